From an optimization exercise on the open Yosys and OpenROAD flow, aimed at small area, a short achievable clock period and few clock cycles; shortcuts taken in it are not production practice.
Function was checked by simulation only, so behaviour that the tests miss may differ from the original.
Runs are listed by start time; runs that overlapped did not see each other's results, and the first one shown may already differ from the original design.
Some runs may be left out. An edit can pass the tests and still lose a function that they never use.
No activity file was given, so power comes from the tool's default toggle rates.

===== design/flow/design.v =====
`timescale 1ns/100ps
module addsub_no_u(
    input       [31:0]                  A,
    input       [31:0]                  B,
    input                               CLK,
    input                               ADD,
    input                               CE,
    output  reg [31:0]                  S
);
always @ (posedge CLK) begin
    if(CE)
        S <= ADD ? (A + B) : (A - B);
end
endmodule
module cmp_signed(
    input       [31:0]                  A,
    input       [31:0]                  B,
    input                               CLK,
    input                               CE,
    output  reg [31:0]                  S
);
always @ (posedge CLK) begin
    if(CE)
        S <= A - B;
end
endmodule
module cmp_u(
    input       [32:0]                  A,
    input       [32:0]                  B,
    input                               CLK,
    input                               CE,
    output  reg [32:0]                  S
);
always @ (posedge CLK) begin
    if(CE)
        S <= A - B;
end
endmodule
`timescale 1ns/100ps
module ADD_SUB(
    input                               clk,
    input                               rst,
    input       [31:0]                  op1,
    input       [31:0]                  op2,
    input                               start,
    input       [1:0]                   use_part,
    input       [1:0]                   op_mode1,
    input       [2:0]                   op_mode2,
    output      reg                             done,
    output      reg     [31:0]                  res
);
reg                                     u0_en;
reg                                     u1_en;
reg                                     u0_add;
reg                                     u1_add;
reg      [1:0]                          u0_run_cnter;
reg      [1:0]                          u1_run_cnter;
wire     [31:0]                         u0_res;
wire     [31:0]                         u1_res;
addsub_no_u addsub_no_u_0(
    .A                      (op1),
    .B                      (op2),
    .CLK                    (clk),
    .ADD                    (u0_add),
    .CE                     (u0_en),
    .S                      (u0_res)
);
addsub_no_u addsub_no_u_1(
    .A                      (op1),
    .B                      (op2),
    .CLK                    (clk),
    .ADD                    (u1_add),
    .CE                     (u1_en),
    .S                      (u1_res)
);
always @ (posedge clk) begin
    if(!rst) begin
        case (use_part)
        'b10: begin
            if(start) begin
                u1_en <= 'd1;
                u0_en <= u0_add;
                u0_add <= u0_add;
                if(op_mode2[2] == 'b1) begin
                    u1_add <= 'd0;
                end
                else begin
                    u1_add <= 'd1;
                end
            end
            else if(u1_run_cnter == 'd0) begin
                u1_en <= 'd0;
                u1_add <= u1_add;
                u1_add <= u1_add;
                u0_add <= u0_add;
            end
            else begin
                u1_en <= u1_en;
                u0_en <= u0_en;
                u0_add <= u0_add;
                u1_add <= u1_add;
            end
        end
        'b01: begin
            if(start) begin
                u0_en <= 'b1;
                u1_en <= u1_en;
                u1_add <= u1_add;
                if(op_mode2[2] == 'b1) begin
                    u0_add <= 'd0;
                end
                else begin
                    u0_add <= 'd1;
                end
            end
            else if(u0_run_cnter == 'd0) begin
                u0_en <= 'd0;
                u0_add <= u0_add;
                u1_add <= u1_add;
                u1_en <= u1_en;
            end
            else begin
                u0_en <= u0_en;
                u0_add <= u0_add;
                u1_add <= u1_add;
                u1_en <= u1_en;
            end
        end
        default: begin
            u1_en <= 'b0;
            u1_add <= 'b1;
            u0_en <= 'd0;
            u0_add <= 'b1;
        end
        endcase
    end   
    else begin
        u1_en <= 'd0;
        u1_add <= 'd1;
        u0_en <= 'd0;
        u0_add <= 'd1;
    end
end
always @ (posedge clk) begin
    if(!rst) begin
        if(u1_en) begin
            if(u1_run_cnter == 'd0)
                u1_run_cnter <= 'd1;
            else
                u1_run_cnter <= u1_run_cnter - 'd1;
        end
        else begin
            u1_run_cnter <= 'd1;
        end
    end
    else begin
        u1_run_cnter <= 'd1;
    end
end
always @ (posedge clk) begin
    if(!rst) begin
        if(u0_en) begin
            if(u0_run_cnter == 'd0)
                u0_run_cnter <= 'd1;
            else
                u0_run_cnter <= u0_run_cnter - 'd1;
        end
        else begin
            u0_run_cnter <= 'd1;
        end
    end
    else begin
        u0_run_cnter <= 'd1;
    end
end
always @ (posedge clk) begin
    if(!rst) begin
        if(u0_run_cnter == 'd0 || u1_run_cnter == 'd0) begin
            done <= 'd1;
        end
        else begin
            done <= 'd0;
        end
    end
    else begin
        done <= 'd0;
    end
end
always @ (posedge clk) begin
    if(!rst) begin
        if(u0_run_cnter == 'd0 || u1_run_cnter == 'd0) begin
            if(u0_run_cnter == 'd0)
                res <= u0_res;
            else 
                res <= u1_res;
        end
        else begin
            res <= res;
        end
    end
    else begin
        res <= 'd0;
    end
end
endmodule
`timescale 1ns/100ps
module SHIFT(
    input                               clk,
    input                               rst,
    input       [31:0]                  op1,
    input       [31:0]                  op2,
	input		[31:0]					imm_data,
    input                               start,
    input       [1:0]                   use_part,
    input       [1:0]                   op_mode1,
    input       [2:0]                   op_mode2,
    output      reg                             done,
    output      reg     [31:0]                  res
);
always @ (posedge clk) begin
	if(!rst) begin
		if(start) begin
			done <= 'd1;
			if(op_mode1 == 'd0 && op_mode2 == 'd0) begin
				res <= op1 << op2[4:0];
			end
			else if (op_mode1 == 'd0 && op_mode2 == 'b010) begin
				res <= op1 >> op2[4:0];
			end
			else if (op_mode1 == 'b10 && op_mode2 == 'b000) begin
				res <= op1 << imm_data[4:0];
			end
			else if (op_mode1 == 'b10 && op_mode2 == 'b010) begin
				res <= op1 >> imm_data[4:0];
			end
			else if ( op_mode1 == 'b00 && op_mode2 == 'b100 ) begin
				case (op2[4:0])
				'd0: begin
					res <= op1;
				end
				'd1: begin
					res <= {op1[31], op1[31:1]};
				end
				'd2: begin
					res <= {{2{op1[31]}}, op1[31:2]};
				end
				'd3: begin
					res <= {{3{op1[31]}}, op1[31:3]};
				end
				'd4: begin
					res <= {{4{op1[31]}}, op1[31:4]};
				end
				'd5: begin
					res <= {{5{op1[31]}}, op1[31:5]};
				end
				'd6: begin
					res <= {{6{op1[31]}}, op1[31:6]};
				end
				'd7: begin
					res <= {{7{op1[31]}}, op1[31:7]};
				end
				'd8: begin
					res <= {{8{op1[31]}}, op1[31:8]};
				end
				'd9: begin
					res <= {{9{op1[31]}}, op1[31:9]};
				end
				'd10: begin
					res <= {{10{op1[31]}}, op1[31:10]};
				end
				'd11: begin
					res <= {{11{op1[31]}}, op1[31:11]};
				end
				'd12: begin
					res <= {{12{op1[31]}}, op1[31:12]};
				end
				'd13: begin
					res <= {{13{op1[31]}}, op1[31:13]};
				end
				'd14: begin
					res <= {{14{op1[31]}}, op1[31:14]};
				end
				'd15: begin
					res <= {{15{op1[31]}}, op1[31:15]};
				end
				'd16: begin
					res <= {{16{op1[31]}}, op1[31:16]};
				end
				'd17: begin
					res <= {{17{op1[31]}}, op1[31:17]};
				end
				'd18: begin
					res <= {{18{op1[31]}}, op1[31:18]};
				end
				'd19: begin
					res <= {{19{op1[31]}}, op1[31:19]};
				end
				'd20: begin
					res <= {{20{op1[31]}}, op1[31:20]};
				end
				'd21: begin
					res <= {{21{op1[31]}}, op1[31:21]};
				end
				'd22: begin
					res <= {{22{op1[31]}}, op1[31:22]};
				end
				'd23: begin
					res <= {{23{op1[31]}}, op1[31:23]};
				end
				'd24: begin
					res <= {{24{op1[31]}}, op1[31:24]};
				end
				'd25: begin
					res <= {{25{op1[31]}}, op1[31:25]};
				end
				'd26: begin
					res <= {{26{op1[31]}}, op1[31:26]};
				end
				'd27: begin
					res <= {{27{op1[31]}}, op1[31:27]};
				end
				'd28: begin
					res <= {{28{op1[31]}}, op1[31:28]};
				end
				'd29: begin
					res <= {{29{op1[31]}}, op1[31:29]};
				end
				'd30: begin
					res <= {{30{op1[31]}}, op1[31:30]};
				end
				'd31: begin
					res <= {{31{op1[31]}}, op1[31:31]};
				end
				default: begin
					res <= res;
				end
				endcase
			end
			else if ( op_mode1 == 'b10 && op_mode2 == 'b100 ) begin
				case (imm_data[4:0])
				'd0: begin
					res <= op1;
				end
				'd1: begin
					res <= {op1[31], op1[31:1]};
				end
				'd2: begin
					res <= {{2{op1[31]}}, op1[31:2]};
				end
				'd3: begin
					res <= {{3{op1[31]}}, op1[31:3]};
				end
				'd4: begin
					res <= {{4{op1[31]}}, op1[31:4]};
				end
				'd5: begin
					res <= {{5{op1[31]}}, op1[31:5]};
				end
				'd6: begin
					res <= {{6{op1[31]}}, op1[31:6]};
				end
				'd7: begin
					res <= {{7{op1[31]}}, op1[31:7]};
				end
				'd8: begin
					res <= {{8{op1[31]}}, op1[31:8]};
				end
				'd9: begin
					res <= {{9{op1[31]}}, op1[31:9]};
				end
				'd10: begin
					res <= {{10{op1[31]}}, op1[31:10]};
				end
				'd11: begin
					res <= {{11{op1[31]}}, op1[31:11]};
				end
				'd12: begin
					res <= {{12{op1[31]}}, op1[31:12]};
				end
				'd13: begin
					res <= {{13{op1[31]}}, op1[31:13]};
				end
				'd14: begin
					res <= {{14{op1[31]}}, op1[31:14]};
				end
				'd15: begin
					res <= {{15{op1[31]}}, op1[31:15]};
				end
				'd16: begin
					res <= {{16{op1[31]}}, op1[31:16]};
				end
				'd17: begin
					res <= {{17{op1[31]}}, op1[31:17]};
				end
				'd18: begin
					res <= {{18{op1[31]}}, op1[31:18]};
				end
				'd19: begin
					res <= {{19{op1[31]}}, op1[31:19]};
				end
				'd20: begin
					res <= {{20{op1[31]}}, op1[31:20]};
				end
				'd21: begin
					res <= {{21{op1[31]}}, op1[31:21]};
				end
				'd22: begin
					res <= {{22{op1[31]}}, op1[31:22]};
				end
				'd23: begin
					res <= {{23{op1[31]}}, op1[31:23]};
				end
				'd24: begin
					res <= {{24{op1[31]}}, op1[31:24]};
				end
				'd25: begin
					res <= {{25{op1[31]}}, op1[31:25]};
				end
				'd26: begin
					res <= {{26{op1[31]}}, op1[31:26]};
				end
				'd27: begin
					res <= {{27{op1[31]}}, op1[31:27]};
				end
				'd28: begin
					res <= {{28{op1[31]}}, op1[31:28]};
				end
				'd29: begin
					res <= {{29{op1[31]}}, op1[31:29]};
				end
				'd30: begin
					res <= {{30{op1[31]}}, op1[31:30]};
				end
				'd31: begin
					res <= {{31{op1[31]}}, op1[31:31]};
				end
				default: begin
					res <= res;
				end
				endcase
			end
			else begin
				res <= res;
			end
		end
		else begin
			done <= 'd0;
			res <= res;
		end
	end
	else begin
		done <= 'd0;
		res <= 'd0;
	end
end
endmodule
`timescale 1ns/100ps
module LOGIC(
    input                               clk,
    input                               rst,
    input       [31:0]                  op1,
    input       [31:0]                  op2,
    input                               start,
    input       [1:0]                   use_part,
    input       [1:0]                   op_mode1,
    input       [2:0]                   op_mode2,
    output      reg                             done,
    output      reg     [31:0]                  res
);
always @ (posedge clk) begin
    if(!rst) begin
        if(start) begin
            case (op_mode2)
            'b000: begin
                res <= (~op1 & op2) | (op1 & ~op2);
                done <= 'd1;
            end
            'b100: begin
                res <= op1 | op2;
                done <= 'd1;
            end
            'b010: begin
                res <= op1 & op2;
                done <= 'd1;
            end
            default: begin
                done <= done;
                res <= res;
            end
            endcase
        end
        else begin
            res <= res;
            done <= 'd0;
        end
    end
    else begin
        done <= 'd0;
        res <= 'd0;
    end
end
endmodule
`timescale 1ns/100ps
module CMP_U_PART(
    input                       clk,
    input                       rst,
    input       [31:0]                  op1,
    input       [31:0]                  op2,
    input                               start,
    output      reg                             done,
    output      reg     [31:0]                  res
);
reg         [2:0]                         delay;
reg                                       u0_en;
wire         [32:0]                        cmp_res;
cmp_u cmp_u_0(
    .A                      ({1'b0, op1}),
    .B                      ({1'b0, op2}),
    .CLK                    (clk),
    .CE                     (u0_en),
    .S                      (cmp_res)
);
always @ (posedge clk) begin
    if(!rst) begin
        if(start) begin
            u0_en <= 'd1;
        end
        else if (delay == 'd0) begin
            u0_en <= 'd0;
        end
        else begin
            u0_en <= u0_en;
        end
    end
    else begin
        u0_en <= 'd0;
    end
end
always @ (posedge clk) begin
    if(!rst) begin
        if(u0_en) begin
            if(delay == 'd0)
                delay <= 'd1;
            else
                delay <= delay - 'd1;
        end
        else begin
            delay <= 'd1;
        end
    end
    else begin
        delay <= 'd1;
    end
end
always @ (posedge clk) begin
    if(!rst) begin
        if(delay == 'd0) begin
            done <= 'd1;
        end
        else begin
            done <= 'd0;
        end
    end
    else begin
        done <= 'd0;
    end
end
always @ (posedge clk) begin
    if(!rst) begin
        if(delay == 'd0) begin
            if(cmp_res[32])
                res <= 'd1;
            else 
                res <= 'd0;
        end
        else begin
            res <= res;
        end
    end
    else begin
        res <= 'd0;
    end
end
endmodule
`timescale 1ns/100ps
module CMP_CMPU(
    input                               clk,
    input                               rst,
    input       [31:0]                  op1,
    input       [31:0]                  op2,
    input                               start,
    input       [1:0]                   use_part,
    input       [1:0]                   op_mode1,
    input       [2:0]                   op_mode2,
    output      reg                             done,
    output      reg     [31:0]                  res
);
reg                                     u0_en;
reg                                     u1_en;
reg                                     u_u0_en;
reg      [1:0]                          u0_run_cnter;
reg      [1:0]                          u1_run_cnter;
wire     [31:0]                         u0_res;
wire     [31:0]                         u1_res;
wire     [31:0]                         u_u0_res;
wire                                    u0_lt;
wire                                    u1_lt;
assign u0_lt = (op1[31] ^ op2[31]) ? op1[31] : u0_res[31];
assign u1_lt = (op1[31] ^ op2[31]) ? op1[31] : u1_res[31];
wire                                    cmp_u_done;
wire     [31:0]                         cmp_u_res;
cmp_signed cmp_s_0(
    .A                      (op1),
    .B                      (op2),
    .CLK                    (clk),
    .CE                     (u0_en),
    .S                      (u0_res)
);
cmp_signed cmp_s_1(
    .A                      (op1),
    .B                      (op2),
    .CLK                    (clk),
    .CE                     (u1_en),
    .S                      (u1_res)
);
CMP_U_PART cmp_u_part(
    .clk                    (clk),
    .rst                    (rst),
    .op1                    (op1),
    .op2                    (op2),
    .start                  (start & op_mode1[0]),
    .done                   (cmp_u_done),
    .res                    (cmp_u_res)
);
always @ (posedge clk) begin
    if(!rst) begin
        case (use_part)
        'b10: begin
            if(start) begin
                if(op_mode1[0] == 'd0) begin
                    u1_en <= 'd1;
                    u0_en <= u0_en;
                    u_u0_en <= u_u0_en;
                end
                else begin
                    u1_en <= 'd0;
                    u0_en <= u0_en;
                    u_u0_en <= u_u0_en;
                end
            end
            else if (u1_run_cnter == 'd0) begin
                u1_en <= 'd0;
                u0_en <= u0_en;
                u_u0_en <= u_u0_en;
            end
            else begin
                u1_en <= u1_en;
                u0_en <= u0_en;
                u_u0_en <= u_u0_en;
            end
        end
        'b01: begin
            if(start) begin
                if(op_mode1[0] == 'd0) begin
                    u0_en <= 'd1;
                    u1_en <= u1_en;
                    u_u0_en <= u_u0_en;
                end
                else begin
                    u1_en <= u1_en;
                    u0_en <= u0_en;
                    u_u0_en <= 'd1;
                end
            end
            else if (u0_run_cnter == 'd0) begin
                u1_en <= u1_en;
                u0_en <= 'd0;
                u_u0_en <= u_u0_en;
            end
            else if (cmp_u_done == 'd0) begin
                u1_en <= u1_en;
                u0_en <= u0_en;
                u_u0_en <= 'd0;
            end
            else begin
                u1_en <= u1_en;
                u0_en <= u0_en;
                u_u0_en <= u_u0_en;
            end
        end
        default: begin
            u1_en <= u1_en;
            u0_en <= u0_en;
            u_u0_en <= u_u0_en;
        end
        endcase
    end
    else begin
        u1_en <= 'd0;
        u0_en <= 'd0;
        u_u0_en <= 'd0;
    end
end
always @ (posedge clk) begin
    if(!rst) begin
        if(u1_en) begin
            if(u1_run_cnter == 'd0)
                u1_run_cnter <= 'd1;
            else
                u1_run_cnter <= u1_run_cnter - 'd1;
        end
        else begin
            u1_run_cnter <= 'd1;
        end
    end
    else begin
        u1_run_cnter <= 'd1;
    end
end
always @ (posedge clk) begin
    if(!rst) begin
        if(u0_en) begin
            if(u0_run_cnter == 'd0)
                u0_run_cnter <= 'd1;
            else
                u0_run_cnter <= u0_run_cnter - 'd1;
        end
        else begin
            u0_run_cnter <= 'd1;
        end
    end
    else begin
        u0_run_cnter <= 'd1;
    end
end
always @ (posedge clk) begin
    if(!rst) begin
        if(u0_run_cnter == 'd0 || u1_run_cnter == 'd0 || cmp_u_done == 'd1) begin
            done <= 'd1;
        end
        else begin
            done <= 'd0;
        end
    end
    else begin
        done <= 'd0;
    end
end
always @ (posedge clk) begin
    if(!rst) begin
        if(u0_run_cnter == 'd0 || u1_run_cnter == 'd0 || cmp_u_done == 'd1) begin
            if(u0_run_cnter == 'd0) begin
                if(u0_lt)
                    res <= 'd1;
                else 
                    res <= 'd0;
            end
            else if(u1_run_cnter == 'd0) begin
                if(u1_lt)
                    res <= 'd1;
                else 
                    res <= 'd0;
            end
            else if (cmp_u_done == 'd1)
                res <= cmp_u_res;
            else 
                res <= res;
        end
        else begin
            res <= res;
        end
    end
    else begin
        res <= 'd0;
    end
end
endmodule
`timescale 1ns/100ps
module BRANCH (
    input                               clk,
    input                               rst,
    input       [31:0]                  op1,   
    input       [31:0]                  op2,   
    input       [31:0]                  imm_data,   
    input       [31:0]                  cur_pc,
    input                               start,
    input       [1:0]                   use_part,
    input       [1:0]                   op_mode1,
    input       [2:0]                   op_mode2,
    output      reg                             done,
    output      reg     [31:0]                  res,
    output      reg     [31:0]                  tar_addr,
    output      reg                             need_jmp
);
reg         [32:0]                      op1_u;
reg         [32:0]                      op2_u;
always @ (*) begin
    op1_u = {1'b0, op1};
    op2_u = {1'b0, op2};
end
always @ (posedge clk) begin
    if(!rst) begin
        if(start) begin
            done <= 'd1;
        end
        else begin
            done <= 'd0;
        end
    end
    else begin
        done <= 'd0;
    end
end
always @ (posedge clk) begin
    if(!rst) begin
        if(start) begin
            case (op_mode1)
            'b00: begin
                res <= cur_pc;
            end
            'b11: begin
                if(op_mode2 == 'd0) begin
                    res <= cur_pc;
                end
                else begin
                    res <= res;
                end
            end
            default: begin
                res <= res;
            end
            endcase
        end
        else begin
            res <= res;
        end
    end
    else begin
        res <= 'd0;
    end
end
always @ (posedge clk) begin
    if(!rst) begin
        if(start) begin
            case (op_mode1)
            'b00: begin
                need_jmp <= 'd1;
                if(op_mode2[2] == 'd0) begin
                    tar_addr <= imm_data + cur_pc;
                end
                else begin
                    tar_addr <= op1 + imm_data;
                end
            end
            'b01: begin
                case (op_mode2) 
                'b000: begin
                    if(op1 == op2) begin
                        need_jmp <= 'd1;
                        tar_addr <= imm_data + cur_pc;
                    end
                    else begin
                        need_jmp <= 'd0;
                        tar_addr <= 'd0;
                    end
                end
                'b001: begin
                    if(op1 != op2) begin
                        need_jmp <= 'd1;
                        tar_addr <= imm_data + cur_pc;
                    end
                    else begin
                        need_jmp <= 'd0;
                        tar_addr <= 'd0;
                    end
                end
                'b010: begin
                    if($signed(op1) < $signed(op2)) begin
                        need_jmp <= 'd1;
                        tar_addr <= imm_data + cur_pc;
                    end
                    else begin
                        need_jmp <= 'd0;
                        tar_addr <= 'd0;
                    end
                end
                'b011: begin
                    if($signed(op1) >= $signed(op2)) begin
                        need_jmp <= 'd1;
                        tar_addr <= imm_data + cur_pc;
                    end
                    else begin
                        need_jmp <= 'd0;
                        tar_addr <= 'd0;
                    end
                end
                'b100: begin
                    if(op1_u < op2_u) begin
                        need_jmp <= 'd1;
                        tar_addr <= imm_data + cur_pc;
                    end
                    else begin
                        need_jmp <= 'd0;
                        tar_addr <= 'd0;
                    end
                end
                'b110: begin
                    if(op1_u >= op2_u) begin
                        need_jmp <= 'd1;
                        tar_addr <= imm_data + cur_pc;
                    end
                    else begin
                        need_jmp <= 'd0;
                        tar_addr <= 'd0;
                    end
                end
                default: begin
                    need_jmp <= 'd0;
                    tar_addr <= 'd0;
                end
                endcase
            end
            'b11: begin
                if(op_mode2 == 3'b000) begin
                    tar_addr <= imm_data + cur_pc;
                    need_jmp <= 'd1;
                end
                else begin
                    tar_addr <= 'd0;
                    need_jmp <= 'd0;
                end
            end
            default: begin
                tar_addr <= 'd0;
                need_jmp <= 'd0;
            end
            endcase
        end
        else begin
            tar_addr <= 'd0;
            need_jmp <= 'd0;
        end
    end
    else begin
        tar_addr <= 'd0;
        need_jmp <= 'd0;
    end
end
endmodule
`timescale 1ns/100ps
module rv052b_alu(
    input                               clk,
    input                               rst,
    input                               start,
    input       [2:0]                   fu,
    input       [1:0]                   op_mode1,
    input       [2:0]                   op_mode2,
    input       [31:0]                  op1,
    input       [31:0]                  op2,
    input       [31:0]                  imm_data,
    input       [31:0]                  cur_pc,
    output                              done,
    output      [31:0]                  res,
    output      [31:0]                  tar_addr,
    output                              need_jmp
);
wire                add_done,   shift_done,   logic_done,   cmp_done,   br_done;
wire    [31:0]      add_res,    shift_res,    logic_res,    cmp_res,    br_res;
ADD_SUB add_sub(
    .clk        (clk),
    .rst        (rst),
    .op1        (op1),
    .op2        (op2),
    .start      (start && fu == 3'd0),
    .use_part   (2'b01),
    .op_mode1   (op_mode1),
    .op_mode2   (op_mode2),
    .done       (add_done),
    .res        (add_res)
);
SHIFT shift(
    .clk        (clk),
    .rst        (rst),
    .op1        (op1),
    .op2        (op2),
    .imm_data   (imm_data),
    .start      (start && fu == 3'd1),
    .use_part   (2'b01),
    .op_mode1   (op_mode1),
    .op_mode2   (op_mode2),
    .done       (shift_done),
    .res        (shift_res)
);
LOGIC logic_u(
    .clk        (clk),
    .rst        (rst),
    .op1        (op1),
    .op2        (op2),
    .start      (start && fu == 3'd2),
    .use_part   (2'b01),
    .op_mode1   (op_mode1),
    .op_mode2   (op_mode2),
    .done       (logic_done),
    .res        (logic_res)
);
CMP_CMPU cmp_cmpu(
    .clk        (clk),
    .rst        (rst),
    .op1        (op1),
    .op2        (op2),
    .start      (start && fu == 3'd3),
    .use_part   (2'b01),
    .op_mode1   (op_mode1),
    .op_mode2   (op_mode2),
    .done       (cmp_done),
    .res        (cmp_res)
);
BRANCH branch(
    .clk        (clk),
    .rst        (rst),
    .op1        (op1),
    .op2        (op2),
    .imm_data   (imm_data),
    .cur_pc     (cur_pc),
    .start      (start && fu == 3'd4),
    .use_part   (2'b01),
    .op_mode1   (op_mode1),
    .op_mode2   (op_mode2),
    .done       (br_done),
    .res        (br_res),
    .tar_addr   (tar_addr),
    .need_jmp   (need_jmp)
);
assign done = add_done | shift_done | logic_done | cmp_done | br_done;
assign res  = add_done   ? add_res   :
              shift_done ? shift_res :
              logic_done ? logic_res :
              cmp_done   ? cmp_res   :
                           br_res;
endmodule

===== design/flow/constraint.sdc =====
create_clock -name core_clock -period 5.0 [get_ports {clk}]
set_input_delay 1.0000 -clock core_clock [delete_from_list [all_inputs] [get_ports {clk}]]
set_output_delay 1.0000 -clock core_clock [all_outputs]
set_load 0.01 [all_outputs]

===== design/flow/config.mk =====
export PLATFORM = sky130hd
export DESIGN_NAME = rv052b_alu
export DESIGN_NICKNAME = rv052b_alu
export VERILOG_FILES = /design/flow/design.v
export SDC_FILE = /design/flow/constraint.sdc
export NUM_CORES = 4
export LEC_CHECK = 0
export CAP_MARGIN = 20
export CORE_MARGIN = 2
export CORE_UTILIZATION = 25
export PLACE_DENSITY = 0.5
export SLEW_MARGIN = 20

===== design/flow/run.sh =====
#!/bin/bash
# synth_recipe.tcl (not shown) runs the flow's synth.tcl, then flattens the netlist and writes it again
# the make line also repeats each setting of config.mk as NAME=value (left out here)
make -C /OpenROAD-flow-scripts/flow DESIGN_CONFIG=/design/flow/config.mk WORK_HOME=/design/flow/orfs CLKGATE_MAP_FILE= SYNTH_SCRIPT=/design/flow/synth_recipe.tcl finish

==> results of run 1 <==
==> layout make-up <==
class | instances | share of cell area (%)
antenna | 7 | 0.0490
sequential | 214 | 12.9
multi-input combinational | 3366 | 65.2
tap | 1612 | 5.64
clock inverter | 10 | 0.203
timing repair buffer | 516 | 12.9
inverter | 115 | 1.21
clock buffer | 31 | 1.90
==> routing by layer <==
layer	vias up	part of all wire [%]	track usage (%)
met5	-	0.023	0
met4	6	6.8	16.2
met3	626	11	5.96
met2	2689	44	43.3
met1	17829	38	34.8
li1	15926	-	-
==> cells in the mapped netlist, drive strengths merged (66+ instances only) <==
cell type / count / share of area (%)
a221oi: 124 / 3.6
a22oi: 161 / 4.0
buf: 87 / 1.2
nor3: 118 / 2.0
mux2i: 137 / 4.6
nor2: 538 / 6.7
nand4: 68 / 1.4
dfxtp: 180 / 12
nand3: 85 / 1.4
mux4: 99 / 7.4
a211oi: 87 / 2.2
clkbuf: 391 / 4.9
a22o: 66 / 1.9
a21oi: 382 / 6.4
nand2: 319 / 4.0
inv: 111 / 1.4
o21ai: 237 / 4.0
ha: 164 / 6.8
==> metrics by stage <==
| step | hold slack [ns] | setup TNS (ns) | instance area, µm² |
|---|---|---|---|
| after floorplan | 0.381 | 0 | 30100 |
| after global placement | 0.392 | -0.0509 | 35000 |
| after detailed placement | 0.400 | -0.128 | 35000 |
| after CTS | 0.414 | 0 | 35700 |
| after global routing | 0.431 | 0 | 35800 |
| final | 0.414 | 0 | 35800 |
==> critical path: cells and delay by family <==
family | cells | cell delay [ns]
multiplexers | 1 | 0.52
buffers and inverters | 5 | 1.35
AO/OA/AOI/OAI | 7 | 1.45
adder cells (fa/ha/maj) | 1 | 0.26
AND/OR/NAND/NOR | 2 | 0.42
==> worst paths after layout <==
check                                end  slack, ns  cells past startpoint
min reg2reg     cmp_cmpu.u0_run_cnter[0]       0.41                      1
max                  branch.tar_addr[12]       0.46                     16
min             cmp_cmpu.u0_run_cnter[0]       0.41                      1
max reg2reg  add_sub.addsub_no_u_0.S[28]       2.55                      5
==> sequential cells by signal (all words and copies together), names as in the netlist, 2 cells and up <==
name                       count
add_sub.addsub_no_u_0.S       32
add_sub.res                   32
branch.res                    32
branch.tar_addr               32
logic_u.res                   32
shift.res                     32
cmp_cmpu.cmp_u_part.delay      3
add_sub.u0_run_cnter           2
cmp_cmpu.u0_run_cnter          2
==> cell families after synthesis <==
group | count (synthesis) | share of synthesized area [%]
xor+xnor | 88 | 2.56
fa+ha+maj | 168 | 7.08
mux | 254 | 12.6
simple gates | 1340 | 20.3
compound gates | 1516 | 34.5
flops | 214 | 15.4
buf+inv | 593 | 7.54
==> power groups by stage <==
stage | clock network (mW) | registers, mW | logic, mW
final | 1.79 | 1.81 | 3.17
after global placement | 0 | 1.85 | 3.06
after detailed placement | 0 | 1.85 | 3.04
after floorplan | 0 | 1.84 | 1.81
after CTS | 1.82 | 1.81 | 3.05
after global routing | 1.86 | 1.81 | 3.32
==> flow_summary.json, run 1 <==
{
  "p_total_mw": 6.77,
  "hold_class": "flip-flop to flip-flop",
  "powerDensity_nw_per_um2": 189,
  "yosysSeqAreaShare_pct": 15.4,
  "finalMaxSlewViolations": 0,
  "irDropWorstVdd_v": 0.000216,
  "slowest_stage": "clkdlybuf4s50_1",
  "wl_per_cell_um": 30.3,
  "avgViaCountPerCell": 6.32,
  "rsz0062_at_grt": "false",
  "place_hpwl_um": 125000,
  "pwr-share-comb_pct": 46.8,
  "rows": 127,
  "setup_ws_ns": 0.458,
  "seqPwrFrac_pct": 26.7,
  "syn_area_um2": 30100,
  "io_buffers": 204,
  "clockBufferDepth": 3,
  "crit_type": "input port to flip-flop",
  "h-tree-depth": 1,
  "power.switching_mw": 2.88,
  "grt_pass1_wl_um": 254000,
  "ant_nets": 0,
  "final_common_cell": "nor2_1",
  "ff_latch_area_um2": 4630,
  "gp_congestion": 1.01,
  "first_iter_violations": 5561,
  "cp-start-kind": "input port",
  "drc": 0,
  "hold_violations": 0,
  "area_growth_pct": 18.8,
  "synth_cells": 4173,
  "multi_input_area_um2": 23300,
  "p_clk_share_pct": 26.5,
  "finClkSkew_ns": 0.0197,
  "ys_async_sr_fraction_pct": 0,
  "tightestPinTransition_ns": 1.23,
  "grt_util_all_layers_pct": 27.6,
  "synth.avg_cell_area_um2": 7.22,
  "crit_fanout": 16,
  "maxCapViolations": 0,
  "boundaryPins": 205,
  "core-area_um2": 120000,
  "final_cell_mix": "535 x nor2_1, 380 x a21oi_1, 318 x nand2_1",
  "placed_cells": 5822,
  "status": "no timing/DRC/antenna violations",
  "cts_tree": "done",
  "cts_sinks": 214,
  "root_buffer": "clkbuf_16",
  "grt_antenna_before_repair": 12,
  "relSlewSlack_pct": 17.0,
  "drive_gt1_share_pct": 13.5,
  "p_int_mw": 3.89,
  "cp-end-kind": "flip-flop",
  "cts_hold_buffers": 0,
  "ys.flop_type": "dfxtp_1",
  "worstPathArrival_ns": 5.02,
  "synth_cell_type_count": 92,
  "post_cts_buffers": 0,
  "die_area_um2": 123000,
  "max_freq_mhz": 220,
  "slowest_delay_ns": 0.56,
  "cts_made_buffers": 23,
  "crit_start": "op1[1]",
  "grt_max_degree": 82,
  "worstPathRequired_ns": 5.48,
  "grt_pass1_vias": 35170,
  "path_cells": "clkdlybuf4s50_1 -> inv_1 -> fa_1 -> o21bai_1 -> a21oi_1 -> nor3_1 -> o21ai_0 -> a21oi_1 -> buf_4 -> buf_4 -> or2_2 -> mux4_2 -> o22ai_4 -> o211ai_4 -> buf_12 -> o21ai_0",
  "clock_latency_ns": 0.55,
  "fin_crit_sh_pct": 90.8,
  "chipWidth_um": 351,
  "nFillCells": 13019,
  "clkTransAtPathRegs_ns": 0.07,
  "place_ws_ns": -0.0338,
  "syn_nets": 4480,
  "yosys_warnings": 9,
  "start_util_pct": 25.2,
  "power.leakage_nw": 13.0,
  "num_vias": 37076,
  "synth-edff-count": 34,
  "synth_seq_cells": 214,
  "post-route-min-period_ns": 4.54,
  "fin_util_pct": 29.9,
  "wirelength_um": 178000,
  "setup_viol": 0,
  "grt_overflow": 0,
  "r2r-start": "add_sub.u0_add",
  "instances_no_fill": 5871,
  "hold_start": "cmp_cmpu.u0_run_cnter[0]",
  "nNetsFinal": 4543,
  "cts_resized": 0,
  "drtPass1Iterations": 12,
  "die_y_um": 351,
  "swShare_pct": 42.6
}
Testbench counts, summed over its fixed seeds: cycles 31,577.
==> run 2, diff against run 1 <==
==> design/flow/design.v (replaced) <==
`timescale 1ns/100ps
module rv052b_alu(
    input                               clk,
    input                               rst,
    input                               start,
    input       [2:0]                   fu,
    input       [1:0]                   op_mode1,
    input       [2:0]                   op_mode2,
    input       [31:0]                  op1,
    input       [31:0]                  op2,
    input       [31:0]                  imm_data,
    input       [31:0]                  cur_pc,
    output  reg                         done,
    output  reg [31:0]                  res,
    output  reg [31:0]                  tar_addr,
    output  reg                         need_jmp
);
wire    [31:0]  sum = op_mode2[2] ? (op1 - op2) : (op1 + op2);
wire            lt_u = op1 < op2;
wire            lt_s = (op1[31] ^ op2[31]) ? op1[31] : lt_u;
wire            eq   = op1 == op2;
wire    [4:0]   shamt = op_mode1[1] ? imm_data[4:0] : op2[4:0];
wire            left  = ~op_mode2[1] & ~op_mode2[2];
wire            arith = op_mode2[2];
reg     [31:0]  op1_rev;
reg     [31:0]  sh_rev;
integer k;
always @(*) for (k = 0; k < 32; k = k + 1) op1_rev[k] = op1[31-k];
wire    [31:0]  sh_in  = left ? op1_rev : op1;
wire signed [32:0] sh_ext = {arith & op1[31], sh_in};
wire    [32:0]  sh_all = sh_ext >>> shamt;
wire    [31:0]  sh_out = sh_all[31:0];
always @(*) for (k = 0; k < 32; k = k + 1) sh_rev[k] = sh_out[31-k];
wire    [31:0]  shift_res = left ? sh_rev : sh_out;
wire    [31:0]  logic_res = op_mode2[2] ? (op1 | op2) :
                            op_mode2[1] ? (op1 & op2) : (op1 ^ op2);
reg             taken;
always @(*) begin
    case (op_mode2)
    3'b000:  taken = eq;
    3'b001:  taken = ~eq;
    3'b010:  taken = lt_s;
    3'b011:  taken = ~lt_s;
    3'b100:  taken = lt_u;
    default: taken = ~lt_u;
    endcase
end
wire            cond   = op_mode1 == 2'b01;
wire            jmp    = ~cond | taken;
wire    [31:0]  base   = (op_mode1 == 2'b00 && op_mode2[2]) ? op1 : cur_pc;
wire    [31:0]  target = base + imm_data;
reg     [31:0]  res_d;
always @(*) begin
    case (fu)
    3'd0:    res_d = sum;
    3'd1:    res_d = shift_res;
    3'd2:    res_d = logic_res;
    3'd3:    res_d = {31'd0, op_mode1[0] ? lt_u : lt_s};
    default: res_d = cur_pc;
    endcase
end
always @(posedge clk) begin
    done     <= start & ~rst;
    res      <= res_d;
    tar_addr <= jmp ? target : 32'd0;
    need_jmp <= jmp;
end
endmodule
==> flow_summary.json, run 2 <==
{
  "timing.hold.ws_ns": 1.22,
  "synth_mux_area_share_pct": 13.4,
  "area_growth_pct": 36.8,
  "ys.flop_type": "dfxtp_1",
  "avgViaCountPerCell": 5.47,
  "post-route-min-period_ns": 4.59,
  "crit_buf_inv": 5,
  "grt_util_all_layers_pct": 26.2,
  "root_buffer": "clkbuf_16",
  "cp-end-kind": "flip-flop",
  "core-area_um2": 45300,
  "nNetsFinal": 2146,
  "synth.avg_cell_area_um2": 7.35,
  "relSlewSlack_pct": 39.2,
  "drc": 0,
  "worstPathArrival_ns": 4.79,
  "num_vias": 13584,
  "io_buffers": 204,
  "boundaryPins": 205,
  "hold_class": "input port to flip-flop",
  "fin_tns_setup_ns": 0,
  "synth-simple-area-share_pct": 17.7,
  "cts_resized": 0,
  "cts_tree": "done",
  "grt_pass1_vias": 13261,
  "worstPathRequired_ns": 5.21,
  "gp_congestion": 0.980,
  "grt_pass1_wl_um": 90700,
  "clockBufferDepth": 2,
  "synth_top_area_share_pct": 13.9,
  "slowest_stage": "clkdlybuf4s50_1",
  "cp-start-kind": "input port",
  "ys_async_sr_fraction_pct": 0,
  "yosysMostFrequentCell": "nand2_1",
  "max_freq_mhz": 218,
  "chipWidth_um": 218,
  "clkTransAtPathRegs_ns": 0.07,
  "syn_nets": 1826,
  "cts_hold_buffers": 0,
  "final_cell_mix": "201 x clkdlybuf4s50_1, 198 x buf_4, 145 x nand2_1",
  "wirelength_um": 63500,
  "irDropWorstVdd_v": 0.000157,
  "tightestPinTransition_ns": 0.912,
  "syn_area_um2": 11400,
  "cpLargestDelayFamily": "compound AO/OA/AOI/OAI gates",
  "synth_top_family_by_area": "compound AO/OA/AOI/OAI gates",
  "yosys_warnings": 1,
  "synth_area_leaders": "ha_1 14%, dfxtp_1 12%, a21oi_1 6.1%, mux4_2 5.3%, nand2_1 4.8%",
  "status": "no timing/DRC/antenna violations",
  "drtPass1Iterations": 7,
  "drive_gt1_share_pct": 16.8,
  "cp_num_cells": 15,
  "first_iter_violations": 1480,
  "crit_type": "input port to flip-flop",
  "setup_viol": 0,
  "synth-edff-count": 0,
  "grt_max_degree": 56,
  "h-tree-depth": 3,
  "cts_made_buffers": 9,
  "die_area_um2": 47500,
  "rsz0062_at_grt": "false",
  "start_util_pct": 25.3,
  "netlist_top_cells_count": "145 x nand2_1, 139 x a21oi_1, 137 x nor2_1, 127 x ha_1, 110 x inv_1",
  "top_regs": "res (32), tar_addr (32)",
  "fin_crit_sh_pct": 91.7,
  "place_hpwl_um": 52400,
  "synth_seq_cells": 66,
  "hold_violations": 0,
  "maxCapViolations": 0,
  "slowest_delay_ns": 0.55,
  "min_path_cells": 2,
  "synthAdderAreaFrac_pct": 14.4,
  "synth_cells": 1557,
  "powerDensity_nw_per_um2": 212,
  "grt_antenna_before_repair": 2,
  "final_common_cell": "clkdlybuf4s50_1",
  "synth_xor_area_share_pct": 4.36,
  "yosys.area.top_type": "ha_1",
  "crit_fanout": 8,
  "path_cells": "clkdlybuf4s50_1 -> inv_1 -> ha_1 -> buf_4 -> inv_1 -> a211oi_1 -> o2111ai_1 -> or3_1 -> a21boi_0 -> buf_4 -> nor3_1 -> o21ai_0 -> xnor2_1 -> a21oi_1 -> a21oi_1",
  "grt_overflow": 0,
  "yosysSeqAreaShare_pct": 11.5,
  "cts_sinks": 66,
  "finalMaxSlewViolations": 0,
  "nFillCells": 4882,
  "die_y_um": 218,
  "wl_per_cell_um": 25.6,
  "synth_compound_area_share_pct": 31.1,
  "power.leakage_nw": 6.78,
  "rows": 78,
  "post_cts_buffers": 0,
  "synth_cell_type_count": 85,
  "ant_nets": 0
}
## run 2: cell count changes in the layout (fill, tap and decap cells not counted), sizes merged, moves of 56 or more
cell / change
a211oi: -56
a21oi: -241
a221oi: -115
a22o: -65
a22oi: -152
buf: -141
dfxtp: -114
mux2i: -86
mux4: -72
nand2: -174
nand4: -62
nor2: -400
nor3: -89
o21ai: -125
## run 2: final cells by class
cell class	instances	area [µm²]	area share [%]
Tap cell	600	751	4.79
Clock inverter	5	32.5	0.208
Inverter	112	420	2.68
Timing Repair Buffer	407	3610	23.1
Sequential cell	66	1320	8.44
Antenna cell	1	2.50	0.0160
Clock buffer	10	229	1.46
Multi-Input combinational cell	1281	9290	59.3
## run 2: cells by family (layout without fill, tap and decap cells)
logic type	count (synthesis)	after routing
muxes	112	112
and+or+nand+nor	443	443
adders and majority gates	130	130
xor gates and xnor gates	57	57
AOI/OAI and AO/OA	539	539
buffers and inverters	210	534
DFF	66	66
other	0	1
## run 2: where the power goes
group	switching (mW)	leakage, nW	total (mW)	internal [mW]
Sequential	0.0355	0.556	0.663	0.628
Clock	0.260	0.120	0.592	0.332
Combinational	1.15	6.11	2.07	0.924
Total	1.44	6.78	3.32	1.88
## run 2: final timing paths
kind,startpoint,end,slack [ns]
worst min-delay path,rst,done,1.22
worst max-delay path,op1[14],res[25],0.41
## run 2: per-stage QoR
stage,instances,area [µm²],setup slack (ns),utilization [%],power (mW)
after floorplan,1557,11400,0.387,-,1.71
after global placement,2466,15400,0.100,34.0,2.72
after detailed placement,2466,15400,0.120,34.0,2.71
after CTS,2481,15700,0.444,34.6,3.32
after global routing,2481,15700,0.217,34.6,3.51
final,2482,15700,0.414,34.6,3.32
## run 2: per-layer routing
| metal | GRT usage, % | part of all wire [%] | vias up |
|---|---|---|---|
| met5 | 0 | 0 | - |
| met4 | 15.3 | 6.7 | 0 |
| met3 | 3.28 | 7.0 | 126 |
| met2 | 41.8 | 44 | 654 |
| met1 | 33.7 | 42 | 6467 |
| li1 | - | - | 6337 |
Testbench counts for the RTL of run 2, summed over its fixed seeds: cycles 16,000.
==> run 3, diff against run 2 <==
==> design/flow/design.v (replaced) <==
`timescale 1ns/100ps
module rv052b_alu(
    input                               clk,
    input                               rst,
    input                               start,
    input       [2:0]                   fu,
    input       [1:0]                   op_mode1,
    input       [2:0]                   op_mode2,
    input       [31:0]                  op1,
    input       [31:0]                  op2,
    input       [31:0]                  imm_data,
    input       [31:0]                  cur_pc,
    output  reg                         done,
    output  reg [31:0]                  res,
    output  reg [31:0]                  tar_addr,
    output  reg                         need_jmp
);
wire            f_add   = fu == 3'd0;
wire            f_shift = fu == 3'd1;
wire            f_logic = fu == 3'd2;
wire            f_cmp   = fu == 3'd3;
wire            f_br    = fu == 3'd4;
wire            sub     = op_mode2[2] & ~fu[1];
wire    [31:0]  sum;
wire    [31:0]  prop;
wire    [31:0]  gen;
pfx_add main_add(
    .a      (op1),
    .b      (op2 ^ {32{sub}}),
    .cin    (sub),
    .s      (sum),
    .p      (prop),
    .g      (gen),
    .cout   (),
    .pall   ()
);
wire            lt_lo;
wire            eq_lo;
cmp_tree cmp(
    .a      (op1[30:0]),
    .b      (op2[30:0]),
    .lt     (lt_lo),
    .eq     (eq_lo)
);
wire            eq_hi   = ~(op1[31] ^ op2[31]);
wire            lt_u    = (~op1[31] & op2[31]) | (eq_hi & lt_lo);
wire            lt_s    = (op1[31] & ~op2[31]) | (eq_hi & lt_lo);
wire            eq      = eq_hi & eq_lo;
wire    [4:0]   shamt   = op_mode1[1] ? imm_data[4:0] : op2[4:0];
wire            left    = ~op_mode2[1] & ~op_mode2[2];
wire            fill    = op_mode2[2] & op1[31];
reg     [31:0]  op1_rev;
integer k;
always @(*) for (k = 0; k < 32; k = k + 1) op1_rev[k] = op1[31-k];
wire    [31:0]  sh0     = left ? op1_rev : op1;
wire    [31:0]  sh1     = shamt[4] ? {{16{fill}}, sh0[31:16]} : sh0;
wire    [31:0]  sh2     = shamt[3] ? {{ 8{fill}}, sh1[31: 8]} : sh1;
wire    [31:0]  sh3     = shamt[2] ? {{ 4{fill}}, sh2[31: 4]} : sh2;
wire    [31:0]  sh4     = shamt[1] ? {{ 2{fill}}, sh3[31: 2]} : sh3;
wire    [31:0]  shr     = shamt[0] ? {      fill, sh4[31: 1]} : sh4;
reg     [31:0]  shr_rev;
always @(*) for (k = 0; k < 32; k = k + 1) shr_rev[k] = shr[31-k];
reg             taken;
always @(*) begin
    case (op_mode2)
    3'b000:  taken = eq;
    3'b001:  taken = ~eq;
    3'b010:  taken = lt_s;
    3'b011:  taken = ~lt_s;
    3'b100:  taken = lt_u;
    default: taken = ~lt_u;
    endcase
end
wire            cond    = ~op_mode1[1] & op_mode1[0];
wire            jmp     = ~cond | taken;
wire            jalr    = ~op_mode1[0] & op_mode2[2];
wire    [31:0]  base    = jalr ? op1 : cur_pc;
wire    [31:0]  target;
pfx_add tar_add(
    .a      (base),
    .b      (imm_data),
    .cin    (1'b0),
    .s      (target),
    .p      (),
    .g      (),
    .cout   (),
    .pall   ()
);
wire            s_sum   = f_add;
wire            s_xor   = f_logic & ~op_mode2[1];                    
wire            s_and   = f_logic & (op_mode2[1] | op_mode2[2]);     
wire            s_shr   = f_shift & ~left;
wire            s_shl   = f_shift & left;
wire            s_pc    = f_br;
wire            s_lt    = f_cmp;
wire            lt      = op_mode1[0] ? lt_u : lt_s;
wire    [31:0]  res_d   = ({32{s_sum}} & sum)
                        | ({32{s_xor}} & prop)
                        | ({32{s_and}} & gen)
                        | ({32{s_shr}} & shr)
                        | ({32{s_shl}} & shr_rev)
                        | ({32{s_pc }} & cur_pc)
                        | {31'd0, s_lt & lt};
always @(posedge clk) begin
    done     <= start & ~rst;
    res      <= res_d;
    tar_addr <= {32{jmp}} & target;
    need_jmp <= jmp;
end
endmodule
module pfx_add(
    input       [31:0]                  a,
    input       [31:0]                  b,
    input                               cin,
    output      [31:0]                  s,
    output      [31:0]                  p,
    output      [31:0]                  g,
    output                              cout,
    output                              pall
);
assign p = a ^ b;
assign g = a & b;
wire    [31:0]  gl [0:5];
wire    [31:0]  pl [0:5];
assign gl[0] = {g[31:1], g[0] | (p[0] & cin)};
assign pl[0] = p;
genvar l, i;
generate
    for (l = 0; l < 5; l = l + 1) begin : lvl
        for (i = 0; i < 32; i = i + 1) begin : bit_
            if ((i >> l) & 1) begin : comb
                localparam integer J = ((i >> l) << l) - 1;
                assign gl[l+1][i] = gl[l][i] | (pl[l][i] & gl[l][J]);
                assign pl[l+1][i] = pl[l][i] & pl[l][J];
            end else begin : pass
                assign gl[l+1][i] = gl[l][i];
                assign pl[l+1][i] = pl[l][i];
            end
        end
    end
endgenerate
assign s    = p ^ {gl[5][30:0], cin};
assign cout = gl[5][31];
assign pall = pl[5][31];
endmodule
module cmp_tree(
    input       [30:0]                  a,
    input       [30:0]                  b,
    output                              lt,
    output                              eq
);
wire    [31:0]  l0 = {~a & b, 1'b0};
wire    [31:0]  e0 = {~(a ^ b), 1'b1};
wire    [15:0]  l1, e1;
wire    [7:0]   l2, e2;
wire    [3:0]   l3, e3;
wire    [1:0]   l4, e4;
genvar i;
generate
    for (i = 0; i < 16; i = i + 1) begin : c1
        assign l1[i] = l0[2*i+1] | (e0[2*i+1] & l0[2*i]);
        assign e1[i] = e0[2*i+1] & e0[2*i];
    end
    for (i = 0; i < 8; i = i + 1) begin : c2
        assign l2[i] = l1[2*i+1] | (e1[2*i+1] & l1[2*i]);
        assign e2[i] = e1[2*i+1] & e1[2*i];
    end
    for (i = 0; i < 4; i = i + 1) begin : c3
        assign l3[i] = l2[2*i+1] | (e2[2*i+1] & l2[2*i]);
        assign e3[i] = e2[2*i+1] & e2[2*i];
    end
    for (i = 0; i < 2; i = i + 1) begin : c4
        assign l4[i] = l3[2*i+1] | (e3[2*i+1] & l3[2*i]);
        assign e4[i] = e3[2*i+1] & e3[2*i];
    end
endgenerate
assign lt = l4[1] | (e4[1] & l4[0]);
assign eq = e4[1] & e4[0];
endmodule
==> design/flow/flow/run.sh (new file) <==
#!/bin/bash
# The standard layout (standard.sh, unchanged steps and settings),
# with the port buffers made from sky130_fd_sc_hd__buf_2 instead of the
# cell buffer_ports picks by default.
set -euo pipefail
export BUFFER_PORTS_ARGS="-buffer_cell sky130_fd_sc_hd__buf_2"
bash standard.sh finish > standard_flow.log 2>&1
==> design/flow/standard.sh (new file) <==
#!/bin/bash
# synth_recipe.tcl (not shown) runs the flow's synth.tcl, then flattens the netlist and writes it again
# the make line also repeats each setting of config.mk as NAME=value (left out here)
make -C /OpenROAD-flow-scripts/flow DESIGN_CONFIG=/design/flow/config.mk WORK_HOME=/design/flow/orfs CLKGATE_MAP_FILE= SYNTH_SCRIPT=/design/flow/synth_recipe.tcl "${@:-finish}"
--- a/design/flow/config.mk
+++ b/design/flow/config.mk
@@ -9,4 +9,5 @@
 export CORE_MARGIN = 2
 export CORE_UTILIZATION = 25
 export PLACE_DENSITY = 0.5
+export SETUP_SLACK_MARGIN = 1
 export SLEW_MARGIN = 20
removed: design/flow/run.sh
==> flow_summary.json, run 3 <==
{
  "post-route-min-period_ns": 3.90,
  "h-tree-depth": 3,
  "p_clk_share_pct": 26.4,
  "p_int_mw": 1.63,
  "placed_cells": 1759,
  "area_growth_pct": 22.6,
  "cp-end-kind": "flip-flop",
  "pwr-share-comb_pct": 50.2,
  "powerDensity_nw_per_um2": 260,
  "fin_crit_sh_pct": 78.0,
  "grt_max_degree": 59,
  "max_freq_mhz": 256,
  "instances_no_fill": 1783,
  "gp_congestion": 0.949,
  "core-area_um2": 35400,
  "grt_antenna_before_repair": 1,
  "rows": 69,
  "netlist_top_cells_count": "137 x nand2_1, 95 x ha_1, 94 x o21ai_0, 66 x dfxtp_1, 64 x a21oi_1",
  "tightestPinTransition_ns": 0.966,
  "ys_async_sr_fraction_pct": 0,
  "design_area_um2": 10900,
  "crit_fanout": 7,
  "synth_compound_area_share_pct": 28.6,
  "wl_per_cell_um": 23.9,
  "start_util_pct": 25.2,
  "cts_tree": "done",
  "status": "no timing/DRC/antenna violations",
  "synth_top_area_share_pct": 14.8,
  "chipWidth_um": 193,
  "wirelength_um": 42600,
  "die_area_um2": 37200,
  "seqPwrFrac_pct": 23.3,
  "drtPass1Iterations": 6,
  "maxCapViolations": 0,
  "num_vias": 10029,
  "worstPathArrival_ns": 4.21,
  "nNetsFinal": 1561,
  "timing.hold.ws_ns": 0.780,
  "yosys.area.top_type": "dfxtp_1",
  "relSlewSlack_pct": 35.4,
  "placed_area_um2": 10400,
  "first_iter_violations": 1042,
  "cts_sinks": 66,
  "yosys_warnings": 2,
  "rsz0062_at_grt": "false",
  "drive_gt1_share_pct": 23.8,
  "syn_area_um2": 8920,
  "clockBufferDepth": 2,
  "io_buffers": 204,
  "power.switching_mw": 1.21,
  "synth_seq_cells": 66,
  "avgViaCountPerCell": 5.62,
  "final_common_cell": "buf_2",
  "drc": 0,
  "irDropWorstVdd_v": 0.000185,
  "synthAdderAreaFrac_pct": 15.6,
  "die_y_um": 193,
  "synth-edff-count": 0,
  "yosysMostFrequentCell": "nand2_1",
  "yosysSeqAreaShare_pct": 14.8,
  "synth_cells": 1144,
  "grt_pass1_wl_um": 60500,
  "syn_nets": 1388,
  "finalMaxSlewViolations": 0,
  "synth-simple-area-share_pct": 17.2,
  "worstPathRequired_ns": 5.31,
  "ant_nets": 0,
  "cp-start-kind": "input port",
  "synth_xor_area_share_pct": 5.99,
  "hold_class": "input port to flip-flop",
  "place_hpwl_um": 34600,
  "final_cell_mix": "204 x buf_2, 137 x nand2_1, 93 x ha_1",
  "grt_pass1_vias": 9266,
  "ys.flop_type": "dfxtp_1",
  "clkTransAtPathRegs_ns": 0.06,
  "root_buffer": "clkbuf_16",
  "grt_util_all_layers_pct": 22.4,
  "boundaryPins": 205,
  "cts_hold_buffers": 0,
  "synth_mux_area_share_pct": 12.0,
  "fin_tns_setup_ns": 0,
  "top_regs": "res (32), tar_addr (32)",
  "synth_area_leaders": "dfxtp_1 15%, ha_1 13%, nand2_1 5.8%, mux2i_1 5.5%, o21ai_0 5.3%",
  "n_antenna_cell": 0,
  "grt_overflow": 0,
  "swShare_pct": 42.5,
  "hold_violations": 0,
  "synth.avg_cell_area_um2": 7.80,
  "crit_type": "input port to flip-flop",
  "p_total_mw": 2.84,
  "power.leakage_nw": 4.98,
  "synth_top_family_by_area": "compound AO/OA/AOI/OAI gates",
  "synth_cell_type_count": 69,
  "cts_made_buffers": 9,
  "setup_viol": 0
}
run 3: changes by cell type after synthesis, moves of 15 or more:
| cell | delta |
|---|---|
| inv_1 | -51 |
| a21oi_1 | -75 |
| a211oi_1 | -18 |
| a222oi_1 | +19 |
| o21bai_1 | -17 |
| nor2_1 | -77 |
| mux2_2 | -23 |
| clkbuf_1 | -15 |
| ha_1 | -32 |
| nor2b_1 | -21 |
run 3: worst paths after layout:
check	start	endpoint	slack (ns)	cells after the start
max	fu[1]	res[31]	1.10	14
min	rst	done	0.78	2
run 3: what timing repair did:
| action | in CTS | in global routing |
|---|---|---|
| endpoints found under the setup margin | 5 | 22 |
| gates resized for setup | 1 | 17 |
| buffers inserted | 0 | 6 |
| pin swaps | 0 | 3 |
| gates cloned | 0 | 2 |
run 3: critical path, stage by stage:
cell      delay [ns]
buf_2           0.22
nand2b_4        0.27
buf_4           0.18
xnor2_1         0.07
ha_1            0.35
o21ai_0         0.16
o21ai_2         0.24
nand4_1         0.18
a21oi_2         0.23
o21ai_1         0.14
o22ai_2         0.40
a221oi_2        0.14
or4b_1          0.52
nand3_1         0.09
run 3: cell type report:
cell class / instances / area [µm²]
sequential: 66 / 1320
timing repair buffer: 230 / 1280
clock inverter: 7 / 98.8
tap: 461 / 577
multi-input combinational: 951 / 7220
inverter: 59 / 221
fill: 3856 / 24500
clock buffer: 9 / 225
run 3: metrics by stage:
step | setup slack (ns) | utilization (%)
6_report | 1.10 | 30.9
5_1_grt | 0.965 | 30.9
4_1_cts | 1.04 | 30.4
3_5_place_dp | 0.562 | 29.5
3_3_place_gp | 0.587 | 29.5
2_1_floorplan | 0.910 | -
run 3: kinds of logic (layout without fill, tap and decap cells):
group | count (synthesis) | count (layout)
AOI/OAI and AO/OA | 375 | 375
xor gates and xnor gates | 61 | 61
and+or+nand+nor | 329 | 329
muxes | 81 | 81
adders and majority gates | 105 | 105
DFF | 66 | 66
buffers and inverters | 127 | 305
run 3: metal layers:
| metal | routed length [µm] | up-vias | global-route usage (%) |
|---|---|---|---|
| met5 | 7 | - | 0 |
| met1 | 19100 | 4816 | 31.0 |
| met4 | 1650 | 2 | 8.30 |
| met2 | 18500 | 486 | 34.2 |
| met3 | 3360 | 79 | 4.55 |
| li1 | - | 4646 | - |
run 3: power groups by stage:
stage	clock, mW	sequential (mW)	combinational [mW]
global placement	0	0.677	1.38
global route	0.789	0.672	1.55
floorplan	0	0.724	0.826
finish	0.751	0.663	1.43
detailed placement	0	0.674	1.38
CTS	0.773	0.665	1.38
Testbench counts for the RTL of run 3, summed over its fixed seeds: cycles 16,000.
==> run 4, diff against run 3 <==
--- a/design/flow/design.v
+++ b/design/flow/design.v
@@ -24,15 +24,13 @@
 wire    [31:0]  sum;
 wire    [31:0]  prop;
 wire    [31:0]  gen;
-pfx_add main_add(
+main_add main_add(
     .a      (op1),
-    .b      (op2 ^ {32{sub}}),
-    .cin    (sub),
+    .b      (op2),
+    .sub    (sub),
     .s      (sum),
     .p      (prop),
-    .g      (gen),
-    .cout   (),
-    .pall   ()
+    .g      (gen)
 );
 wire            lt_lo;
 wire            eq_lo;
@@ -49,15 +47,15 @@
 wire    [4:0]   shamt   = op_mode1[1] ? imm_data[4:0] : op2[4:0];
 wire            left    = ~op_mode2[1] & ~op_mode2[2];
 wire            fill    = op_mode2[2] & op1[31];
-reg     [31:0]  op1_rev;
+wire    [31:0]  shr;
+shift_right shifter(
+    .a      (op1),
+    .shamt  (shamt),
+    .left   (left),
+    .fill   (fill),
+    .y      (shr)
+);
 integer k;
-always @(*) for (k = 0; k < 32; k = k + 1) op1_rev[k] = op1[31-k];
-wire    [31:0]  sh0     = left ? op1_rev : op1;
-wire    [31:0]  sh1     = shamt[4] ? {{16{fill}}, sh0[31:16]} : sh0;
-wire    [31:0]  sh2     = shamt[3] ? {{ 8{fill}}, sh1[31: 8]} : sh1;
-wire    [31:0]  sh3     = shamt[2] ? {{ 4{fill}}, sh2[31: 4]} : sh2;
-wire    [31:0]  sh4     = shamt[1] ? {{ 2{fill}}, sh3[31: 2]} : sh3;
-wire    [31:0]  shr     = shamt[0] ? {      fill, sh4[31: 1]} : sh4;
 reg     [31:0]  shr_rev;
 always @(*) for (k = 0; k < 32; k = k + 1) shr_rev[k] = shr[31-k];
 reg             taken;
@@ -76,15 +74,10 @@
 wire            jalr    = ~op_mode1[0] & op_mode2[2];
 wire    [31:0]  base    = jalr ? op1 : cur_pc;
 wire    [31:0]  target;
-pfx_add tar_add(
+tar_add tar_add(
     .a      (base),
     .b      (imm_data),
-    .cin    (1'b0),
-    .s      (target),
-    .p      (),
-    .g      (),
-    .cout   (),
-    .pall   ()
+    .s      (target)
 );
 wire            s_sum   = f_add;
 wire            s_xor   = f_logic & ~op_mode2[1];                    
@@ -108,21 +101,47 @@
     need_jmp <= jmp;
 end
 endmodule
-module pfx_add(
+module main_add(
     input       [31:0]                  a,
     input       [31:0]                  b,
-    input                               cin,
+    input                               sub,
     output      [31:0]                  s,
     output      [31:0]                  p,
-    output      [31:0]                  g,
-    output                              cout,
-    output                              pall
-);
-assign p = a ^ b;
-assign g = a & b;
+    output      [31:0]                  g
+);
+wire    [31:0]  bx = b ^ {32{sub}};
+assign p = a ^ bx;
+assign g = a & bx;
+wire    [31:0]  c;
+sklansky carries(
+    .g      ({g[31:1], g[0] | (p[0] & sub)}),
+    .p      (p),
+    .c      (c)
+);
+assign s = p ^ {c[30:0], sub};
+endmodule
+module tar_add(
+    input       [31:0]                  a,
+    input       [31:0]                  b,
+    output      [31:0]                  s
+);
+wire    [31:0]  p = a ^ b;
+wire    [31:0]  c;
+sklansky carries(
+    .g      (a & b),
+    .p      (p),
+    .c      (c)
+);
+assign s = p ^ {c[30:0], 1'b0};
+endmodule
+module sklansky(
+    input       [31:0]                  g,
+    input       [31:0]                  p,
+    output      [31:0]                  c
+);
 wire    [31:0]  gl [0:5];
 wire    [31:0]  pl [0:5];
-assign gl[0] = {g[31:1], g[0] | (p[0] & cin)};
+assign gl[0] = g;
 assign pl[0] = p;
 genvar l, i;
 generate
@@ -139,9 +158,7 @@
         end
     end
 endgenerate
-assign s    = p ^ {gl[5][30:0], cin};
-assign cout = gl[5][31];
-assign pall = pl[5][31];
+assign c = gl[5];
 endmodule
 module cmp_tree(
     input       [30:0]                  a,
@@ -177,3 +194,20 @@
 assign lt = l4[1] | (e4[1] & l4[0]);
 assign eq = e4[1] & e4[0];
 endmodule
+module shift_right(
+    input       [31:0]                  a,
+    input       [4:0]                   shamt,
+    input                               left,
+    input                               fill,
+    output      [31:0]                  y
+);
+reg     [31:0]  a_rev;
+integer k;
+always @(*) for (k = 0; k < 32; k = k + 1) a_rev[k] = a[31-k];
+wire    [31:0]  sh0     = left ? a_rev : a;
+wire    [31:0]  sh1     = shamt[4] ? {{16{fill}}, sh0[31:16]} : sh0;
+wire    [31:0]  sh2     = shamt[3] ? {{ 8{fill}}, sh1[31: 8]} : sh1;
+wire    [31:0]  sh3     = shamt[2] ? {{ 4{fill}}, sh2[31: 4]} : sh2;
+wire    [31:0]  sh4     = shamt[1] ? {{ 2{fill}}, sh3[31: 2]} : sh3;
+assign          y       = shamt[0] ? {      fill, sh4[31: 1]} : sh4;
+endmodule
==> design/flow/flow/run.sh (replaced) <==
#!/bin/bash
# The standard layout (standard.sh, same make targets and settings) with
# two changes: the port buffers are sky130_fd_sc_hd__buf_1 instead of the
# cell buffer_ports picks by default, and synthesis maps the modules named
# in area_modules.txt with an area-oriented ABC script (abc_override.tcl,
# prepended to the standard flow's own synthesis script synth_recipe.tcl).
set -euo pipefail
here=$(pwd)
export BUFFER_PORTS_ARGS="-buffer_cell sky130_fd_sc_hd__buf_1"
cat flow/abc_override.tcl synth_recipe.tcl > my_synth.tcl
sed "s#SYNTH_SCRIPT=[^ ]*synth_recipe.tcl#SYNTH_SCRIPT=$here/my_synth.tcl#" standard.sh > my_standard.sh
grep -q "SYNTH_SCRIPT=$here/my_synth.tcl" my_standard.sh
bash my_standard.sh finish > standard_flow.log 2>&1
==> design/flow/flow/abc_override.tcl (new file) <==
# Prepended to synth_recipe.tcl by run.sh. Technology mapping: the modules
# listed in flow/area_modules.txt (kept as their own hierarchy with
# SYNTH_HIERARCHICAL 1) are mapped first with the ABC script flow/area.abc;
# the rest of the design then with ORFS's own script, unchanged.
set ::my_flow_dir [file join [file dirname [file normalize [info script]]] flow]
proc abc {args} {
  set fp [open [file join $::my_flow_dir area_modules.txt] r]
  set mods [string trim [read $fp]]
  close $fp
  set area_args $args
  set i [lsearch -exact $area_args -script]
  lset area_args [expr { $i + 1 }] [file join $::my_flow_dir area.abc]
  foreach m $mods {
    yosys abc {*}$area_args $m
  }
  yosys abc {*}$args
}
==> design/flow/flow/area.abc (new file) <==
strash
dch
map -a
topo
stime -c
buffer -c
upsize -c
dnsize -c
==> design/flow/flow/area_modules.txt (new file) <==
shift_right
--- a/design/flow/config.mk
+++ b/design/flow/config.mk
@@ -7,7 +7,8 @@
 export LEC_CHECK = 0
 export CAP_MARGIN = 20
 export CORE_MARGIN = 2
-export CORE_UTILIZATION = 25
-export PLACE_DENSITY = 0.5
-export SETUP_SLACK_MARGIN = 1
+export CORE_UTILIZATION = 70
+export PLACE_DENSITY = 0.8
+export SETUP_SLACK_MARGIN = 1.25
 export SLEW_MARGIN = 20
+export SYNTH_HIERARCHICAL = 1
==> flow_summary.json, run 4 <==
{
  "status": "aborted with a tool error",
  "failing_step": "5_1_grt",
  "tool.error": "[ERROR GRT-0232] Routing congestion too high. Check the congestion heatmap in the GUI.",
  "synth_cells": 1119,
  "root_buffer": "clkbuf_16",
  "place_hpwl_um": 24300,
  "boundaryPins": 205,
  "die_y_um": 116,
  "worst_endpoint": "res[31]$_DFF_P_/D",
  "clockBufferDepth": 2,
  "synth.avg_cell_area_um2": 7.87,
  "placed_cells": 1442,
  "worst_endpoint_kind": "register input",
  "cts_hold_buffers": 0,
  "start_util_pct": 72.4,
  "yosys_warnings": 9,
  "grt_overflow": 224,
  "cts_sinks": 66,
  "io_buffers": 204,
  "chipWidth_um": 116,
  "rows": 40,
  "gp_congestion": 1.12,
  "cts_made_buffers": 9,
  "grt_max_degree": 36,
  "h-tree-depth": 3,
  "syn_nets": 1355,
  "syn_area_um2": 8810,
  "grt_util_all_layers_pct": 87.0
}
-- run 4: what timing repair did --
| item | 4_1_cts |
|---|---|
| endpoints found under the setup margin | 50 |
| resized for setup | 30 |
| setup buffers | 13 |
| cloned | 4 |
| pin swaps | 20 |
-- run 4: worst min path at each step --
stage / cells after the start / start / endpoint
after detailed placement: 2 / rst / done
after global placement: 2 / rst / done
after floorplan: 1 / rst / done
after CTS: 2 / rst / done
-- run 4: power groups by stage --
stage / sequential, mW / combinational, mW / clock (mW)
floorplan: 0.733 / 0.890 / 0
global placement: 0.676 / 1.29 / 0
CTS: 0.668 / 1.40 / 0.732
detailed placement: 0.678 / 1.32 / 0
-- run 4: metal layers --
metal	global-route usage, %	GRT overflow
met5	46.7	0
met4	91.6	87
met3	79.2	6
met2	99.6	119
met1	83.2	12
-- run 4: per-stage QoR --
step / hold WS [ns] / power [mW] / setup WS [ns] / util (%) / area, µm²
detailed placement: 1.17 / 2.00 / 0.352 / 78.4 / 9540
CTS: 0.812 / 2.80 / 1.24 / 84.4 / 10300
floorplan: 1.07 / 1.62 / 1.21 / - / 8850
global placement: 1.15 / 1.96 / 0.530 / 78.4 / 9540
Testbench counts for the RTL of run 4, summed over its fixed seeds: cycles 16,000.
==> run 5, diff against run 4 <==
--- a/design/flow/design.v
+++ b/design/flow/design.v
@@ -20,30 +20,25 @@
 wire            f_logic = fu == 3'd2;
 wire            f_cmp   = fu == 3'd3;
 wire            f_br    = fu == 3'd4;
-wire            sub     = op_mode2[2] & ~fu[1];
+wire            sub     = fu[2] | fu[0] | (op_mode2[2] & ~fu[1]);
 wire    [31:0]  sum;
 wire    [31:0]  prop;
 wire    [31:0]  gen;
+wire            cout;
+wire            pall;
 main_add main_add(
     .a      (op1),
     .b      (op2),
     .sub    (sub),
     .s      (sum),
     .p      (prop),
-    .g      (gen)
+    .g      (gen),
+    .cout   (cout),
+    .pall   (pall)
 );
-wire            lt_lo;
-wire            eq_lo;
-cmp_tree cmp(
-    .a      (op1[30:0]),
-    .b      (op2[30:0]),
-    .lt     (lt_lo),
-    .eq     (eq_lo)
-);
-wire            eq_hi   = ~(op1[31] ^ op2[31]);
-wire            lt_u    = (~op1[31] & op2[31]) | (eq_hi & lt_lo);
-wire            lt_s    = (op1[31] & ~op2[31]) | (eq_hi & lt_lo);
-wire            eq      = eq_hi & eq_lo;
+wire            lt_u    = ~cout;
+wire            lt_s    = (op1[31] ^ op2[31]) ? op1[31] : lt_u;
+wire            eq      = pall;
 wire    [4:0]   shamt   = op_mode1[1] ? imm_data[4:0] : op2[4:0];
 wire            left    = ~op_mode2[1] & ~op_mode2[2];
 wire            fill    = op_mode2[2] & op1[31];
@@ -107,7 +102,9 @@
     input                               sub,
     output      [31:0]                  s,
     output      [31:0]                  p,
-    output      [31:0]                  g
+    output      [31:0]                  g,
+    output                              cout,
+    output                              pall
 );
 wire    [31:0]  bx = b ^ {32{sub}};
 assign p = a ^ bx;
@@ -116,9 +113,11 @@
 sklansky carries(
     .g      ({g[31:1], g[0] | (p[0] & sub)}),
     .p      (p),
-    .c      (c)
+    .c      (c),
+    .pall   (pall)
 );
 assign s = p ^ {c[30:0], sub};
+assign cout = c[31];
 endmodule
 module tar_add(
     input       [31:0]                  a,
@@ -130,14 +129,16 @@
 sklansky carries(
     .g      (a & b),
     .p      (p),
-    .c      (c)
+    .c      (c),
+    .pall   ()
 );
 assign s = p ^ {c[30:0], 1'b0};
 endmodule
 module sklansky(
     input       [31:0]                  g,
     input       [31:0]                  p,
-    output      [31:0]                  c
+    output      [31:0]                  c,
+    output                              pall
 );
 wire    [31:0]  gl [0:5];
 wire    [31:0]  pl [0:5];
@@ -158,41 +159,8 @@
         end
     end
 endgenerate
-assign c = gl[5];
-endmodule
-module cmp_tree(
-    input       [30:0]                  a,
-    input       [30:0]                  b,
-    output                              lt,
-    output                              eq
-);
-wire    [31:0]  l0 = {~a & b, 1'b0};
-wire    [31:0]  e0 = {~(a ^ b), 1'b1};
-wire    [15:0]  l1, e1;
-wire    [7:0]   l2, e2;
-wire    [3:0]   l3, e3;
-wire    [1:0]   l4, e4;
-genvar i;
-generate
-    for (i = 0; i < 16; i = i + 1) begin : c1
-        assign l1[i] = l0[2*i+1] | (e0[2*i+1] & l0[2*i]);
-        assign e1[i] = e0[2*i+1] & e0[2*i];
-    end
-    for (i = 0; i < 8; i = i + 1) begin : c2
-        assign l2[i] = l1[2*i+1] | (e1[2*i+1] & l1[2*i]);
-        assign e2[i] = e1[2*i+1] & e1[2*i];
-    end
-    for (i = 0; i < 4; i = i + 1) begin : c3
-        assign l3[i] = l2[2*i+1] | (e2[2*i+1] & l2[2*i]);
-        assign e3[i] = e2[2*i+1] & e2[2*i];
-    end
-    for (i = 0; i < 2; i = i + 1) begin : c4
-        assign l4[i] = l3[2*i+1] | (e3[2*i+1] & l3[2*i]);
-        assign e4[i] = e3[2*i+1] & e3[2*i];
-    end
-endgenerate
-assign lt = l4[1] | (e4[1] & l4[0]);
-assign eq = e4[1] & e4[0];
+assign c    = gl[5];
+assign pall = pl[5][31];
 endmodule
 module shift_right(
     input       [31:0]                  a,
--- a/design/flow/config.mk
+++ b/design/flow/config.mk
@@ -7,8 +7,8 @@
 export LEC_CHECK = 0
 export CAP_MARGIN = 20
 export CORE_MARGIN = 2
-export CORE_UTILIZATION = 70
-export PLACE_DENSITY = 0.8
+export CORE_UTILIZATION = 45
+export PLACE_DENSITY = 0.65
 export SETUP_SLACK_MARGIN = 1.25
 export SLEW_MARGIN = 20
 export SYNTH_HIERARCHICAL = 1
==> flow_summary.json, run 5 <==
{
  "maxCapViolations": 0,
  "h-tree-depth": 3,
  "drc": 0,
  "slowest_delay_ns": 0.38,
  "chipWidth_um": 140,
  "rsz0062_at_grt": "true",
  "path_common_cell": "buf_12",
  "grt_antenna_before_repair": 0,
  "cts_hold_buffers": 0,
  "ant_nets": 0,
  "boundaryPins": 205,
  "worstPathArrival_ns": 4.18,
  "wirelength_um": 33800,
  "power.leakage_nw": 4.44,
  "final_cell_mix": "198 x buf_1, 168 x nand2_1, 93 x xor2_1, 93 x o21ai_1, 66 x dfxtp_1",
  "slowest_stage": "ha_2",
  "fin_tns_setup_ns": 0,
  "drive_gt1_share_pct": 16.2,
  "crit_type": "input port to flip-flop",
  "num_vias": 9400,
  "place_hpwl_um": 25500,
  "clockBufferDepth": 2,
  "yosys_warnings": 9,
  "fin_crit_sh_pct": 78.8,
  "grt_max_degree": 42,
  "die_y_um": 140,
  "io_buffers": 204,
  "max_freq_mhz": 254,
  "first_iter_violations": 1399,
  "root_buffer": "clkbuf_16",
  "die_area_um2": 19500,
  "tightestPinTransition_ns": 0.886,
  "rows": 49,
  "syn_nets": 1286,
  "grt_util_all_layers_pct": 33.1,
  "grt_overflow": 0,
  "cp-end-kind": "flip-flop",
  "nNetsFinal": 1493,
  "hold_class": "input port to flip-flop",
  "crit_end": "tar_addr[30]",
  "crit_start": "fu[1]",
  "post-route-min-period_ns": 3.94,
  "cts_sinks": 66,
  "status": "no timing/DRC/antenna violations",
  "top_regs": "res (32), tar_addr (32)",
  "area_growth_pct": 22.0,
  "cp-start-kind": "input port",
  "core-area_um2": 18000,
  "synth_cells": 1083,
  "path_cells": "buf_12 -> o21ai_4 -> buf_12 -> xor2_1 -> ha_2 -> a21o_1 -> nand4_1 -> a31oi_4 -> nor3_4 -> a211oi_4 -> o21bai_1 -> and3b_2 -> o32ai_4 -> buf_6 -> buf_16 -> a21boi_1",
  "grt_pass1_vias": 8712,
  "wl_per_cell_um": 22.2,
  "start_util_pct": 46.0,
  "syn_area_um2": 8300,
  "powerDensity_nw_per_um2": 284,
  "n_antenna_cell": 0,
  "design_area_um2": 10100,
  "synth.avg_cell_area_um2": 7.66,
  "final_common_cell": "buf_1",
  "irDropWorstVdd_v": 0.000200,
  "cts_made_buffers": 9,
  "cts_tree": "done",
  "grt_pass1_wl_um": 50400,
  "placed_area_um2": 9190,
  "clkTransAtPathRegs_ns": 0.06,
  "relSlewSlack_pct": 40.8,
  "nFillCells": 1848,
  "finalMaxSlewViolations": 0,
  "hold_violations": 0,
  "setup_viol": 0,
  "crit_fanout": 8,
  "worstPathRequired_ns": 5.24,
  "drtPass1Iterations": 10,
  "avgViaCountPerCell": 6.17,
  "gp_congestion": 1.05
}
run 5: worst min-delay path by stage:
stage / start / end / slack, ns / cells after the start
3_3_place_gp: rst / done / 1.16 / 2
2_1_floorplan: rst / done / 1.07 / 1
5_1_grt: rst / done / 0.80 / 2
4_1_cts: rst / done / 0.79 / 2
6_report: rst / done / 0.80 / 2
3_5_place_dp: rst / done / 1.17 / 2
run 5: worst max-delay path: cells and delay by family:
kind            cells  cell delay (ns)
compound gates      7             1.57
buf+inv             4             0.66
simple gates        3             0.49
fa+ha+maj           1             0.38
xor+xnor            1             0.08
run 5: repair_timing:
action                     CTS  global route
gates cloned                 4             1
gates resized for setup     34            40
setup endpoints to repair   50            62
pin swaps                   22            23
setup buffers               15            15
run 5: layout make-up:
cell class,instances,area [µm²],area share [%]
timing repair buffer,264,1430,14.1
tap,229,287,2.83
clock inverter,6,72.6,0.717
multi-input combinational,896,6570,64.9
clock buffer,10,239,2.36
sequential,66,1320,13.1
inverter,53,204,2.02
run 5: where the power goes:
| group | leakage [nW] | switching [mW] | internal, mW |
|---|---|---|---|
| combinational | 3.74 | 0.906 | 0.601 |
| clock | 0.155 | 0.289 | 0.407 |
| sequential | 0.552 | 0.0332 | 0.640 |
| total | 4.44 | 1.23 | 1.65 |
run 5: stage by stage:
step,hold WS (ns),setup slack [ns],instances,utilization (%),total power [mW]
after floorplan,1.07,1.01,1083,-,1.64
after global placement,1.16,0.219,1473,51.0,2.03
after detailed placement,1.17,0.120,1473,51.0,2.03
after CTS,0.789,1.11,1508,54.5,2.79
after global routing,0.801,0.933,1524,56.2,3.03
final,0.796,1.06,1524,56.2,2.88
run 5: routing by layer:
metal,up-vias,global-route usage (%),wire [µm]
met1,4309,45.8,13900
li1,4412,-,-
met2,591,51.1,14800
met5,-,0,0
met3,88,5.02,3700
met4,0,13.9,1410
Testbench counts for the RTL of run 5, summed over its fixed seeds: cycles 16,000.
==> run 6, diff against run 5 <==
--- a/design/flow/config.mk
+++ b/design/flow/config.mk
@@ -7,8 +7,8 @@
 export LEC_CHECK = 0
 export CAP_MARGIN = 20
 export CORE_MARGIN = 2
-export CORE_UTILIZATION = 45
-export PLACE_DENSITY = 0.65
+export CORE_UTILIZATION = 35
+export PLACE_DENSITY = 0.6
 export SETUP_SLACK_MARGIN = 1.25
 export SLEW_MARGIN = 20
 export SYNTH_HIERARCHICAL = 1
==> flow_summary.json, run 6 <==
{
  "grt_util_all_layers_pct": 26.8,
  "syn_area_um2": 8300,
  "hold_class": "input port to flip-flop",
  "nNetsFinal": 1494,
  "rsz0062_at_grt": "true",
  "finalMaxSlewViolations": 0,
  "drtPass1Iterations": 8,
  "grt_overflow": 0,
  "avgViaCountPerCell": 5.73,
  "p_clk_share_pct": 24.4,
  "core-area_um2": 23400,
  "drive_gt1_share_pct": 15.4,
  "grt_util_met3_pct": 5.67,
  "tightestPinTransition_ns": 0.723,
  "hold_violations": 0,
  "final_cell_mix": "198 x buf_1, 169 x nand2_1, 96 x o21ai_1",
  "worstPathArrival_ns": 4.25,
  "cts_made_buffers": 9,
  "max_freq_mhz": 249,
  "setup_viol": 0,
  "drc": 0,
  "post-route-min-period_ns": 4.02,
  "power.switching_mw": 1.20,
  "cts_sinks": 66,
  "top_usage_layer": "met2",
  "top_regs": "res (32), tar_addr (32)",
  "clockBufferDepth": 2,
  "cp-end-kind": "flip-flop",
  "h-tree-depth": 3,
  "crit_type": "input port to flip-flop",
  "die_y_um": 158,
  "first_iter_violations": 1190,
  "boundaryPins": 205,
  "io_buffers": 204,
  "die_area_um2": 25000,
  "fin_tns_setup_ns": 0,
  "n_antenna_cell": 0,
  "cp-start-kind": "input port",
  "seqPwrFrac_pct": 23.3,
  "grt_antenna_before_repair": 0,
  "powerDensity_nw_per_um2": 282,
  "root_buffer": "clkbuf_16",
  "power.leakage_nw": 4.45,
  "pwr-share-comb_pct": 52.3,
  "clkTransAtPathRegs_ns": 0.06,
  "syn_nets": 1286,
  "irDropWorstVdd_v": 0.000142,
  "grt_max_degree": 43,
  "synth.avg_cell_area_um2": 7.66,
  "relSlewSlack_pct": 51.3,
  "final_common_cell": "buf_1",
  "start_util_pct": 35.5,
  "grt_pass1_vias": 8583,
  "status": "no timing/DRC/antenna violations",
  "swShare_pct": 41.7,
  "p_int_mw": 1.68,
  "nFillCells": 2450,
  "wirelength_um": 34700,
  "cts_hold_buffers": 0,
  "wl_per_cell_um": 21.5,
  "num_vias": 9255,
  "gp_congestion": 1.02,
  "ant_nets": 0,
  "worstPathRequired_ns": 5.23,
  "yosys_warnings": 9,
  "timing.hold.ws_ns": 0.796,
  "grt_pass1_wl_um": 50800,
  "crit_fanout": 8,
  "met1_usage_pct": 37.6,
  "synth_cells": 1083,
  "rows": 56,
  "fin_crit_sh_pct": 80.5,
  "chipWidth_um": 158,
  "maxCapViolations": 0,
  "place_hpwl_um": 26300,
  "grt_use_met2_pct": 41.0,
  "area_growth_pct": 23.3,
  "cts_tree": "done"
}
## run 6: layer usage
layer	up-vias	wire [µm]
met4	0	989
met3	61	3630
met5	-	0
met2	491	14900
met1	4277	15100
li1	4426	-
## run 6: stage by stage
| step | util [%] | power (mW) | setup slack, ns | instances | area, µm² |
|---|---|---|---|---|---|
| 5_1_grt | 43.7 | 3.05 | 0.894 | 1615 | 10200 |
| 4_1_cts | 42.9 | 2.83 | 1.13 | 1606 | 10000 |
| 3_3_place_gp | 39.7 | 2.03 | 0.350 | 1562 | 9290 |
| 2_1_floorplan | - | 1.64 | 1.01 | 1083 | 8370 |
| 3_5_place_dp | 39.7 | 2.03 | 0.228 | 1562 | 9290 |
| 6_report | 43.7 | 2.88 | 0.977 | 1615 | 10200 |
## run 6: area by class of cell
class                   instances  area (µm²)  area share, %
inverters                      53         204           1.99
repair buffers                265        1460           14.3
well taps                     319         399           3.90
multi-input cells             896        6530           63.8
clock buffers                  12         236           2.31
clock inverters                 4        76.3          0.746
flip-flops and latches         66        1320           12.9
## run 6: worst max-delay path, cell delays in order
cell and delay (ns):
buf_8 0.08, inv_6 0.03, o21ai_4 0.26, buf_6 0.18
buf_16 0.15, xor2_1 0.08, ha_1 0.30, and4_4 0.26
nand3b_1 0.14, o22ai_4 0.23, o21bai_4 0.12, a211oi_4 0.27
o21bai_1 0.14, and3b_2 0.25, o32ai_4 0.30, buf_6 0.18
clkbuf_16 0.17, a21boi_1 0.06
## run 6: final timing paths
kind | start | end | slack, ns | cells after the start
max | op_mode2[2] | tar_addr[24] | 0.98 | 18
min | rst | done | 0.80 | 2
## run 6: repair_timing
action                                  CTS  global route
setup buffers                            23             7
cloned                                    5             2
gates resized for setup                  42            23
pin swaps                                27            14
endpoints found under the setup margin   46            61
## run 6: power groups by stage
stage	Clock [mW]	Combinational (mW)	Sequential, mW
finish	0.705	1.51	0.672
global route	0.732	1.64	0.680
CTS	0.717	1.44	0.674
detailed placement	0	1.35	0.683
global placement	0	1.34	0.686
floorplan	0	0.898	0.739
==> run 7, diff against run 6 <==
==> design/flow/design.v (replaced) <==
`timescale 1ns/100ps
module rv052b_alu(
    input                               clk,
    input                               rst,
    input                               start,
    input       [2:0]                   fu,
    input       [1:0]                   op_mode1,
    input       [2:0]                   op_mode2,
    input       [31:0]                  op1,
    input       [31:0]                  op2,
    input       [31:0]                  imm_data,
    input       [31:0]                  cur_pc,
    output  reg                         done,
    output  reg [31:0]                  res,
    output  reg [31:0]                  tar_addr,
    output  reg                         need_jmp
);
wire            f_add   = fu == 3'd0;
wire            f_shift = fu == 3'd1;
wire            f_logic = fu == 3'd2;
wire            f_cmp   = fu == 3'd3;
wire            f_br    = fu == 3'd4;
wire            sub     = fu[2] | fu[0] | (op_mode2[2] & ~fu[1]);
wire    [31:0]  sum;
wire    [31:0]  prop;
wire    [31:0]  gen;
wire            cout;
wire            pall;
wire    [31:0]  op2_x   = op2 ^ {32{sub}};
assign          prop    = op1 ^ op2_x;
assign          gen     = op1 & op2_x;
wire    [32:0]  main_pc = prefix({gen[31:1], gen[0] | (prop[0] & sub)}, prop);
assign          sum     = prop ^ {main_pc[30:0], sub};
assign          cout    = main_pc[31];
assign          pall    = main_pc[32];
wire            lt_u    = ~cout;
wire            lt_s    = (op1[31] ^ op2[31]) ? op1[31] : lt_u;
wire            eq      = pall;
wire    [4:0]   shamt   = op_mode1[1] ? imm_data[4:0] : op2[4:0];
wire            left    = ~op_mode2[1] & ~op_mode2[2];
wire            fill    = op_mode2[2] & op1[31];
wire    [31:0]  shr;
shift_right shifter(
    .a      (op1),
    .shamt  (shamt),
    .left   (left),
    .fill   (fill),
    .y      (shr)
);
integer k;
reg     [31:0]  shr_rev;
always @(*) for (k = 0; k < 32; k = k + 1) shr_rev[k] = shr[31-k];
wire            sgn_d   = op1[31] ^ op2[31];
wire            is_eq   = op_mode2 == 3'b000;
wire            is_ne   = op_mode2 == 3'b001;
wire            is_lt   = op_mode2 == 3'b010;
wire            is_ge   = op_mode2 == 3'b011;
wire            is_ltu  = op_mode2 == 3'b100;
wire            is_geu  = op_mode2 == 3'b110;
wire            cond    = ~op_mode1[1] & op_mode1[0];
wire            j_any   = ~cond | (is_lt & sgn_d & op1[31]) | (is_ge & sgn_d & ~op1[31]);
wire            j_c1    = is_ge & ~sgn_d | is_geu;       
wire            j_c0    = is_lt & ~sgn_d | is_ltu;       
wire            j_p     = cond & (is_eq | is_ne);
wire            j_pv    = is_eq;                         
wire            jmp     = j_any | (cout ? j_c1 : j_c0) | (j_p & ~(pall ^ j_pv));
wire            taken   = jmp;
wire            jalr    = ~op_mode1[0] & op_mode2[2];
wire    [31:0]  base    = jalr ? op1 : cur_pc;
wire    [31:0]  target;
wire    [31:0]  tar_p   = base ^ imm_data;
wire    [32:0]  tar_pc  = prefix(base & imm_data, tar_p);
assign          target  = tar_p ^ {tar_pc[30:0], 1'b0};
wire            s_sum   = f_add;
wire            s_xor   = f_logic & ~op_mode2[1];                    
wire            s_and   = f_logic & (op_mode2[1] | op_mode2[2]);     
wire            s_shr   = f_shift & ~left;
wire            s_shl   = f_shift & left;
wire            s_pc    = f_br;
wire            s_lt    = f_cmp;
wire            lt      = op_mode1[0] ? lt_u : lt_s;
wire    [31:0]  res_d   = ({32{s_sum}} & sum)
                        | ({32{s_xor}} & prop)
                        | ({32{s_and}} & gen)
                        | ({32{s_shr}} & shr)
                        | ({32{s_shl}} & shr_rev)
                        | ({32{s_pc }} & cur_pc)
                        | {31'd0, s_lt & lt};
always @(posedge clk) begin
    done     <= start & ~rst;
    res      <= res_d;
    tar_addr <= {32{jmp}} & target;
    need_jmp <= jmp;
end
function [32:0] prefix;
    input   [31:0]  g;
    input   [31:0]  p;
    reg     [31:0]  gg, pp, gn, pn;
    integer l, i, j;
    begin
        gg = g;
        pp = p;
        for (l = 0; l < 5; l = l + 1) begin
            gn = gg;
            pn = pp;
            for (i = 0; i < 32; i = i + 1) begin
                if ((i >> l) & 1) begin
                    j = ((i >> l) << l) - 1;
                    gn[i] = gg[i] | (pp[i] & gg[j]);
                    pn[i] = pp[i] & pp[j];
                end
            end
            gg = gn;
            pp = pn;
        end
        prefix = {pp[31], gg};
    end
endfunction
endmodule
module shift_right(
    input       [31:0]                  a,
    input       [4:0]                   shamt,
    input                               left,
    input                               fill,
    output      [31:0]                  y
);
reg     [31:0]  a_rev;
integer k;
always @(*) for (k = 0; k < 32; k = k + 1) a_rev[k] = a[31-k];
wire    [31:0]  sh0     = left ? a_rev : a;
wire    [31:0]  sh1     = shamt[4] ? {{16{fill}}, sh0[31:16]} : sh0;
wire    [31:0]  sh2     = shamt[3] ? {{ 8{fill}}, sh1[31: 8]} : sh1;
wire    [31:0]  sh3     = shamt[2] ? {{ 4{fill}}, sh2[31: 4]} : sh2;
wire    [31:0]  sh4     = shamt[1] ? {{ 2{fill}}, sh3[31: 2]} : sh3;
assign          y       = shamt[0] ? {      fill, sh4[31: 1]} : sh4;
endmodule
--- a/design/flow/config.mk
+++ b/design/flow/config.mk
@@ -7,8 +7,8 @@
 export LEC_CHECK = 0
 export CAP_MARGIN = 20
 export CORE_MARGIN = 2
-export CORE_UTILIZATION = 35
-export PLACE_DENSITY = 0.6
+export CORE_UTILIZATION = 45
+export PLACE_DENSITY = 0.65
 export SETUP_SLACK_MARGIN = 1.25
 export SLEW_MARGIN = 20
 export SYNTH_HIERARCHICAL = 1
==> flow_summary.json, run 7 <==
{
  "maxCapViolations": 0,
  "grt_util_all_layers_pct": 34.2,
  "synth_top_area_share_pct": 15.8,
  "crit_type": "input port to flip-flop",
  "route.met2.wl_um": 15900,
  "cts_hold_buffers": 0,
  "io_buffers": 204,
  "crit_fanout": 7,
  "syn_area_um2": 8380,
  "nNetsFinal": 1595,
  "met1_length_um": 15100,
  "instances_no_fill": 1619,
  "synth-edff-count": 0,
  "ant_nets": 0,
  "clockBufferDepth": 2,
  "max_freq_mhz": 261,
  "h-tree-depth": 3,
  "grt_max_degree": 35,
  "rsz0062_at_grt": "true",
  "grt_pass1_wl_um": 52300,
  "cts_sinks": 66,
  "first_iter_violations": 1024,
  "final_cell_mix": "198 x buf_1, 190 x nand2_1, 98 x o21ai_1",
  "cts_tree": "done",
  "synth.avg_cell_area_um2": 7.21,
  "die_y_um": 140,
  "ys_async_sr_fraction_pct": 0,
  "cp-start-kind": "input port",
  "clkTransAtPathRegs_ns": 0.07,
  "design_area_um2": 10800,
  "boundaryPins": 205,
  "yosys.area.top_type": "dfxtp_1",
  "drive_gt1_share_pct": 18.4,
  "chipWidth_um": 140,
  "synth_cell_type_count": 72,
  "worstPathArrival_ns": 4.08,
  "grt_pass1_vias": 9220,
  "tightestPinTransition_ns": 1.15,
  "maxUsedRoutingLayer": "met4",
  "path_cells": "buf_4 -> o21ai_4 -> buf_6 -> buf_6 -> xor2_1 -> ha_1 -> buf_4 -> a21oi_2 -> o21a_1 -> o21ai_1 -> o211ai_1 -> mux2i_1 -> a211oi_2 -> o311a_4 -> clkbuf_16 -> nor2_4",
  "die_area_um2": 19700,
  "wirelength_um": 36500,
  "power.leakage_nw": 4.46,
  "fin_crit_sh_pct": 76.6,
  "hold_violations": 0,
  "final_common_cell": "buf_1",
  "met3_length_um": 3770,
  "placed_area_um2": 9310,
  "synth_seq_cells": 66,
  "place_hpwl_um": 27600,
  "synth_cells": 1163,
  "slowest_stage": "o311a_4",
  "slowest_delay_ns": 0.39,
  "start_util_pct": 46.2,
  "yosys_warnings": 8,
  "gp_congestion": 0.982,
  "hold_class": "input port to flip-flop",
  "fin_tns_setup_ns": 0,
  "grt_overflow": 0,
  "drc": 0,
  "num_vias": 10009,
  "wl_per_cell_um": 22.5,
  "yosysSeqAreaShare_pct": 15.8,
  "irDropWorstVdd_v": 0.000203,
  "avgViaCountPerCell": 6.18,
  "cp-end-kind": "flip-flop",
  "yosysMostFrequentCell": "nand2_1",
  "powerDensity_nw_per_um2": 273,
  "cpLargestDelayFamily": "compound AO/OA/AOI/OAI gates",
  "crit_buf_inv": 5,
  "cts_made_buffers": 9,
  "post-route-min-period_ns": 3.83,
  "rows": 49,
  "top_regs": "res (32), tar_addr (32)",
  "placed_cells": 1552,
  "ys.flop_type": "dfxtp_1",
  "netlist_top_cells_count": "190 x nand2_1, 94 x o21ai_1, 84 x a21oi_1, 74 x nor2_1, 66 x dfxtp_1",
  "synth_area_leaders": "dfxtp_1 16%, ha_1 9.3%, nand2_1 8.5%, mux2i_1 5.7%, o21ai_1 5.6%",
  "syn_nets": 1374,
  "finalMaxSlewViolations": 0,
  "status": "no timing/DRC/antenna violations",
  "root_buffer": "clkbuf_16",
  "area_growth_pct": 29.4,
  "fin_util_pct": 59.7,
  "grt_antenna_before_repair": 1,
  "relSlewSlack_pct": 23.6,
  "worstPathRequired_ns": 5.24,
  "core-area_um2": 18100,
  "setup_viol": 0,
  "drtPass1Iterations": 8
}
==> run 7: repair_timing <==
action                     CTS  global route
gates cloned                 0             7
pin swaps                   16            46
setup endpoints to repair   56            59
buffers inserted            14            29
gates resized for setup     50           129
==> run 7: power by group <==
group / internal, mW / switching [mW] / total (mW)
clock: 0.441 / 0.283 / 0.724
sequential: 0.634 / 0.0340 / 0.668
combinational: 0.626 / 0.942 / 1.57
==> run 7: per-stage QoR <==
step	setup slack [ns]	hold slack (ns)	power [mW]
floorplan	1.25	1.07	1.55
global placement	0.538	1.16	1.96
detailed placement	0.382	1.16	1.96
CTS	1.26	0.792	2.74
global route	1.13	0.840	3.10
finish	1.17	0.796	2.96
==> run 7: per-layer routing <==
layer / vias to the layer above / track usage, %
met5: - / 0
met4: 0 / 15.3
met3: 117 / 6.53
met2: 648 / 52.8
met1: 4616 / 46.5
li1: 4628 / -
==> run 7: logic make-up after synthesis <==
group | count (synthesis) | share of synthesized area (%)
compound gates | 384 | 29.3
simple gates | 360 | 18.9
buf+inv | 135 | 7.36
mux | 83 | 10.4
fa+ha+maj | 72 | 11.6
flops | 66 | 15.8
xor+xnor | 63 | 6.58
==> run 7: layout make-up <==
type	count	area, µm²
Antenna cell	1	2.50
Clock buffer	9	225
Clock inverter	7	100
Fill cell	1674	7300
Inverter	65	259
Multi-Input combinational cell	962	7060
Sequential cell	66	1320
Tap cell	229	287
Timing Repair Buffer	280	1590
==> run 7: Yosys stat by module (local to each module, per instance) <==
module | cell area, µm² | flip-flops and latches
shift_right | 2050 | 0
rv052b_alu | 6330 | 66
==> run 7: path summary, 6_finish.rpt <==
path	start	endpoint	depth (start not counted)	slack, ns
setup / recovery	fu[1]	tar_addr[10]	16	1.17
hold / removal	rst	done	2	0.80
Testbench counts for the RTL of run 7, summed over its fixed seeds: cycles 16,000.
==> run 8, diff against run 7 <==
--- a/design/flow/config.mk
+++ b/design/flow/config.mk
@@ -9,6 +9,6 @@
 export CORE_MARGIN = 2
 export CORE_UTILIZATION = 45
 export PLACE_DENSITY = 0.65
-export SETUP_SLACK_MARGIN = 1.25
+export SETUP_SLACK_MARGIN = 1.0
 export SLEW_MARGIN = 20
 export SYNTH_HIERARCHICAL = 1
==> flow_summary.json, run 8 <==
{
  "status": "no timing/DRC/antenna violations",
  "final_cell_mix": "199 x buf_1, 190 x nand2_1, 95 x o21ai_1",
  "core-area_um2": 18100,
  "power.leakage_nw": 4.19,
  "worstPathArrival_ns": 4.15,
  "wirelength_um": 32800,
  "final_common_cell": "buf_1",
  "synth_cell_type_count": 72,
  "slowest_stage": "nor4_2",
  "num_vias": 9705,
  "syn_nets": 1374,
  "drive_gt1_share_pct": 12.4,
  "top_regs": "res (32), tar_addr (32)",
  "cts_hold_buffers": 0,
  "post-route-min-period_ns": 3.90,
  "powerDensity_nw_per_um2": 275,
  "setup_ws_ns": 1.10,
  "start_util_pct": 46.2,
  "drc": 0,
  "grt_util_all_layers_pct": 30.7,
  "fin_crit_sh_pct": 78.0,
  "path_cells": "clkbuf_4 -> inv_2 -> o21ai_4 -> buf_4 -> buf_16 -> xor2_1 -> ha_1 -> nand4_1 -> nor2_2 -> nand3_1 -> nor4_2 -> xor2_1 -> a211oi_2 -> o311a_4 -> inv_1 -> and2_1",
  "clockBufferDepth": 2,
  "grt_pass1_wl_um": 47600,
  "n_antenna_cell": 0,
  "clkTransAtPathRegs_ns": 0.06,
  "die_area_um2": 19700,
  "synth-edff-count": 0,
  "nFillCells": 1798,
  "rows": 49,
  "yosys_warnings": 8,
  "grt_pass1_vias": 8707,
  "gp_congestion": 0.964,
  "place_hpwl_um": 24400,
  "synth_cells": 1163,
  "irDropWorstVdd_v": 0.000180,
  "yosys.area.top_type": "dfxtp_1",
  "rsz0062_at_grt": "true",
  "avgViaCountPerCell": 6.08,
  "cp-start-kind": "input port",
  "ys.flop_type": "dfxtp_1",
  "first_iter_violations": 1160,
  "ys_async_sr_fraction_pct": 0,
  "max_freq_mhz": 256,
  "synth_area_leaders": "dfxtp_1 16%, ha_1 9.3%, nand2_1 8.5%, mux2i_1 5.7%, o21ai_1 5.6%",
  "finalMaxSlewViolations": 0,
  "wl_per_cell_um": 20.6,
  "die_y_um": 140,
  "worstPathRequired_ns": 5.25,
  "grt_max_degree": 35,
  "ff_latch_area_um2": 1320,
  "syn_area_um2": 8380,
  "cts_sinks": 66,
  "drtPass1Iterations": 7,
  "yosysSeqAreaShare_pct": 15.8,
  "synth_seq_cells": 66,
  "path_common_cell": "xor2_1",
  "setup_viol": 0,
  "netlist_top_cells_count": "190 x nand2_1, 94 x o21ai_1, 84 x a21oi_1, 74 x nor2_1, 66 x dfxtp_1",
  "crit_type": "input port to flip-flop",
  "hold_violations": 0,
  "fin_tns_setup_ns": 0,
  "ant_nets": 0,
  "boundaryPins": 205,
  "area_growth_pct": 20.1,
  "relSlewSlack_pct": 40.5,
  "multi_input_area_um2": 6610,
  "grt_overflow": 0,
  "maxCapViolations": 0,
  "yosysMostFrequentCell": "nand2_1",
  "timing.hold.ws_ns": 0.793,
  "io_buffers": 204,
  "nNetsFinal": 1573,
  "placed_cells": 1546,
  "root_buffer": "clkbuf_16",
  "place_ws_ns": 0.493,
  "tightestPinTransition_ns": 0.892,
  "slowest_delay_ns": 0.34,
  "crit_fanout": 16,
  "cp-end-kind": "flip-flop",
  "grt_antenna_before_repair": 0,
  "instances_no_fill": 1596,
  "hold_class": "input port to flip-flop",
  "cts_made_buffers": 9,
  "cts_tree": "done",
  "chipWidth_um": 140,
  "synth_top_area_share_pct": 15.8,
  "h-tree-depth": 3,
  "synth.avg_cell_area_um2": 7.21
}
## run 8: cell counts after synthesis
Identical to the previous run, type by type.
## run 8: final cells by class
class | count | area share [%]
Tap cell | 229 | 2.85
Clock buffer | 10 | 2.27
Timing Repair Buffer | 255 | 12.4
Sequential cell | 66 | 13.1
Clock inverter | 6 | 1.14
Multi-Input combinational cell | 964 | 65.7
Inverter | 65 | 2.49
Timing Repair inverter | 1 | 0.0497
## run 8: critical path: cells and delay by family
family | cells | cell delay [ns]
compound gates | 3 | 0.79
fa+ha+maj | 1 | 0.33
simple gates | 5 | 1.04
buf+inv | 5 | 0.76
xor+xnor | 2 | 0.22
## run 8: worst paths after layout
path	from	end	cells past startpoint
worst max-delay path	op_mode2[2]	tar_addr[2]	16
worst min-delay path	rst	done	2
## run 8: power by group
group	switching (mW)	total [mW]	internal, mW
clock network	0.262	0.751	0.489
logic	0.836	1.35	0.517
registers	0.0327	0.667	0.634
## run 8: kinds of logic (layout without fill, tap and decap cells)
group / after synthesis / after routing / share of synthesized area (%)
buf+inv: 135 / 337 / 7.36
xor+xnor: 63 / 63 / 6.58
compound gates: 384 / 384 / 29.3
flops: 66 / 66 / 15.8
simple gates: 360 / 361 / 18.9
fa+ha+maj: 72 / 72 / 11.6
mux: 83 / 84 / 10.4
## run 8: what timing repair did
item | in CTS | in global routing
setup endpoints to repair | 37 | 56
pin swaps | 1 | 14
setup buffers | 1 | 27
gates resized for setup | 7 | 39
cloned | 1 | 5
## run 8: per-layer routing
metal | GRT usage, % | up-vias | routed length (µm)
li1 | - | 4605 | -
met1 | 41.3 | 4418 | 13700
met2 | 48.8 | 581 | 14600
met3 | 4.62 | 101 | 2720
met4 | 13.3 | 0 | 1750
met5 | 0 | - | 0
## run 8: stage by stage
step | cell area, µm² | total power, mW | util, %
2_1_floorplan | 8390 | 1.55 | -
3_3_place_gp | 9260 | 1.91 | 51.0
3_5_place_dp | 9260 | 1.91 | 51.0
4_1_cts | 9660 | 2.69 | 53.2
5_1_grt | 10100 | 2.94 | 55.5
6_report | 10100 | 2.77 | 55.5
## run 8: per-module statistics from Yosys (local to each module, per instance)
module | cells | copies in the design | area (µm²)
rv052b_alu | 774 | 1 | 6330
shift_right | 389 | 1 | 2050

## afterwards: timing with drivers on the ports
Ports are ideal in the flow. The routed layouts listed here were re-timed in OpenROAD.
Step 1 sets driving cells, clkbuf_16 on the clock port and buf_2 on the other inputs (assumed; they add their load-dependent delay and slew).
Step 2 times the ports against the registers' clock, not the clock port: input delays grow and output delays shrink by t, the midpoint of the rising clock arrivals with the driver on.
Three values: ideal ports, drivers, drivers and shift; two values: the first two.
| run | shift t [ns] | setup WS [ns] | cell pins on the clock port's net |
|---|---|---|---|
| run 1 | 0.615 | 0.458 / 0.497 / -0.118 | 1 |
| run 2 | 0.378 | 0.414 / 0.434 / 0.056 | 1 |
| run 3 | 0.425 | 1.098 / 1.111 / 0.686 | 1 |
| run 5 | 0.395 | 1.059 / 1.057 / 0.662 | 1 |
| run 6 | 0.393 | 0.977 / 0.973 / 0.580 | 1 |
| run 7 | 0.395 | 1.168 / 1.187 / 0.792 | 1 |
| run 8 | 0.388 | 1.098 / 1.118 / 0.731 | 1 |
With both steps, setup timing fails in run 1, where it was met with ideal ports. For run 1, which loses most, drivers alone change the setup slack by +0.039 ns; drivers and shift together by -0.576 ns.
